Background: an optimization exercise with open tools, aiming at small area. Do not read the settings as production practice. At most, simulation tests tie the RTL to the original design; equivalence was not proved. Runs are listed by start time; runs that overlapped did not see each other's results, and the first one shown may already differ from the original design. Not every run is shown, and edits may drop behaviour that the tests do not exercise. No functional check of the RTL was part of run 1. Power is estimated from default activity; no workload was simulated.

$ cat micro.mem
001000000000000000000000110000000000100000000000
001000000000000000000001000000000000100000000000
110001000000011100000000001000000000000000001000
000000000000000000000000000000000000000000000000
001000000000000000000000000000000000000000000000
001000000000000000000000000000000000000000000000
001000000000000000000000000000000000000000000000
001000000000000000000000000000000000000000000000
001000000000000000000000000000000000000000000000
001000000000000000000000000000000000000000000000
000100001000100110100000000010000001000000000000
000100001000100110100000000010000011000000000000
000100001001100010100000000010000101000000000000
000100001001100010100000000010000111000000000000
000000000000000000000000000000000000100000000000
000100001000100110100000000010010001000000000000
000100001000100110100000000010110001000000000000
001000000000000000000001100000000000100000000000
001000000000000000000001100000000000100000000000
001000000000000000000001100000000000100000000000
001000000000000000000001100000000000100000000000
000000000000000000000000000000000000000000000000
001000000000000000000001100000000000100000000000
001000000000000000000001100000000000100000000000
000000000000000000000000000000000000000000000000
000000000000000000000000000000000000000000000000
000000000000000000000000000000000000000000000000
000000000000000000000000000000000000000000000000
000100001000000010100000000010000001000000000100
000000000000000000000000000000000000000000000000
001000000000000000000010000000000000100000000000
000000100000000000000000000000000000000000000000
100000000110000000000000000010000000000000000000
000100001010000001110000000010000001000000000000
000000000000000000000000000000000000000000000000
000000000000000000000000000000000001000100000000
000000100000000000000000000000000000000000000000
000000000000000000000000000000000000000001000000
000100001111000010100000000010000001000000000000
000100001000000011110000000010000001000000000000
000000001000100100000000000010000001000000010000
001000001000000000001000000010000000000000000000
000000001000000000000000000000000001000000100000
000100000000000010100000011010000001000000000000
000000001010000000000000000010000001000000000000
001000000000000000000010100000000000000000000000
001000000000000000000010100000000000000000000000
000100001000100110100000000010001001000000000000
000100001000100110100000000010001011000000000000
100000000110000000000000000010000000000000000000
001000001111000000001000000010000000100010000000
001000001000000000001000000010000000100000000000
000000000000000000000000000000000000000000000000
000000000000000000000000000000000000000000000000
000000000000000000000000000000000000000000000000
000000000000000000000000000000000000000000000000
000000000000000000000000000000000000000000000000
000000000000000000000000000000000000000000000000
000000000000000000000000000000000000000000000000
000000000000000000000000000000000000000000000000
000000000000000000000000000000000000000000000000
000000000000000000000000000000000000000000000000
000000000000000000000000000000000000000000000000
000000000000000000000000000000000000000000000000
000000000000000000000000000000000000000000000000
000000000000000000000000000000000000000000000000
000000000000000000000000000000000000000000000000
000000000000000000000000000000000000000000000000
100000000101000000000000010000000000000000000000
100000000101000000000000010000000000000000000000
100000000101000000000000010000000000000000000000
100000000101000000000000010000000000000000000000
100000000101000000000000010000000000000000000000
100000000101000000000000010000000000000000000000
000000000000000000000000000000000000000000000000
000000000000000000000000000000000000000000000000
000000000000000000000000000000000000000000000000
000000000000000000000000000000000000000000000000
000000000000000000000000000000000000000000000000
000000000000000000000000000000000000000000000000
000000000000000000000000000000000000000000000000
000000000000000000000000000000000000000000000000
000000000000000000000000000000000000000000000000
000000000000000000000000000000000000000000000000
000000000000000000000000000000000000000000000000
000000000000000000000000000000000000000000000000
000000000000000000000000000000000000000000000000
000000000000000000000000000000000000000000000000
100000001000100100000000000010000000000000000000
100000001000100100000000000010000000000000000000
100000001000100100000000000010000000000000000000
100000001000100100000000000010000000000000000000
000000000000000000000000000000000000000000000000
000000000000000000000000000000000000000000000000
000000000000000000000000000000000000000000000000
100000000110000000000000000010000000000000000000
001100000000000010100100010000000000000000001000
000000000000000000000000000000000000000000000000
000000000000000000000000000000000000000000000000
000000000000000000000000000000000000000000000000
100000000110000000000000000010000000000000000000
000000000000000000000000000000000000000000000000
000000000000000000000000000000000000000000000000
000000000000000000000000000000000000000000000000
000000000000000000000000000000000000000000000000
000000000000000000000000000000000000000000000000
000000000000000000000000000000000000000000000000
000000000000000000000000000000000000000000000000
000000000000000000000000000000000000000000000000
000000000000000000000000000000000000000000000000
000000000000000000000000000000000000000000000000
000000000000000000000000000000000000000000000000
000000000000000000000000000000000000000000000000
001100000000000010100100010000000000000010001000
000000000000000000000000000000000000000000000000
000000000000000000000000000000000000000000000000
000000000000000000000000000000000000000000000000
000000000000000000000000000000000000000000000000
000000000000000000000000000000000000000000000000
000000000000000000000000000000000000000000000000
000000000000000000000000000000000000000000000000
000000000000000000000000000000000000000000000000
000000000000000000000000000000000000000000000000
000000000000000000000000000000000000000000000000
000000000000000000000000000000000000000000000000
000000000000000000000000000000000000000000000000
000000000000000000000000000000000000000000000000
000000000000000000000000000000000000000000000000
000100000000000010100000010000000000000000000000
000100000111000001110000010000000000000000000000
000000000000000000000000000000000000000000000000
000000000000000000000000000000000000000000000000
001100000000000010110100010000000000000000001000
001100010000000010110100010000000000000000001000
001010001011000000001000000010000000000000000000
001010011011000000001000000010000000000000000000
001010000000000000001000000010000000000000000000
001010010000000000001000000010000000000000000000
000000000000000000000000000000000000000000000000
000000000000000000000000000000000000000000000000
000000000000000000000000000000000000000000000000
000000000000000000000000000000000000000000000000
000000001000100100000000000011010010000000000000
000000000000000000000000000000000000000000000000
000000000000000000000000000000000000000000000000
000100000000100110100000001100000000000000000000
000100000000100110100000001100000010000000000000
000100001001000010100000000100000100000000000000
000100001001000010100000000100000110000000000000
000000000000000000000000000000000000000000000000
000100000000100110100000010010010000000000000000
000100000000100110100000010010110000000000000000
001100000000000010100100010000000000000000001000
001100010000000010100100010000000000000000001000
001010001010000000001000000010000000000000000000
001010011010000000001000000010000000000000000000
000000000000000000000000000000000000000000000000
000000000000000000000000000000000000000000000000
000100000000101110110000010010001100000000000000
001010001010000000001000000010000000000000000000
000000000000000000000000000000000000010000000000
000000000000000000000000000000000000000000000000
000000000000000000000000000000000000000000000000
000000000000000000000000000000000000000000000000
001010001010000000001000000010000000000010000000
000000000000000000000000000000000000000001000000
000000000000000000000000000000000000000000000000
000000000000000000000000000000000000000000000000
000000000000000000000000000000000000000000000000
000100000000000010100000000110000000000000000000
000000000000000000000000000000000000000000000000
000000000000000000000000000000000000000000000000
000000000000000000000000000000000000000000000000
000100001100000010110000000100001000000000000000
000100001100000010110000000100001010000000000000
000000000000000000000000000000000000000000000000
000000000000000000000000000000000000000000000000
000000000000000000000000000000000000010000000000
000100000000000010100000010010000000000000000000
000100000000000011110000010010000000000010000000
000000000000000000000000000000000000000000000000
000000000000000000000000000000000000000000000000
000000000000000000000000000000000000000000000000
000000000000000000000000000000000000000000000000
000000000000000000000000000000000000000000000000
000000000000000000000000000000000000000000000000
000000000000000000000000000000000000000000000000
000000000000000000000000000000000000000000000000
000000000000000000000000000000000000000000000000
000000000000000000000000000000000000000000000000
000000000000000000000000000000000000000000000000
000000000000000000000000000000000000000000000000
$ cat run.sh
#!/bin/bash
# synth_recipe.tcl (not shown) runs the flow's synth.tcl, then flattens the netlist and writes it again
# the make line also repeats each setting of config.mk as NAME=value (left out here)
make -C /OpenROAD-flow-scripts/flow DESIGN_CONFIG=/design/flow/config.mk WORK_HOME=/design/flow/orfs CLKGATE_MAP_FILE= SYNTH_SCRIPT=/design/flow/synth_recipe.tcl finish
$ cat config.mk
export PLATFORM = sky130hd
export DESIGN_NAME = cpu
export DESIGN_NICKNAME = cpu
export VERILOG_FILES = /design/flow/design.v
export SDC_FILE = /design/flow/constraint.sdc
export NUM_CORES = 4
export LEC_CHECK = 0
export CAP_MARGIN = 20
export CORE_MARGIN = 2
export CORE_UTILIZATION = 30
export PLACE_DENSITY = 0.5
export SLEW_MARGIN = 20
export SYNTH_MEMORY_MAX_BITS = 16384
$ cat constraint.sdc
create_clock -name core_clock -period 28.0 [get_ports {clk}]
set_input_delay 5.6000 -clock core_clock [delete_from_list [all_inputs] [get_ports {clk}]]
set_output_delay 5.6000 -clock core_clock [all_outputs]
set_load 0.01 [all_outputs]
$ cat design.v
module alu(
  x,y,
  f,
	sext,
  out,
	carry_out
);
  input       [15:0]  x,y;
  input       [2:0]   f;
	input				sext;
  output      [15:0]  out;
	output			carry_out;
  reg [15:0] out;
	reg [16:0] cout;
	assign carry_out = cout[16];
  always @* begin
		cout = 0;
    case(f)
      3'b000:
				begin
					if (sext) begin
						out =  { {8{x[7]}}, {x[7:0]}};
					end else begin
						out = x + y;
						cout = x + y;
					end
				end
      3'b001:
				begin
					out = x - y;
					cout = x - y;
				end
			3'b010: out = x & y;
			3'b011: out = x | y;
			3'b100: out = x << y;
			3'b101: out = x >> y;
			3'b110: out = (x << 9) | (y & 16'h1ff);
      default:
				begin
					out = x + y;
					cout = x + y;
				end
    endcase
  end
endmodule
module register(
in, reset, load, clk, out
);
input [15:0] in;
input load, reset, clk;
output [15:0] out;
reg [15:0] out;
always @(negedge clk)
begin
if (reset && load)
	out <= 0;
else if (reset)
	out <= 0;
else if (load)
	out <= in;
end
endmodule
module register_posedge(
in, reset, load, clk, out
);
input [15:0] in;
input load, reset, clk;
output [15:0] out;
reg [15:0] out;
always @(posedge clk)
begin
if (reset && load)
	out <= 0;
else if (reset)
	out <= 0;
else if (load)
	out <= in;
end
endmodule
module controlreg(
	reset,
	clk,
	in,
	curr_out,
	read_out,
	we,
	bank,
	ureg,
	CRY,
	setCRY
);
input reset, clk, we, bank, CRY, setCRY, ureg;
input [7:0] in;
output [7:0] curr_out, read_out;
reg [7:0] uCR, sCR;
assign curr_out = (bank == 0) ? uCR : sCR;
assign read_out = (ureg) ? uCR :
									(bank == 0) ? uCR : sCR;
always @(posedge clk) begin
	if (reset) begin
		uCR <= 8'h8;
		sCR <= 8'h1;
	end else if (we) begin
		if (bank == 0 || ureg)
			uCR <= in;
		else
			sCR <= in;
	end else if (setCRY) begin
		if (bank == 0)
			uCR[1] <= CRY;
		else
			sCR[1] <= CRY;
	end
end
endmodule
module irq_encoder(
	reset,
	uart_irq,
	timer_irq,
	disk_irq,
	syscall_irq,
	page_fault,
	prot_fault,
	trapnr,
	irq,
	deassert,
	fault,
	clk
);
input reset, uart_irq, timer_irq, disk_irq, syscall_irq, page_fault, prot_fault, deassert, clk;
output irq, fault;
output [7:0] trapnr;
reg [7:0] trapnr;
wire irq, fault;
assign fault = (trapnr[0] | trapnr[1]);
assign irq = (trapnr[2] | trapnr[3] | trapnr[4] | trapnr[5]);
always @(posedge clk)
begin
	if (reset == 1) begin
		trapnr <= 0;
	end else if (prot_fault == 1) begin
		trapnr <= trapnr | 8'b00000001;
  end else if (page_fault == 1) begin
   	trapnr <= trapnr | 8'b00000010;
  end else if (uart_irq == 1) begin
   	trapnr <= trapnr | 8'b00000100;
  end else if (disk_irq == 1) begin
   	trapnr <= trapnr | 8'b00001000;
  end else if (syscall_irq == 1) begin
   	trapnr <= trapnr | 8'b00010000;
  end else if (timer_irq == 1) begin
   	trapnr <= trapnr | 8'b00100000;
	end
	if (deassert == 1) begin
		if (trapnr[0] == 1) begin
			trapnr[0] <= 0;
		end else if (trapnr[1] == 1) begin
			trapnr[1] <= 0;
		end else if (trapnr[2] == 1) begin
			trapnr[2] <= 0;
		end else if (trapnr[3] == 1) begin
			trapnr[3] <= 0;
		end else if (trapnr[4] == 1) begin
			trapnr[4] <= 0;
		end else if (trapnr[5] == 1) begin
			trapnr[5] <= 0;
		end else if (trapnr[6] == 1) begin
			trapnr[6] <= 0;
		end else if (trapnr[7] == 1) begin
			trapnr[7] <= 0;
		end
	end
end
endmodule
module rom (
address,   
data       
);
input [7:0] address;
output [47:0] data;
reg [47:0] mem [0:191];
assign data = mem[address];
initial begin
  $readmemb("micro.mem", mem);  
end
endmodule
module decoder (
  instr,
  MAR_LOAD,
  IR_LOAD,
  MDR_LOAD,
  REG_LOAD,
  RAM_LOAD,
  INCR_PC,
	DECR_SP,
	INCR_SP,
  BE,
	RE,
  REGR0S,
  REGR1S,
  REGWS,
  OP0S,
  OP1S,
  IRimm,
  MDRS,
  ALUfunc,
  COND_CHK,
  cond,
  state,
  reset,
	HLT,
	fault_r,
	irq_r,
	SYSCALL,
	RETI,
	cont_r,
	WPTB,
	WPTE,
	IVEC_LOAD,
	UREG,
	SEXT,
  clk
);
input clk, reset, fault_r, irq_r, cont_r;
input [15:0] instr;
output MDR_LOAD, REG_LOAD, MAR_LOAD, IR_LOAD, RAM_LOAD, INCR_PC, BE, COND_CHK, HLT, RE, SYSCALL, RETI, DECR_SP, INCR_SP;
output WPTB, WPTE, IVEC_LOAD, UREG, SEXT;
output [1:0] MDRS, OP0S, OP1S;
output [15:0] IRimm;
output [2:0] ALUfunc, cond;
output [3:0] REGWS, REGR0S, REGR1S;
output [3:0] state;
reg [15:0] IRimm;
reg HLT;
wire brk;
reg [3:0] state;
wire [3:0] next_state;
parameter FETCH = 4'b0001, FETCHM = 4'b0010, DECODE = 4'b0011, DECODEM = 4'b0100, READ = 4'b0101, READM = 4'b0110, EXEC = 4'b0111, EXECM = 4'b1000, BREAK = 4'b1001;
parameter ARG0 = 8, ARG1 = 9, TGT = 10, TGT2 = 11, ARG2 = 12, FLAGS = 15;
parameter IMM7 = 0, IMM10 = 1, IMM13 = 2, IMMIR = 3, IMM7U = 4, IMM4 = 5;
assign next_state = fsm_function(state, skipstate);
function [3:0] fsm_function;
	input [3:0] state;
  input [2:0] skipstate;
	case(state)
		FETCH: fsm_function = FETCHM;
		FETCHM: fsm_function = DECODE;
		DECODE: fsm_function = DECODEM;
		DECODEM:
      begin
        if(skipstate == 0) begin
          fsm_function = READ;
        end else if(skipstate == 1) begin
          fsm_function = EXEC;
        end else begin
          fsm_function = FETCH;
        end
      end
		READ: fsm_function = READM;
		READM: fsm_function = EXEC;
		EXEC: fsm_function = EXECM;
		EXECM:
			begin
					if (brk == 1) begin
						fsm_function = BREAK;
					end else if (irq_r == 1) begin
						fsm_function = 0;
					end else begin
						fsm_function = FETCH;
					end
			end
		BREAK: fsm_function = BREAK;
		default: fsm_function = FETCH;
	endcase
endfunction
reg [7:0] ROMaddr;
wire [47:0] ROMread;
rom micro (
  .address (ROMaddr),
  .data    (ROMread)
);
always @(negedge clk)
begin
  if(reset == 1) begin
    state <= 0;
		HLT <= 0;
  end
	else if (instr == 16'hfe00) begin
		state <= 0;
		HLT <= 1;
	end
	else if (state == BREAK && cont_r == 1) begin
		state <= 0;
	end
	else if (fault_r == 1) begin
		state <= 0;
	end else begin
	  state <= next_state;
		HLT <= 0;
  end
end
wire codetype;
wire [5:0] opcodelong;
wire [1:0] opcodeshort;
reg [5:0] opcode;
assign codetype = instr[15];
assign opcodelong = instr[14:9];
assign opcodeshort = instr[14:13];
wire [12:0] imm13;
wire [9:0] imm10;
wire [6:0] imm7;
wire [3:0] imm4;
reg [15:0] immir;
assign imm7 = instr[8:2];
assign imm10 = instr[12:3];
assign imm13 = instr[12:0];
assign imm4 = instr[8:5];
wire [2:0] tgt, arg0, arg1, arg2;
wire [1:0] tgt2;
assign arg0 = instr[8:6];
assign arg1 = instr[5:3];
assign tgt = instr[2:0];
assign tgt2 = instr[1:0];
assign arg2 = instr[5:2];
wire [3:0] xregr0s, xregr1s, xregws, imms;
reg [3:0] REGR0S, REGR1S, REGWS;
wire [1:0] MDRS, condtype, skipstate;
wire [2:0] ALUfunc;
reg [2:0] cond;
assign xregr0s = ROMread[39:36];
assign xregr1s = ROMread[35:32];
assign xregws = ROMread[31:28];
assign MDRS = ROMread[27:26];
assign imms = ROMread[25:23];
assign OP0S = ROMread[22:21];
assign OP1S = ROMread[20:19];
assign condtype = ROMread[18:17];
assign COND_CHK = ROMread[16];
assign ALUfunc = ROMread[15:13];
assign skipstate = ROMread[12:11];
assign RETI = ROMread[8];
assign UREG = ROMread[7];
assign brk = ROMread[6];
wire loadpos, loadneg;
assign loadpos = state[0];
not(loadneg, state[0]);
and( MAR_LOAD, loadpos, ROMread[47]);
and( IR_LOAD, loadneg, ROMread[46]);
and( MDR_LOAD, loadpos, ROMread[45]);
and( REG_LOAD, loadneg, ROMread[44]);
and( RAM_LOAD, loadneg, ROMread[43]);
and( INCR_PC, loadneg, ROMread[42]);
and( DECR_SP, loadneg, ROMread[41]);
and( INCR_SP, loadneg, ROMread[10]);
reg RE_fetch;
assign BE = ROMread[40];
assign WPTB = ROMread[5];
assign WPTE = ROMread[4];
or(RE, RE_fetch, ROMread[3]);
assign SEXT = ROMread[2];
assign IVEC_LOAD = (opcode == 6'd44 && state == DECODEM) ? 1'b1 : 1'b0;
assign SYSCALL = (opcode == 6'd34 && state == DECODEM) ? 1'b1 : 1'b0;
always @* begin
	RE_fetch = 0;
  ROMaddr = 3;  
  if(codetype != 1) begin
    opcode = {4'b0, opcodeshort};
  end else begin
    opcode = opcodelong;
  end
  case(state)
    FETCH:
			begin
				ROMaddr = 2;
				RE_fetch = 1'b1;
			end
    FETCHM:
			begin
				ROMaddr = 2;
				RE_fetch = 1'b1;
			end
    DECODE: ROMaddr = opcode;
    DECODEM: ROMaddr = opcode;
    READ: ROMaddr = opcode + 64;
    READM: ROMaddr = opcode + 64;
    EXEC: ROMaddr = opcode + 128;
    EXECM: ROMaddr = opcode + 128;
    default: ROMaddr = 3;
  endcase
  case(xregr0s)
    ARG0: REGR0S = arg0;
    ARG1: REGR0S = arg1;
    TGT: REGR0S = tgt;
    TGT2: REGR0S = tgt2 + 1;  
    ARG2: REGR0S = arg2;
    default: REGR0S = xregr0s[3:0];
  endcase
  case(xregr1s)
    ARG0: REGR1S = arg0;
    ARG1: REGR1S = arg1;
    TGT: REGR1S = tgt;
    TGT2: REGR1S = tgt2 + 1;  
	 	ARG2: REGR1S = arg2;
    default: REGR1S = xregr1s[3:0];
  endcase
  case(xregws)
    ARG0: REGWS = arg0;
    ARG1: REGWS = arg1;
    TGT: REGWS = tgt;
    TGT2: REGWS = tgt2 + 1;  
    default: REGWS = xregws[3:0];
  endcase
  case(arg0)
    0: immir = 1;
    1: immir = 2;
    2: immir = 4;
    3: immir = 8;
    4: immir = -8;
    5: immir = -4;
    6: immir = -2;
    7: immir = -1;
  endcase
  case(imms)
    IMM7: IRimm = { {9{imm7[6]}}, {imm7}} ;
    IMM10: IRimm = { {6{imm10[9]}}, {imm10}} ;
    IMM13: IRimm = { {3{imm13[12]}}, {imm13}} ;
    IMMIR: IRimm = immir;  
		IMM7U: IRimm = { {9'b000000000}, {imm7} };
		IMM4: IRimm = { {12'b000000000000}, {imm4} };
    default: IRimm = 0;
  endcase
  case(condtype)
    0: cond = 0;
    1: cond = 1;
    2: cond = tgt;
    default: cond = 0;
  endcase
end
endmodule
module cpu (
  reset,
	RAMin,
  RAMout,
  RAMaddr,
	we,
	re,
  be,
	hlt,
	UART_intr,
	cont,
	brk,
  clk
);
input clk, reset, UART_intr, cont;
input [15:0] RAMout;
output we, be, hlt, re, brk;
output [15:0] RAMin;
output [18:0] RAMaddr;
wire [1:0] op0s, op1s, mdrs;
wire [15:0] IRimm;
wire [2:0] cond, ALUfunc;
wire [3:0] regr0s, regr1s, regws;
wire [15:0] IRout;
wire [3:0] state;
wire mdr_load, mar_load, mar_load_decoder, reg_load, ram_load, ir_load, incr_pc, cond_chk, fault, irq, reti, incr_sp, decr_sp;
wire wptb, wpte, ivec_load, syscall_irq, ureg, sext, brk;
wire [7:0] CRin, CRout, CRread;
wire [15:0] regw;
wire [15:0] ALUout, ivec_out;
reg skip;
reg bank;
reg [15:0] ptb, ptidx, pte, pageaddr_t;
reg [15:0] pagetable [0:63];
integer pt_i;
parameter FETCH = 4'b0001, FETCHM = 4'b0010, DECODE = 4'b0011, DECODEM = 4'b0100, READ = 4'b0101, READM = 4'b0110, EXEC = 4'b0111, EXECM = 4'b1000;
assign brk = (state == 4'b1001) ? 1'b1 : 0;
wire handle_irq;
assign handle_irq = irq & CRout[3];
decoder decoder (
  .instr      (IRout),
  .MDR_LOAD   (mdr_load),
  .MAR_LOAD   (mar_load_decoder),
  .REG_LOAD   (reg_load),
  .RAM_LOAD   (ram_load),
  .IR_LOAD    (ir_load),
  .INCR_PC    (incr_pc),
	.DECR_SP		(decr_sp),
	.INCR_SP		(incr_sp),
  .BE			    (be),
	.RE					(re),
  .OP0S       (op0s),
  .OP1S       (op1s),
  .IRimm      (IRimm),
  .MDRS       (mdrs),
  .REGR0S     (regr0s),
  .REGR1S     (regr1s),
  .REGWS      (regws),
  .ALUfunc    (ALUfunc),
  .COND_CHK   (cond_chk),
  .cond       (cond),
  .state      (state),
  .reset      (reset),
	.HLT				(hlt),
	.fault_r		(fault),
	.irq_r			(handle_irq),
	.RETI				(reti),
	.cont_r			(cont),
	.WPTB				(wptb),
	.WPTE				(wpte),
	.IVEC_LOAD	(ivec_load),
	.SYSCALL		(syscall_irq),
	.UREG				(ureg),
	.SEXT				(sext),
  .clk        (clk)
);
wire [7:0] trapnr;
reg deassert_trap;
wire page_fault, prot_fault;
irq_encoder irq_encoder (
	.reset			(reset),
	.uart_irq		(UART_intr),
	.timer_irq	(1'b0),
	.disk_irq		(1'b0),
	.syscall_irq (syscall_irq),
	.page_fault	(page_fault),
	.prot_fault	(prot_fault),
	.trapnr			(trapnr),
	.irq				(irq),
	.fault			(fault),
	.deassert		(deassert_trap),
	.clk				(clk)
);
wire [15:0] MDRout, MARin, MARout, IRin;
reg [15:0] MDRin;
register_posedge MDR (
  .in     (MDRin),
  .reset  (reset),
  .load   (mdr_load),
  .clk    (clk),
  .out    (MDRout)
);
reg mar_force;
or(mar_load, mar_load_decoder, mar_force);
register_posedge MAR (
  .in     (MARin),
  .reset  (reset),
  .load   (mar_load),
  .clk    (clk),
  .out    (MARout)
);
wire load_cr2;
wire [15:0] CR2out;
and(load_cr2, ~bank, mar_load);
register_posedge CR2 (
  .in     (MARin),
  .reset  (reset),
  .load   (load_cr2),
  .clk    (clk),
  .out    (CR2out)
);
register IR (
  .in     (RAMout),
  .reset  (reset),
  .load   (ir_load),
  .clk    (clk),
  .out    (IRout)
);
wire CRY, setCRY, uMode, sMode, CRwe;
controlreg Creg (
	.reset		(reset),
	.clk			(clk),
	.in				(CRin),
	.curr_out	(CRout),
	.read_out (CRread),
	.we				(CRwe),
	.bank			(bank),
	.ureg     (ureg),
	.CRY			(CRY),
	.setCRY		(setCRY)
);
register Ivec (
  .in     (ALUout),
  .reset  (reset),
  .load   (ivec_load),
  .clk    (clk),
  .out    (ivec_out)
);
assign setCRY = (state == EXEC) ? 1'b1 : 0;
assign CRin = regw[7:0];
assign CRwe = (regws == 4'b1111 && reg_load) ? 1'b1 : 0;
assign sMode = CRout[0];
not(uMode, CRout[0]);
reg [15:0] op0, op1;
alu alu (
  .x          (op0),
  .y          (op1),
  .f          (ALUfunc),
	.sext				(sext),
  .out        (ALUout),
	.carry_out	(CRY)
);
assign regw = ALUout;
assign MARin = ALUout;
assign RAMin = MDRout;
assign we = ram_load;
reg [15:0] regr0, regr1;
always @* begin
  case(mdrs)
  2'b00: MDRin = IRimm;
  2'b01: MDRin = RAMout;
  2'b10: MDRin = ALUout;
  default: MDRin = IRimm;
  endcase
  case(op0s)
  2'b00: op0 = regr0;
  2'b01: op0 = regr1;
  2'b10: op0 = MDRout;
  2'b11: op0 = ptb;
  default: op0 = regr0;
  endcase
  case(op1s)
  2'b00: op1 = regr0;
  2'b01: op1 = regr1;
  2'b10: op1 = MDRout;
  2'b11: op1 = pagetable[MDRout[5:0]];
  default: op1 = regr1;
  endcase
  skip = 0;
  if (cond_chk == 1) begin
    if(ALUout == 0) begin
      if(cond == 3 | cond == 0 | cond == 5 | cond == 7) begin
        skip = 1;
      end
    end else begin
			if ($signed(op0) < $signed(op1)) begin
      	if(cond == 3 | cond == 1 | cond == 2) begin
        	skip = 1;
      	end
			end
    	if ($signed(op0) > $signed(op1))  begin
	      if(cond == 5 | cond == 1 | cond == 4) begin
	        skip = 1;
	      end
    	end
			if(CRout[1] == 1) begin
				if(cond == 6 | cond == 7) begin
					skip = 1;
				end
			end
		end
  end
end
always @(posedge clk) begin
	if (reset == 1) begin
		bank <= 1;
		deassert_trap <= 0;
		mar_force <= 0;
	end else if (state == 0 && fault == 1) begin
		bank <= 1'b1;
		mar_force <= 1'b1;  
		deassert_trap <= 1'b1;
	end else if (state == 0 && handle_irq) begin
		bank <= 1'b1;
		deassert_trap <= 1;
	end else if (reti == 1) begin
		bank <= 0;
	end else begin
		deassert_trap <= 0;
		mar_force <= 0;
	end
end
reg [18:0] pageaddr;
wire page_not_present, prot_f;
not(page_not_present, pte[0]);
and(prot_f, uMode, pte[1]);
and(page_fault, CRout[2], page_not_present);
and(prot_fault, CRout[2], prot_f);
assign RAMaddr = (MARout >= 16'hff80) ? MARout :
								 (CRout[2] == 1) ? pageaddr :
								 MARout;
always @* begin
	ptidx <= ptb + {{11{1'b0}},{MARout[15:11]}};
	pte <= pagetable[ptidx[5:0]];
	pageaddr <= {{pte[15:8]}, {MARout[10:0]}};
end
always @(negedge clk) begin
	if (reset) begin
		for (pt_i = 0; pt_i < 64; pt_i = pt_i + 1)
			pagetable[pt_i] <= 16'h0000;
	end else if (wpte) begin
		pagetable[op0[5:0]] <= op1;
	end
	if (reset) begin
		ptb <= 0;
	end else if (wptb) begin
		ptb <= op0;
	end
end
wire loadneg, incr_pc_temp, incr_pc_out;
not(loadneg, state[0]);
or(incr_pc_temp, skip, incr_pc);
and(incr_pc_out, loadneg, incr_pc_temp);
reg [15:0] R1;
reg [15:0] R2;
reg [15:0] R3;
reg [15:0] R4;
reg [15:0] R5;
reg [15:0] R6;
reg [15:0] PC;
reg [15:0] sR1;
reg [15:0] sR2;
reg [15:0] sR3;
reg [15:0] sR4;
reg [15:0] sR5;
reg [15:0] sR6;
reg [15:0] sPC;
always @*
begin
	if (bank==0 || ureg == 1) begin
		case(regr0s)
		4'b0000: regr0 = 0;
		4'b0001: regr0 = R1;
		4'b0010: regr0 = R2;
		4'b0011: regr0 = R3;
		4'b0100: regr0 = R4;
		4'b0101: regr0 = R5;
		4'b0110: regr0 = R6;
		4'b0111: regr0 = PC;
		4'b1110: regr0 = 16'hdead;
		4'b1111: regr0 = CRread;
	  default: regr0 = 0;
		endcase
		case(regr1s)
		4'b0000: regr1 = 0;
		4'b0001: regr1 = R1;
		4'b0010: regr1 = R2;
		4'b0011: regr1 = R3;
		4'b0100: regr1 = R4;
		4'b0101: regr1 = R5;
		4'b0110: regr1 = R6;
		4'b0111: regr1 = PC;
	  default: regr1 = 0;
		endcase
	end else begin
		case(regr0s)
		4'b0000: regr0 = 0;
		4'b0001: regr0 = sR1;
		4'b0010: regr0 = sR2;
		4'b0011: regr0 = sR3;
		4'b0100: regr0 = sR4;
		4'b0101: regr0 = sR5;
		4'b0110: regr0 = sR6;
		4'b0111: regr0 = sPC;
		4'b1110: regr0 = CR2out;
		4'b1111: regr0 = CRread;
	  default: regr0 = 0;
		endcase
		case(regr1s)
		4'b0000: regr1 = 0;
		4'b0001: regr1 = sR1;
		4'b0010: regr1 = sR2;
		4'b0011: regr1 = sR3;
		4'b0100: regr1 = sR4;
		4'b0101: regr1 = sR5;
		4'b0110: regr1 = sR6;
		4'b0111: regr1 = sPC;
	  default: regr1 = 0;
		endcase
	end
end
always @(negedge clk)
begin
	if (reset) begin
		R1 <= 0;
		R2 <= 0;
		R3 <= 0;
		R4 <= 0;
		R5 <= 0;
		sR1 <= 0;
		sR2 <= 0;
		sR3 <= 0;
		sR4 <= 0;
		sR5 <= 0;
	end else if ((irq == 1 || fault == 1) && deassert_trap) begin
		sR1 <= { {8'b00000000}, {trapnr} };
		if (syscall_irq) begin
		end
	end else if (reg_load) begin
		if (bank==0 || ureg==1) begin
	    case(regws)
			4'b0001: R1 <= regw;
			4'b0010: R2 <= regw;
			4'b0011: R3 <= regw;
			4'b0100: R4 <= regw;
			4'b0101: R5 <= regw;
	    endcase
  	end else begin
			case(regws)
			4'b0001: sR1 <= regw;
			4'b0010: sR2 <= regw;
			4'b0011: sR3 <= regw;
			4'b0100: sR4 <= regw;
			4'b0101: sR5 <= regw;
			endcase
		end
	end
	if (reset) begin
		R6 <= 0;
		sR6 <= 0;
	end else if (incr_sp) begin
		if (bank == 0)
			R6 <= R6 + 16'h2;
		else
			sR6 <= sR6 + 16'h2;
	end else if (decr_sp) begin
		if (bank == 0)
			R6 <= R6 - 16'h2;
		else
			sR6 <= sR6 - 16'h2;
	end else if (reg_load && regws == 4'b0110) begin
		if (bank == 0 || ureg == 1)
			R6 <= regw;
		else
			sR6 <= regw;
	end
	if (reset) begin
		PC <= 0;
		sPC <= ivec_out;
	end else if (syscall_irq) begin
		sPC <= ivec_out;
	end else if (mar_force) begin
		PC <= PC - 16'h2;
	end else if (incr_pc_out) begin
		if (bank == 0)
			PC <= PC + 16'h2;
		else
			sPC <= sPC + 16'h2;
	end else if (reti) begin
		sPC <= ivec_out;
	end else if (reg_load && regws == 4'b0111) begin
		if (bank == 0 || ureg == 1)
			PC <= regw;
		else
			sPC <= regw;
	end
end
endmodule
==> results.txt, run 1 <==
combinational cell fraction of total power 0.166; max-slew violations 0; setup bufs post-CTS 0; Power, Total 6510 uW; Critical Path End Type register; Setup violations, final 0; library cells used by synthesis 110; TritonCTS clock tree yes; data required time of the critical path ~29 ns; Post-Syn Area between 70000 and 80000 um2; Top cell by count, worst path nor2_1; Clock Root Buffer clkbuf_16; Sw Share 0.341; clock slew at reported path FFs ~0.06 ns; main combinational cell family by area after synthesis multiplexers; Worst VDD drop around 0.056 mV; Power Density 69.2 nW/um2; DR vias 68783; Primary FF master, synth edfxtp_1; routed length per instance about 30 um; Iter 0 DRT Violations about 8600; Simple-Gate Fraction of Synth Area 0.148; Startpoint Class register; register area share after synthesis 0.485; Synth warnings 8; initial antenna violation count 17; HP Class reg -> reg; Pleak ~0.035 uW; Sequential Power Share 0.357; vias in the first global route between 60000 and 70000; most flop-heavy register pagetable; Initial Util 0.302; crit path max fanout 25; syn_area_per_cell between 10 and 15 um2; Compound-Gate Fraction of Synth Area 0.124; Largest stage delay, worst path between 0.8 and 0.9 ns; Syn Inst Count approximately 7200; Area growth syn-to-layout 19.8%; Seq cells post-synth 1381; number of synthesized flops with an enable pin 1040; Net Count, Synth roughly 7300; clock latency (worst-skew pair) approximately 0.89 ns; register area ~38000 um2; final-stage net count 8399; CTS sink cnt about 1400; area leader, netlist edfxtp_1; count leader, synth nor2_1; top post-synthesis cells by area edfxtp_1 (40%), mux4_2 (15%), dfxtp_1 (8.7%); Multi-input gate area 37800 um2; core area ~260000 um2; internal power 4290 uW; Setup Skew between 0.1 and 0.15 ns; FP Rows 187; top cell type's share of synthesized area 0.398; unrepaired setup endpoints after global routing no; total CTS buffers about 170; Max stage delay cell, worst path ha_1; CTS Buffer Depth 4; first-pass GRT wire length 501 mm; Routability Congestion approximately 1; filler cell count 26069; Post-synth top cells nor2_1 (1568), edfxtp_1 (1040), mux4_2 (540); GRT Residual Overflow 0; io pins 60; TritonRoute pass-1 iters 6; number of flip-flops in the largest register between 1000 and 1500; vias per cell ~5.8; All-Layer GR Usage 0.263; antenna viol nets, final 0; largest net degree at the start of global routing 110; worst slew pin tran approximately 1.2 ns; share of cells above drive strength 1 0.149; Slew headroom 0.166; chip width approximately 520 um; DRC viols 0; H-tree Lvls 4; clock power share 0.477; cts hold-fix bufs 0; XOR/XNOR Fraction of Synth Area 0.00558; final core utilization 0.362; die area between 200000 and 300000 um2; Final TNS setup 0 ns; Post-Synth Adder-Cell Area 0.0129; outcome no timing/DRC/antenna violations; PortBufs 59; Max-Cap Viols 0; arrival time worst endpoint roughly 27 ns; placed wire-length estimate 242 mm; drt total wl 358 mm; Net Sw Power between 2000 and 2500 uW; die boundary height roughly 520 um; post-cts gate resize count 0; crit path kind reg -> reg; final hold violation count 0; asr flop ratio synth 0; post-synthesis mux area share 0.184
-- worst paths after layout --
| path | from | to | slack [ns] | cells after the start |
|---|---|---|---|---|
| worst max-delay path | decoder.state[3] | MDR.out[15] | 1.84 | 38 |
| worst min-delay path | ptb[6] | ptb[6] | 0.46 | 2 |
| worst min register to register | ptb[6] | ptb[6] | 0.46 | 2 |
| worst max register to register | decoder.state[3] | MDR.out[15] | 1.84 | 38 |
-- per-stage QoR --
stage,setup slack [ns],hold WS [ns],std cells,area [um2]
after floorplan,3.86,0.432,7191,78500
after global placement,2.10,0.444,10315,83300
after detailed placement,2.04,0.451,10316,83300
after CTS,1.99,0.456,11916,94000
after global routing,1.27,0.477,11919,94100
final,1.84,0.458,11922,94100
-- layout make-up --
cell class / count / share of cell area
clock buffers: 181 / 0.0472
flip-flops and latches: 1381 / 0.405
repair buffers: 321 / 0.0289
clock inverters: 1420 / 0.0670
multi-input cells: 5015 / 0.401
diodes: 4 / 0.000106
inverters: 104 / 0.00415
well taps: 3496 / 0.0465
-- cell usage in the layout (no fill, tap or decap), types with 18 or more instances in the layout --
| master | n |
|---|---|
| a211o_1 | 27 |
| a211oi_1 | 227 |
| a21o_1 | 36 |
| a21oi_1 | 354 |
| a221oi_1 | 31 |
| a22oi_1 | 53 |
| a31oi_1 | 43 |
| and2_1 | 34 |
| and3_1 | 37 |
| buf_4 | 247 |
| bufinv_16 | 31 |
| clkbuf_16 | 176 |
| clkdlybuf4s50_1 | 58 |
| clkinvlp_2 | 31 |
| dfxtp_1 | 336 |
| edfxtp_1 | 1040 |
| ha_1 | 75 |
| inv_1 | 1430 |
| mux2_2 | 31 |
| mux2i_1 | 194 |
| mux4_2 | 540 |
| nand2_1 | 488 |
| nand2b_1 | 69 |
| nand3_1 | 161 |
| nand4_1 | 42 |
| nor2_1 | 1554 |
| nor2b_1 | 26 |
| nor3_1 | 94 |
| nor4_1 | 27 |
| o211ai_1 | 47 |
| o21ai_0 | 201 |
| o221ai_1 | 21 |
| o22a_1 | 18 |
| o22ai_1 | 51 |
| o31ai_1 | 24 |
| or2_2 | 18 |
| or3_1 | 26 |
| xnor2_1 | 26 |
| xor2_1 | 20 |
-- worst max-delay path, delay by kind of cell (launching register included) --
kind	cells	cell delay, ns
AO/OA/AOI/OAI	17	5.34
AND/OR/NAND/NOR	15	3.84
adder cells (fa/ha/maj)	2	1.16
buffers and inverters	4	0.89
flip-flops	1	0.75
-- per-layer routing --
metal | track usage | vias to the layer above | share of wire
met3 | 0.0588 | 693 | 0.087
met4 | 0.128 | 6 | 0.047
li1 | - | 29255 | -
met5 | 0 | - | 0.00011
met2 | 0.422 | 3846 | 0.47
met1 | 0.332 | 34983 | 0.39
-- power by group through the flow --
| stage | combinational, uW | sequential (uW) | clock, uW |
|---|---|---|---|
| final | 1080 | 2330 | 3100 |
| after global routing | 1110 | 2330 | 3400 |
| after CTS | 1060 | 2330 | 3170 |
| after detailed placement | 1060 | 2350 | 277 |
| after global placement | 1060 | 2350 | 277 |
| after floorplan | 615 | 2320 | 277 |
-- kinds of logic after synthesis --
logic type               after synthesis
AND/OR/NAND/NOR                     2704
AO/OA/AOI/OAI                       1415
flip-flops                          1381
buffers and inverters                795
multiplexers                         767
adder cells (fa/ha/maj)               79
XOR/XNOR                              50
==> run 2: changes to the inputs <==
==> design.v (replaced) <==
module alu (
  input [15:0] x, y,
  input [2:0] f,
  input sext,
  output [15:0] out,
  output carry_out,
  output zero,
  output ne,
  output lt
);
wire sub   = (f == 3'd1);
wire f_add = ((f == 3'd0) & ~sext) | sub | (f == 3'd7);
wire f_sx  = (f == 3'd0) & sext;
wire f_and = (f == 3'd2);
wire f_or  = (f == 3'd3);
wire f_shr = (f == 3'd5);
wire f_mrg = (f == 3'd6);
wire big   = |y[15:4];
wire f_l   = (f == 3'd4) & ~big;
wire f_r   = f_shr & ~big;
wire [15:0] yb, p, sum;
wire [16:0] c;
assign c[0] = sub;
genvar i;
generate
  for (i = 0; i < 16; i = i + 1) begin : add
    c_xor2 ux (.a(y[i]), .b(sub), .y(yb[i]));
    c_xor2 up (.a(x[i]), .b(yb[i]), .y(p[i]));
    c_xor2 us (.a(p[i]), .b(c[i]), .y(sum[i]));
    c_maj3 uc (.a(x[i]), .b(yb[i]), .c(c[i]), .y(c[i+1]));
  end
endgenerate
assign carry_out = f_add & (c[16] ^ sub);
assign ne = |p;
assign lt = sum[15] ^ (~p[15] & (x[15] ^ sum[15]));
wire [15:0] s0, s1, s2, s3, s4;
wire na0 = ~y[0], na2 = ~y[2];
generate
  for (i = 0; i < 16; i = i + 1) begin : sh
    c_mux2 ur (.a0(x[i]), .a1(x[15-i]), .s(f_shr), .y(s0[i]));
    if (i >= 1) begin : l0
      c_mux2i m (.a0(s0[i]), .a1(s0[i-1]), .s(y[0]), .y(s1[i]));
    end else begin : z0
      c_nand2 m (.a(s0[i]), .b(na0), .y(s1[i]));
    end
    if (i >= 2) begin : l1
      c_mux2i m (.a0(s1[i]), .a1(s1[i-2]), .s(y[1]), .y(s2[i]));
    end else begin : z1
      c_nor2 m (.a(s1[i]), .b(y[1]), .y(s2[i]));
    end
    if (i >= 4) begin : l2
      c_mux2i m (.a0(s2[i]), .a1(s2[i-4]), .s(y[2]), .y(s3[i]));
    end else begin : z2
      c_nand2 m (.a(s2[i]), .b(na2), .y(s3[i]));
    end
    if (i >= 8) begin : l3
      c_mux2i m (.a0(s3[i]), .a1(s3[i-8]), .s(y[3]), .y(s4[i]));
    end else begin : z3
      c_nor2 m (.a(s3[i]), .b(y[3]), .y(s4[i]));
    end
  end
endgenerate
wire [15:0] sx  = {{8{x[7]}}, x[7:0]};
wire [15:0] mrg = {x[6:0], y[8:0]};
generate
  for (i = 0; i < 16; i = i + 1) begin : res
    wire t1, t2, t3, t4;
    c_a222oi u1 (.a1(f_add), .a2(sum[i]), .b1(f_l), .b2(s4[i]), .c1(f_r), .c2(s4[15-i]), .y(t1));
    c_a22oi  u2 (.a1(f_mrg), .a2(mrg[i]), .b1(f_sx), .b2(sx[i]), .y(t2));
    c_o21ai  u3 (.a1(x[i]), .a2(y[i]), .b1(f_or), .y(t3));
    c_nand3  u4 (.a(f_and), .b(x[i]), .c(y[i]), .y(t4));
    c_nand4  u5 (.a(t1), .b(t2), .c(t3), .d(t4), .y(out[i]));
  end
endgenerate
assign zero = ~|out;
endmodule
module c_a222oi (input a1, a2, b1, b2, c1, c2, output y);
  assign y = ~((a1 & a2) | (b1 & b2) | (c1 & c2));
endmodule
module c_a22oi (input a1, a2, b1, b2, output y);
  assign y = ~((a1 & a2) | (b1 & b2));
endmodule
module c_o21ai (input a1, a2, b1, output y);
  assign y = ~((a1 | a2) & b1);
endmodule
module c_nand4 (input a, b, c, d, output y);
  assign y = ~(a & b & c & d);
endmodule
module c_nand3 (input a, b, c, output y);
  assign y = ~(a & b & c);
endmodule
module c_nand2 (input a, b, output y);
  assign y = ~(a & b);
endmodule
module c_nor2 (input a, b, output y);
  assign y = ~(a | b);
endmodule
module c_or2 (input a, b, output y);
  assign y = a | b;
endmodule
module c_xor2 (input a, b, output y);
  assign y = a ^ b;
endmodule
module c_maj3 (input a, b, c, output y);
  assign y = (a & b) | (a & c) | (b & c);
endmodule
module c_mux2 (input a0, a1, s, output y);
  assign y = s ? a1 : a0;
endmodule
module c_mux2i (input a0, a1, s, output y);
  assign y = ~(s ? a1 : a0);
endmodule
module rd64 (input [63:0] d, input [63:0] s, output y);
  wire [21:0] t;
  genvar i;
  generate
    for (i = 0; i < 21; i = i + 1) begin : g
      c_a222oi u (.a1(d[3*i]), .a2(s[3*i]), .b1(d[3*i+1]), .b2(s[3*i+1]),
                  .c1(d[3*i+2]), .c2(s[3*i+2]), .y(t[i]));
    end
  endgenerate
  c_nand2 u21 (.a(d[63]), .b(s[63]), .y(t[21]));
  wire [5:0] o;
  c_nand4 n0 (.a(t[0]),  .b(t[1]),  .c(t[2]),  .d(t[3]),  .y(o[0]));
  c_nand4 n1 (.a(t[4]),  .b(t[5]),  .c(t[6]),  .d(t[7]),  .y(o[1]));
  c_nand4 n2 (.a(t[8]),  .b(t[9]),  .c(t[10]), .d(t[11]), .y(o[2]));
  c_nand4 n3 (.a(t[12]), .b(t[13]), .c(t[14]), .d(t[15]), .y(o[3]));
  c_nand4 n4 (.a(t[16]), .b(t[17]), .c(t[18]), .d(t[19]), .y(o[4]));
  c_nand2 n5 (.a(t[20]), .b(t[21]), .y(o[5]));
  wire [2:0] p;
  c_nor2 m0 (.a(o[0]), .b(o[1]), .y(p[0]));
  c_nor2 m1 (.a(o[2]), .b(o[3]), .y(p[1]));
  c_nor2 m2 (.a(o[4]), .b(o[5]), .y(p[2]));
  c_nand3 f (.a(p[0]), .b(p[1]), .c(p[2]), .y(y));
endmodule
module rd18 (input [17:0] d, input [17:0] s, output y);
  wire [5:0] t;
  genvar i;
  generate
    for (i = 0; i < 6; i = i + 1) begin : g
      c_a222oi u (.a1(d[3*i]), .a2(s[3*i]), .b1(d[3*i+1]), .b2(s[3*i+1]),
                  .c1(d[3*i+2]), .c2(s[3*i+2]), .y(t[i]));
    end
  endgenerate
  wire x0, x1;
  c_nand3 n0 (.a(t[0]), .b(t[1]), .c(t[2]), .y(x0));
  c_nand3 n1 (.a(t[3]), .b(t[4]), .c(t[5]), .y(x1));
  c_or2 o (.a(x0), .b(x1), .y(y));
endmodule
module rd16 (input [15:0] d, input [15:0] s, output y);
  wire [5:0] t;
  genvar i;
  generate
    for (i = 0; i < 5; i = i + 1) begin : g
      c_a222oi u (.a1(d[3*i]), .a2(s[3*i]), .b1(d[3*i+1]), .b2(s[3*i+1]),
                  .c1(d[3*i+2]), .c2(s[3*i+2]), .y(t[i]));
    end
  endgenerate
  c_nand2 u5 (.a(d[15]), .b(s[15]), .y(t[5]));
  wire x0, x1;
  c_nand3 n0 (.a(t[0]), .b(t[1]), .c(t[2]), .y(x0));
  c_nand3 n1 (.a(t[3]), .b(t[4]), .c(t[5]), .y(x1));
  c_or2 o (.a(x0), .b(x1), .y(y));
endmodule
module rom (
address,   
data       
);
input [7:0] address;
output [47:0] data;
reg [47:0] mem [0:191];
assign data = mem[address];
initial begin
  $readmemb("micro.mem", mem);  
end
endmodule
module cpu (
  reset,
  RAMin,
  RAMout,
  RAMaddr,
  we,
  re,
  be,
  hlt,
  UART_intr,
  cont,
  brk,
  clk
);
input clk, reset, UART_intr, cont;
input [15:0] RAMout;
output we, be, hlt, re, brk;
output [15:0] RAMin;
output [18:0] RAMaddr;
parameter FETCH = 4'd1, FETCHM = 4'd2, DECODE = 4'd3, DECODEM = 4'd4,
          READ = 4'd5, READM = 4'd6, EXEC = 4'd7, EXECM = 4'd8, BREAK = 4'd9;
reg [3:0] state;
reg HLT;
reg [15:0] IR;
reg [15:0] MDR, MAR, Ivec, ptb;
reg [7:0] uCR, sCR;
reg [15:0] op0, op1;
reg t0, t1, t2, t4;
wire [7:0] trapnr = {3'b000, t4, 1'b0, t2, t1, t0};
reg bank, deassert_trap, mar_force;
wire [5:0] opcode = IR[15] ? IR[14:9] : {4'b0000, IR[14:13]};
reg [7:0] ROMaddr;
always @* begin
  case (state)
    FETCH, FETCHM:   ROMaddr = 8'd2;
    DECODE, DECODEM: ROMaddr = {2'b00, opcode};
    READ, READM:     ROMaddr = {2'b01, opcode};
    EXEC, EXECM:     ROMaddr = {2'b10, opcode};
    default:         ROMaddr = 8'd3;
  endcase
end
wire [47:0] R;
rom micro (.address(ROMaddr), .data(R));
wire loadpos = state[0];
wire loadneg = ~state[0];
wire [3:0] xregr0s = R[39:36];
wire [3:0] xregr1s = R[35:32];
wire [3:0] xregws  = R[31:28];
wire [1:0] mdrs    = R[27:26];
wire [2:0] imms    = R[25:23];
wire [1:0] op0s    = R[22:21];
wire [1:0] op1s    = R[20:19];
wire [1:0] condtype = R[18:17];
wire cond_chk      = R[16];
wire [2:0] ALUfunc = R[15:13];
wire [1:0] skipstate = R[12:11];
wire reti          = R[8];
wire ureg          = R[7];
wire ubrk          = R[6];
wire wptb          = R[5];
wire wpte          = R[4];
wire sext          = R[2];
wire mar_load_dec = loadpos & R[47];
wire ir_load      = loadneg & R[46];
wire mdr_load     = loadpos & R[45];
wire reg_load     = loadneg & R[44];
wire ram_load     = loadneg & R[43];
wire incr_pc      = loadneg & R[42];
wire decr_sp      = loadneg & R[41];
wire incr_sp      = loadneg & R[10];
wire fetch_st = (state == FETCH) | (state == FETCHM);
assign be  = R[40];
assign re  = fetch_st | R[3];
assign we  = ram_load;
assign hlt = HLT;
assign brk = (state == BREAK);
wire decodem    = (state == DECODEM);
wire ivec_load  = decodem & (opcode == 6'd44);
wire syscall    = decodem & (opcode == 6'd34);
wire [2:0] arg0 = IR[8:6];
wire [2:0] arg1 = IR[5:3];
wire [2:0] tgt  = IR[2:0];
wire [1:0] tgt2 = IR[1:0];
wire [2:0] arg2 = IR[4:2];    
function [3:0] regsel;
  input [3:0] x;
  input allow_arg2;
  begin
    case (x)
      4'd8:  regsel = {1'b0, arg0};
      4'd9:  regsel = {1'b0, arg1};
      4'd10: regsel = {1'b0, tgt};
      4'd11: regsel = {2'b00, tgt2} + 4'd1;
      4'd12: regsel = allow_arg2 ? {1'b0, arg2} : x;
      default: regsel = x;
    endcase
  end
endfunction
wire [3:0] regr0s = regsel(xregr0s, 1'b1);
wire [3:0] regr1s = regsel(xregr1s, 1'b1);
wire [3:0] regws  = regsel(xregws, 1'b0);
reg [15:0] immir;
always @* begin
  case (arg0)
    3'd0: immir = 16'd1;
    3'd1: immir = 16'd2;
    3'd2: immir = 16'd4;
    3'd3: immir = 16'd8;
    3'd4: immir = 16'hfff8;
    3'd5: immir = 16'hfffc;
    3'd6: immir = 16'hfffe;
    default: immir = 16'hffff;
  endcase
end
reg [15:0] IRimm;
always @* begin
  case (imms)
    3'd0: IRimm = {{9{IR[8]}}, IR[8:2]};
    3'd1: IRimm = {{6{IR[12]}}, IR[12:3]};
    3'd2: IRimm = {{3{IR[12]}}, IR[12:0]};
    3'd3: IRimm = immir;
    3'd4: IRimm = {9'd0, IR[8:2]};
    3'd5: IRimm = {12'd0, IR[8:5]};
    default: IRimm = 16'd0;
  endcase
end
reg [2:0] cond;
always @* begin
  case (condtype)
    2'd1: cond = 3'd1;
    2'd2: cond = tgt;
    default: cond = 3'd0;
  endcase
end
wire fault = trapnr[0] | trapnr[1];
wire irq   = trapnr[2] | trapnr[4];
wire [7:0] CRout  = bank ? sCR : uCR;
wire [7:0] CRread = (ureg | ~bank) ? uCR : sCR;
wire handle_irq = irq & CRout[3];
wire paging = CRout[2];
wire uMode = ~CRout[0];
reg [15:0] R1, R2, R3, R4, R5, R6, PC;
reg [15:0] sR1, sR2, sR3, sR4, sR5, sR6, sPC;
wire uview = ~bank | ureg;
wire op1pt = (op1s == 2'd3);
wire [5:0] tidx  = ptb[5:0] + {1'b0, MAR[15:11]};
reg ph_p, ph_n;
always @(posedge clk) ph_p <= ~reset & ~ph_p;
always @(negedge clk) ph_n <= ph_p;
wire ph2 = ph_p ^ ph_n;
wire [5:0] pt_ra = (ph2 & op1pt) ? MDR[5:0] : tidx;
reg [1023:0] ptf;
wire [63:0] pt_sel = 64'd1 << pt_ra;
wire [15:0] pt_rd;
genvar g, b;
generate
  for (b = 0; b < 16; b = b + 1) begin : ptbit
    wire [63:0] col;
    for (g = 0; g < 64; g = g + 1) begin : ptcol
      assign col[g] = ptf[g*16 + b];
    end
    rd64 rd (.d(col), .s(pt_sel), .y(pt_rd[b]));
  end
endgenerate
reg pw_en;
reg [5:0] pw_idx;
reg [15:0] pw_d;
always @(negedge clk) begin
  pw_en <= wpte;
  pw_idx <= op0[5:0];
  pw_d <= op1;
end
wire [15:0] pt_wd = reset ? 16'd0 : pw_d;
generate
  for (g = 0; g < 64; g = g + 1) begin : ptrow
    always @(posedge clk)
      if (reset | (pw_en & (pw_idx == g)))
        ptf[g*16 +: 16] <= pt_wd;
  end
endgenerate
wire thit = pw_en & (pw_idx == tidx);
wire [9:0] tpte = reset ? 10'd0 : thit ? {pw_d[15:8], pw_d[1:0]} : {pt_rd[15:8], pt_rd[1:0]};
wire page_fault = paging & ~tpte[0];
wire prot_fault = paging & uMode & tpte[1];
wire untrans = &MAR[15:7];
assign RAMaddr = {(paging & ~untrans) ? tpte[9:2] : {3'b000, MAR[15:11]}, MAR[10:0]};
function [17:0] opsel;
  input [1:0] ops;
  input [3:0] r0s, r1s;
  input uv;
  reg [3:0] rs;
  integer j;
  begin
    rs = ops[0] ? r1s : r0s;
    for (j = 1; j < 8; j = j + 1) begin
      opsel[j-1] = ~ops[1] & (rs == j) & uv;
      opsel[j+6] = ~ops[1] & (rs == j) & ~uv;
    end
    opsel[14] = (ops == 2'd2);
    opsel[15] = (ops == 2'd3);
    opsel[16] = (ops == 2'd0) & (r0s == 4'd15) & uv;
    opsel[17] = (ops == 2'd0) & (r0s == 4'd15) & ~uv;
  end
endfunction
wire [17:0] sa = opsel(op0s, regr0s, regr1s, uview);
wire [17:0] sb = opsel(op1s, regr0s, regr1s, uview);
wire [15:0] op0w, op1w;
always @* begin
  op0 = op0w;
  op1 = op1w;
end
generate
  for (b = 0; b < 16; b = b + 1) begin : opbit
    wire [15:0] rv = {MDR[b], sPC[b], sR6[b], sR5[b], sR4[b], sR3[b], sR2[b], sR1[b],
                      PC[b], R6[b], R5[b], R4[b], R3[b], R2[b], R1[b]} ;
    if (b < 8) begin : lo
      rd18 ra (.d({sCR[b], uCR[b], ptb[b], rv[14:0]}), .s(sa), .y(op0w[b]));
      rd18 rb (.d({sCR[b], uCR[b], pt_rd[b], rv[14:0]}), .s(sb), .y(op1w[b]));
    end else begin : hi
      rd16 ra (.d({ptb[b], rv[14:0]}), .s(sa[15:0]), .y(op0w[b]));
      rd16 rb (.d({pt_rd[b], rv[14:0]}), .s(sb[15:0]), .y(op1w[b]));
    end
  end
endgenerate
wire [15:0] ALUout;
wire CRY, zero, ne, lt;
alu alu (.x(op0), .y(op1), .f(ALUfunc), .sext(sext), .out(ALUout), .carry_out(CRY), .zero(zero), .ne(ne), .lt(lt));
reg skip;
always @* begin
  skip = 1'b0;
  if (cond_chk) begin
    if (zero)
      skip = (cond == 3'd0) | (cond == 3'd3) | (cond == 3'd5) | (cond == 3'd7);
    else
      case (cond)
        3'd1: skip = (ALUfunc == 3'd1) | ne;
        3'd2, 3'd3: skip = lt;
        3'd4, 3'd5: skip = ~lt;
        3'd6, 3'd7: skip = CRout[1];
        default: skip = 1'b0;
      endcase
  end
end
wire [15:0] regw = ALUout;
assign RAMin = MDR;
reg [3:0] next_state;
always @* begin
  case (state)
    FETCH:   next_state = FETCHM;
    FETCHM:  next_state = DECODE;
    DECODE:  next_state = DECODEM;
    DECODEM: next_state = (skipstate == 2'd0) ? READ : (skipstate == 2'd1) ? EXEC : FETCH;
    READ:    next_state = READM;
    READM:   next_state = EXEC;
    EXEC:    next_state = EXECM;
    EXECM:   next_state = ubrk ? BREAK : handle_irq ? 4'd0 : FETCH;
    BREAK:   next_state = BREAK;
    default: next_state = FETCH;
  endcase
end
always @(negedge clk) begin
  if (reset) begin
    state <= 4'd0;
    HLT <= 1'b0;
  end else if (IR == 16'hfe00) begin
    state <= 4'd0;
    HLT <= 1'b1;
  end else if ((state == BREAK && cont) || fault) begin
    state <= 4'd0;
  end else begin
    state <= next_state;
    HLT <= 1'b0;
  end
end
wire mar_load = mar_load_dec | mar_force;
always @(posedge clk) begin
  if (reset) begin
    bank <= 1'b1;
    deassert_trap <= 1'b0;
    mar_force <= 1'b0;
  end else if (state == 4'd0 && fault) begin
    bank <= 1'b1;
    mar_force <= 1'b1;
    deassert_trap <= 1'b1;
  end else if (state == 4'd0 && handle_irq) begin
    bank <= 1'b1;
    deassert_trap <= 1'b1;
  end else if (reti) begin
    bank <= 1'b0;
  end else begin
    deassert_trap <= 1'b0;
    mar_force <= 1'b0;
  end
end
reg [15:0] MDRin;
always @* begin
  case (mdrs)
    2'd1: MDRin = RAMout;
    2'd2: MDRin = ALUout;
    default: MDRin = IRimm;
  endcase
end
wire [15:0] aluw = reset ? 16'd0 : ALUout;
always @(posedge clk) begin
  if (reset | mdr_load) MDR <= reset ? 16'd0 : MDRin;
  if (reset | mar_load) MAR <= aluw;
end
wire CRwe = reg_load & (regws == 4'd15);
always @(posedge clk) begin
  if (reset) begin
    uCR <= 8'h8;
    sCR <= 8'h1;
  end else if (CRwe) begin
    if (uview) uCR <= regw[7:0];
    else sCR <= regw[7:0];
  end else if (state == EXEC) begin
    if (~bank) uCR[1] <= CRY;
    else sCR[1] <= CRY;
  end
end
wire s0 = prot_fault;
wire s1 = ~prot_fault & page_fault;
wire s2 = ~prot_fault & ~page_fault & UART_intr;
wire s4 = ~prot_fault & ~page_fault & ~UART_intr & syscall;
wire c0 = deassert_trap & t0;
wire c1 = deassert_trap & ~t0 & t1;
wire c2 = deassert_trap & ~t0 & ~t1 & t2;
wire c4 = deassert_trap & ~t0 & ~t1 & ~t2 & t4;
always @(posedge clk) begin
  if (reset) begin
    t0 <= 1'b0; t1 <= 1'b0; t2 <= 1'b0; t4 <= 1'b0;
  end else begin
    t0 <= (t0 | s0) & ~c0;
    t1 <= (t1 | s1) & ~c1;
    t2 <= (t2 | s2) & ~c2;
    t4 <= (t4 | s4) & ~c4;
  end
end
always @(negedge clk) begin
  if (reset | ir_load) IR <= reset ? 16'd0 : RAMout;
  if (reset | ivec_load) Ivec <= aluw;
  if (reset | wptb) ptb <= reset ? 16'd0 : op0;
end
wire trapw = (irq | fault) & deassert_trap;
wire wr_u = reg_load & uview & ~trapw;
wire wr_s = reg_load & ~uview & ~trapw;
always @(negedge clk) begin
  if (reset | (wr_u && regws == 4'd1)) R1 <= aluw;
  if (reset | (wr_u && regws == 4'd2)) R2 <= aluw;
  if (reset | (wr_u && regws == 4'd3)) R3 <= aluw;
  if (reset | (wr_u && regws == 4'd4)) R4 <= aluw;
  if (reset | (wr_u && regws == 4'd5)) R5 <= aluw;
  if (reset | trapw | (wr_s && regws == 4'd1)) sR1 <= reset ? 16'd0 : trapw ? {8'd0, trapnr} : ALUout;
  if (reset | (wr_s && regws == 4'd2)) sR2 <= aluw;
  if (reset | (wr_s && regws == 4'd3)) sR3 <= aluw;
  if (reset | (wr_s && regws == 4'd4)) sR4 <= aluw;
  if (reset | (wr_s && regws == 4'd5)) sR5 <= aluw;
end
wire spop = incr_sp | decr_sp;
wire [15:0] sp_src = bank ? sR6 : R6;
wire [15:0] sp_nx = {sp_src[15:1] + (incr_sp ? 15'd1 : 15'h7fff), sp_src[0]};
wire rl6 = ~spop & reg_load & (regws == 4'd6);
wire [15:0] sp_d = reset ? 16'd0 : spop ? sp_nx : ALUout;
always @(negedge clk) begin
  if (reset | (spop & ~bank) | (rl6 & uview)) R6 <= sp_d;
  if (reset | (spop & bank) | (rl6 & ~uview)) sR6 <= sp_d;
end
wire incpc = loadneg & (skip | incr_pc);
wire pcop = mar_force | incpc;
wire [15:0] pc_src = (bank & ~mar_force) ? sPC : PC;
wire [15:0] pc_nx = {pc_src[15:1] + (mar_force ? 15'h7fff : 15'd1), pc_src[0]};
wire rl7 = reg_load & (regws == 4'd7);
wire pc_en = ~syscall & (mar_force | (incpc & ~bank) | (~incpc & ~reti & rl7 & uview));
wire spc_en = syscall | (~mar_force & ((incpc & bank) | (~incpc & (reti | (rl7 & ~uview)))));
always @(negedge clk) begin
  if (reset | pc_en) PC <= reset ? 16'd0 : pcop ? pc_nx : ALUout;
  if (reset | spc_en) sPC <= (reset | syscall | (~incpc & reti)) ? Ivec : incpc ? pc_nx : ALUout;
end
endmodule
--- a/config.mk
+++ b/config.mk
@@ -9,5 +9,7 @@
 export CORE_MARGIN = 2
-export CORE_UTILIZATION = 30
-export PLACE_DENSITY = 0.5
+export CORE_UTILIZATION = 50
+export CTS_BUF_LIST = sky130_fd_sc_hd__clkbuf_4 sky130_fd_sc_hd__clkbuf_8
+export PLACE_DENSITY = 0.6
 export SLEW_MARGIN = 20
+export SYNTH_HIERARCHICAL = 1
 export SYNTH_MEMORY_MAX_BITS = 16384
==> run 2 against run 1 <==
Die area is 54% lower. Clock power is 36% lower. Synthesized cell count is 44% lower.
==> results.txt, run 2 <==
outcome no timing/DRC/antenna violations; data required time of the critical path 22.40 ns (-6.33 ns); clock slew at reported path FFs 0.06 ns (about the same); clock latency (worst-skew pair) 1.01 ns (+0.12 ns); Routability Congestion 1.00 (+1.8%); internal power 4000 uW (-6.6%); crit path max fanout 16 (-36%); FP Rows 126 (-33%); Crit path buffers/inverters 6 (+2); pre-CTS WS -0.119 ns (-2.16 ns); Iter 0 DRT Violations 7821 (-8.9%); max-slew violations 0 (unchanged); CTS Buffer Depth 3 (-1); HP Class reg -> reg; Setup violations, final 0 (unchanged); CTS sink cnt 1381 (unchanged); Area after DPL 63100 um2 (-24%); most flop-heavy register ptf; io pins 60 (unchanged); Worst Slack Setup Final 0.260 ns (-1.58 ns); core area 118000 um2 (-55%); DR vias 43273 (-37%); Area growth syn-to-layout 16.0%; cts hold-fix bufs 0 (unchanged); routed length per instance 31.8 um (+6.0%); Post-Syn Area 59500 um2 (-24%); vias per cell 6.77 (+17%); Top cell by count, worst path buf_4; largest net degree at the start of global routing 92 (-16%); Sequential Power Share 0.444 (+0.087); PortBufs 59 (unchanged); commonest non-fill, non-tap cell in the layout edfxtp_1; Setup Skew 0.163 ns (+0.0491 ns); TritonCTS clock tree yes; chip width 349 um (-32%); Synth warnings 8 (unchanged); antenna viol nets, final 0 (unchanged); final-stage net count 4728 (-44%); Syn Inst Count 4030 (-44%); final hold violation count 0 (unchanged); share of cells above drive strength 1 0.156 (+0.00694); die boundary height 349 um (-32%); H-tree Lvls 4 (unchanged); Startpoint Class register; first-pass GRT wire length 287 mm (-43%); Worst VDD drop 0.0619 mV (+10%); Critical Path End Type primary output; filler cell count 9361 (-64%); post-route design area 69000 um2 (-27%); All-Layer GR Usage 0.328 (+0.0650); TritonRoute pass-1 iters 17 (+11); GRT Residual Overflow 0 (unchanged); total CTS buffers 221 (+29%); drt total wl 203 mm (-43%); initial antenna violation count 4 (-13); Slew headroom 0.208 (+0.0424); syn_area_per_cell 14.8 um2 (+35%); crit path kind reg -> out; worst slew pin tran 1.18 ns (-0.0364 ns); Clock Root Buffer clkbuf_8; Max stage delay cell, worst path a222oi_1; arrival time worst endpoint 22.14 ns (-4.75 ns); most frequent cells in the layout edfxtp_1 (1328), a222oi_1 (529), inv_1 (356), nor2_1 (259), clkbuf_8 (229); number of flip-flops in the largest register 1024 (unchanged); combinational cell fraction of total power 0.234 (+0.068); Power Density 88.7 nW/um2 (+28%); clock power share 0.322 (-0.155); Max-Cap Viols 0 (unchanged); Initial Util 0.504 (+0.202); vias in the first global route 41419 (-40%); die area 122000 um2 (-54%); Net Sw Power 2120 uW (-4.6%); Largest stage delay, worst path 0.57 ns (-0.31 ns); Net Count, Synth 4088 (-44%); DRC viols 0 (unchanged); Pleak 0.0259 uW (-27%); CP top delay family simple AND/OR/NAND/NOR gates; placed wire-length estimate 136 mm (-44%); Sw Share 0.346 (+0.00479)
[run 2: cell count changes in the layout (fill, tap and decap cells not counted), sizes merged, moves of 201 or more]
cell / previous run / this run
a211oi: 229 / 28
inv: 1446 / 373
a222oi: 2 / 529
mux4: 540 / 1
dfxtp: 341 / 53
edfxtp: 1040 / 1328
a21oi: 359 / 106
nand2: 493 / 224
nor2: 1571 / 276
[run 2: layout make-up]
class / count / area (um2) / area share
multi-input cells: 2444 / 18000 / 0.261
well taps: 1536 / 1920 / 0.0278
diodes: 3 / 7.51 / 0.000109
flip-flops and latches: 1381 / 40900 / 0.593
clock inverters: 429 / 2230 / 0.0323
clock buffers: 277 / 3510 / 0.0508
inverters: 44 / 165 / 0.00239
repair buffers: 277 / 2260 / 0.0327
[run 2: path summary, 6_finish.rpt]
kind           start  cells after the start          end  slack (ns)
max           IR[15]                     25  RAMaddr[16]        0.26
min             ph_p                      1         ph_p        0.46
max reg2reg  MAR[11]                     48       sPC[5]        0.47
min reg2reg     ph_p                      1         ph_p        0.46
[run 2: power by group through the flow]
| stage | Combinational (uW) | Sequential [uW] | Clock, uW |
|---|---|---|---|
| 2_1_floorplan | 746 | 2660 | 63.9 |
| 3_3_place_gp | 1360 | 2740 | 63.9 |
| 3_5_place_dp | 1360 | 2750 | 63.9 |
| 4_1_cts | 1370 | 2710 | 2000 |
| 5_1_grt | 1480 | 2730 | 2120 |
| 6_report | 1430 | 2720 | 1970 |
[run 2: worst reg2reg max path: cells and delay by family (launching register included)]
family | cells | cell delay, ns
AOI/OAI and AO/OA | 8 | 2.38
xor gates and xnor gates | 3 | 0.66
adders and majority gates | 17 | 5.77
buffers and inverters | 5 | 0.94
DFF | 1 | 0.40
and+or+nand+nor | 15 | 2.98
[run 2: timing repair]
item	CTS	global route
setup buffers	0	2
gates resized for setup	6	27
setup endpoints to repair	38	73
pin swaps	0	7
[run 2: layer usage]
layer / part of all wire / global-route usage / wire length [um] / vias to the layer above
met2: 0.46 / 0.512 / 94000 / 2768
met4: 0.052 / 0.161 / 10600 / 2
li1: - / - / - / 18442
met3: 0.10 / 0.0733 / 21200 / 463
met5: 0.000059 / 0 / 12 / -
met1: 0.38 / 0.434 / 77700 / 21598
[run 2: per-stage QoR]
stage	total power (uW)	utilization	TNS (ns)	hold slack [ns]	instances
after floorplan	3470	-	0	0.406	4030
after global placement	4160	0.534	0	0.417	5678
after detailed placement	4170	0.534	-1.97	0.429	5678
after CTS	6080	0.583	0	0.449	6383
after global routing	6320	0.584	-0.412	0.481	6390
final	6120	0.585	0	0.455	6391
==> run 3: changes to the inputs <==
--- a/design.v
+++ b/design.v
@@ -21,3 +21,4 @@
 wire [15:0] yb, p, sum;
-wire [16:0] c;
+wire [16:0] c;       
+wire [15:0] k0, k1;  
 assign c[0] = sub;
@@ -28,4 +29,26 @@
     c_xor2 up (.a(x[i]), .b(yb[i]), .y(p[i]));
-    c_xor2 us (.a(p[i]), .b(c[i]), .y(sum[i]));
-    c_maj3 uc (.a(x[i]), .b(yb[i]), .c(c[i]), .y(c[i+1]));
+    if (i < 4) begin : b0
+      wire cin = (i == 0) ? c[0] : k0[i-1];
+      c_xor2 us (.a(p[i]), .b(cin), .y(sum[i]));
+      c_maj3 uc (.a(x[i]), .b(yb[i]), .c(cin), .y(k0[i]));
+      assign k1[i] = k0[i];
+    end else if (i % 4 == 0) begin : bf
+      c_xor2 us (.a(p[i]), .b(c[i]), .y(sum[i]));
+      c_and2 ua (.a(x[i]), .b(yb[i]), .y(k0[i]));
+      c_or2  uo (.a(x[i]), .b(yb[i]), .y(k1[i]));
+    end else begin : bn
+      wire s0, s1;
+      c_xor2 us0 (.a(p[i]), .b(k0[i-1]), .y(s0));
+      c_xor2 us1 (.a(p[i]), .b(k1[i-1]), .y(s1));
+      c_mux2 um (.a0(s0), .a1(s1), .s(c[i - i % 4]), .y(sum[i]));
+      c_maj3 uc0 (.a(x[i]), .b(yb[i]), .c(k0[i-1]), .y(k0[i]));
+      c_maj3 uc1 (.a(x[i]), .b(yb[i]), .c(k1[i-1]), .y(k1[i]));
+    end
+    if (i % 4 == 3) begin : bc
+      if (i == 3) begin : c0
+        assign c[4] = k0[3];
+      end else begin : cs
+        c_mux2 uk (.a0(k0[i]), .a1(k1[i]), .s(c[i-3]), .y(c[i+1]));
+      end
+    end
   end
@@ -97,2 +120,5 @@
 endmodule
+module c_and2 (input a, b, output y);
+  assign y = a & b;
+endmodule
 module c_or2 (input a, b, output y);
@@ -322,7 +348,8 @@
 wire [5:0] tidx  = ptb[5:0] + {1'b0, MAR[15:11]};
-reg ph_p, ph_n;
+reg ph_p, ph_n, op1pt_p;
 always @(posedge clk) ph_p <= ~reset & ~ph_p;
 always @(negedge clk) ph_n <= ph_p;
+always @(posedge clk) op1pt_p <= op1pt;
 wire ph2 = ph_p ^ ph_n;
-wire [5:0] pt_ra = (ph2 & op1pt) ? MDR[5:0] : tidx;
+wire [5:0] pt_ra = (ph2 & op1pt_p) ? MDR[5:0] : tidx;
 reg [1023:0] ptf;
--- a/config.mk
+++ b/config.mk
@@ -10,3 +10,5 @@
 export CORE_UTILIZATION = 50
-export CTS_BUF_LIST = sky130_fd_sc_hd__clkbuf_4 sky130_fd_sc_hd__clkbuf_8
+export CTS_BUF_LIST = sky130_fd_sc_hd__clkbuf_8 sky130_fd_sc_hd__clkbuf_16
+export CTS_CLUSTER_DIAMETER = 70
+export CTS_CLUSTER_SIZE = 20
 export PLACE_DENSITY = 0.6
==> run 3 against run 2 <==
Still clean on timing, DRC and antenna. Critical path depth increased by 9. Via count grew 0.11%. Die area is 1.1% higher. Cell area shrank 1.4%. Register-to-register slack gained 1.2 ns. Final cell count down 1.5%. Combinational power is 5% higher. Clock power down 18%. Synthesized area up 1.1%. Utilization fell by 1.6 points. Sequential share of layout area increased by 0.89 points. Worst hold slack lost 0.0096 ns. Largest cell class unchanged.
==> results.txt, run 3 <==
crit path kind reg -> reg; FP Rows 127 (+0.79%); Critical Path End Type register; worst hold path endpoint ph_p; crit path max fanout 21 (+5); PortBufs 59 (unchanged); drt total wl 206 mm (+1.0%); Clock Root Buffer clkbuf_16; Slew headroom 0.177 (-0.0310); Crit path buffers/inverters 2 (-4); worst hold path stage count 1 (unchanged); TritonRoute pass-1 iters 15 (-2); reg2reg end sPC[9]; Max-Cap Viols 0 (unchanged); final hold violation count 0 (unchanged); arrival time worst endpoint 12.81 ns (-9.33 ns); DRC viols 0 (unchanged); Sw Share 0.357 (+0.0114); Syn Inst Count 4133 (+2.6%); Largest stage delay, worst path 0.73 ns (+0.16 ns); HP Class reg -> reg; TritonCTS clock tree yes; All-Layer GR Usage 0.327 (about the same); Multi-input gate area 18600 um2 (+3.2%); unrepaired setup endpoints after global routing no; final core utilization 0.569 (-0.0159); Final TNS setup 0 ns (unchanged); share of cells above drive strength 1 0.120 (-0.0363); antenna viol nets, final 0 (unchanged); CP top delay family simple AND/OR/NAND/NOR gates; max-slew violations 0 (unchanged); CTS Buffer Depth 3 (unchanged); worst r2r path cells 34 (-29%); outcome no timing/DRC/antenna violations; Power Density 85.9 nW/um2 (-3.2%); Startpoint Class register; Net Count, Synth 4191 (+2.5%); most frequent cells in the layout edfxtp_1 (1328), a222oi_1 (529), inv_1 (360), nand2_1 (278), nor2_1 (236); worst slew pin tran 1.23 ns (+0.0414 ns); Top cell by count, worst path maj3_2; die boundary height 351 um (+0.54%); Iter 0 DRT Violations 8087 (+3.4%); combinational cell fraction of total power 0.257 (+0.023); Max stage delay cell, worst path nor2_1; vias per cell 6.88 (+1.7%); DR vias 43320 (+0.11%); first-pass GRT wire length 289 mm (+0.45%); vias in the first global route 40474 (-2.3%); most flop-heavy register ptf; filler cell count 9705 (+3.7%); Setup violations, final 0 (unchanged); GRT Residual Overflow 0 (unchanged); Net Sw Power 2090 uW (-1.4%); Initial Util 0.503 (-0.00116); Worst VDD drop 0.0477 mV (-23%); Synth warnings 8 (unchanged); Area growth syn-to-layout 13.1%; clock slew at reported path FFs 0.08 ns (+0.02 ns); syn_area_per_cell 14.6 um2 (-1.4%); data required time of the critical path 14.46 ns (-7.94 ns); Setup Skew 0.0861 ns (-0.0774 ns); Post-Syn Area 60200 um2 (+1.1%); core area 120000 um2 (+1.3%); clock power share 0.276 (-0.046); Routability Congestion 1.03 (+2.9%); clock latency (worst-skew pair) 0.75 ns (-0.26 ns); Sequential Power Share 0.467 (+0.023); final-stage net count 4673 (-1.2%); total CTS buffers 91 (-59%); r2r setup slk 1.66 ns (+1.19 ns); cts hold-fix bufs 0 (unchanged); largest net degree at the start of global routing 74 (-20%); RR Startpoint MAR[12]; chip width 351 um (+0.54%); routed length per instance 32.7 um (+2.6%); post-cts gate resize count 0 (-6); number of flip-flops in the largest register 1024 (unchanged); Pleak 0.0251 uW (-3.1%); setup bufs post-CTS 0 (unchanged); Hold Startpoint ph_p; initial antenna violation count 6 (+2); internal power 3750 uW (-6.3%); io pins 60 (unchanged); H-tree Lvls 3 (-1); commonest non-fill, non-tap cell in the layout edfxtp_1; die area 123000 um2 (+1.1%); register area 41000 um2 (about the same); placed wire-length estimate 137 mm (+0.82%); CTS sink cnt 1382 (+0.072%)
[run 3: power by group through the flow]
stage | clock [uW] | combinational, uW | sequential [uW]
finish | 1610 | 1500 | 2730
global route | 1730 | 1540 | 2740
CTS | 1630 | 1450 | 2720
detailed placement | 63.9 | 1440 | 2760
global placement | 63.9 | 1440 | 2750
floorplan | 63.9 | 799 | 2670
[run 3: worst max path at each step]
| stage | startpoint | endpoint | slack, ns | cells past startpoint |
|---|---|---|---|---|
| floorplan | MAR[12] | sPC[0] | 3.47 | 34 |
| global placement | MAR[12] | sPC[9] | 2.11 | 34 |
| detailed placement | MAR[12] | sPC[9] | 1.89 | 34 |
| CTS | ptb[1] | RAMaddr[14] | 1.71 | 14 |
| global route | MAR[12] | sPC[9] | 1.48 | 34 |
| finish | MAR[12] | sPC[9] | 1.66 | 34 |
[run 3: layout make-up]
cell class	count	share of cell area
antenna	9	0.000331
clock buffer	99	0.0364
clock inverter	351	0.0255
inverter	55	0.00307
multi-input combinational	2532	0.273
sequential	1382	0.602
tap	1612	0.0296
timing repair buffer	252	0.0301
[run 3: per-stage QoR]
stage / setup slack [ns] / power [uW] / area, um2 / std cells / hold slack (ns)
2_1_floorplan: 3.47 / 3530 / 60200 / 4133 / 0.406
3_3_place_gp: 2.11 / 4250 / 63700 / 5830 / 0.414
3_5_place_dp: 1.89 / 4270 / 63800 / 5832 / 0.432
4_1_cts: 1.71 / 5800 / 68000 / 6281 / 0.450
5_1_grt: 1.48 / 6020 / 68000 / 6283 / 0.490
6_report: 1.66 / 5840 / 68000 / 6292 / 0.446
[run 3: layer usage]
layer  GRT usage  vias up  wire length [um]
li1            -    18389                 -
met1       0.437    21704             77500
met2       0.512     2741             94600
met3      0.0621      482             21300
met4       0.169        4             12100
met5           0        -                28
[run 3: worst register-to-register path: cells and delay by family, from the launching register on]
family          cells  cell delay, ns
simple gates       14            4.92
compound gates      6            2.20
mux                 6            1.97
fa+ha+maj           5            1.78
buf+inv             2            0.55
flops               1            0.47
xor+xnor            1            0.22
==> run 4: changes to the inputs <==
--- a/design.v
+++ b/design.v
@@ -373,5 +373,5 @@
   pw_idx <= op0[5:0];
-  pw_d <= op1;
+  pw_d <= reset ? 16'd0 : op1;    
 end
-wire [15:0] pt_wd = reset ? 16'd0 : pw_d;
+wire [15:0] pt_wd = pw_d;
 generate
--- a/config.mk
+++ b/config.mk
@@ -10,5 +10,5 @@
 export CORE_UTILIZATION = 50
-export CTS_BUF_LIST = sky130_fd_sc_hd__clkbuf_8 sky130_fd_sc_hd__clkbuf_16
-export CTS_CLUSTER_DIAMETER = 70
-export CTS_CLUSTER_SIZE = 20
+export CTS_BUF_LIST = sky130_fd_sc_hd__clkbuf_8
+export CTS_CLUSTER_DIAMETER = 60
+export CTS_CLUSTER_SIZE = 14
 export PLACE_DENSITY = 0.6
==> run 4 against run 3 <==
Highest routed layer unchanged. Critical path depth down 2. Sequential share of layout area rose by 0.75 points. Total power shrank 2.6%. Combinational power is 3% higher. Final cell count grew 0.67%. Still clean on timing, DRC and antenna. Setup slack lost 0.30 ns. Clock-buffer cell count up 27. Die area shrank 0.40%. Register-to-register slack got worse by 0.30 ns. Synthesized cell count down 0.85%.
==> results.txt, run 4 <==
chip width 350 um (-0.20%); die area 123000 um2 (-0.40%); Worst VDD drop 0.0571 mV (+20%); reg2reg end sPC[14]; post-cts gate resize count 0 (unchanged); final-stage net count 4689 (+0.34%); total CTS buffers 120 (+32%); most frequent cells in the layout edfxtp_1 (1328), a222oi_1 (529), inv_1 (376), nand2_1 (299), nor2_1 (287); Startpoint Class register; Post-Syn Area 59900 um2 (-0.41%); Initial Util 0.502 (-0.000705); TritonRoute pass-1 iters 23 (+8); CTS Buffer Depth 3 (unchanged); M3 GR Usage 0.0665 (+0.00446); placed wire-length estimate 144 mm (+5.6%); routed length per instance 34.0 um (+4.0%); first-pass GRT wire length 298 mm (+3.3%); RR Startpoint MAR[12]; Power Density 84.6 nW/um2 (-1.5%); worst r2r path cells 32 (-5.9%); DR vias 43455 (+0.31%); unrepaired setup endpoints after global routing no; H-tree Lvls 3 (unchanged); post-route design area 67200 um2 (-1.2%); CTS sink cnt 1382 (unchanged); data required time of the critical path 14.40 ns (-0.06 ns); worst hold path endpoint ph_p; PortBufs 59 (unchanged); vias per cell 6.86 (-0.35%); antenna viol nets, final 0 (unchanged); clock slew at reported path FFs 0.11 ns (+0.03 ns); Max-Cap Viols 0 (unchanged); Final TNS setup 0 ns (unchanged); busiest layer in global routing met2; cts hold-fix bufs 0 (unchanged); Top cell by count, worst path a222oi_1; met2 usage 0.536 (+0.0232); clock power share 0.244 (-0.032); crit path max fanout 25 (+19%); syn_area_per_cell 14.6 um2 (+0.45%); worst hold path stage count 1 (unchanged); DRC viols 0 (unchanged); Hold Startpoint ph_p; arrival time worst endpoint 13.04 ns (+0.23 ns); Setup violations, final 0 (unchanged); die boundary height 350 um (-0.20%); worst slew pin tran 1.15 ns (-0.0762 ns); Routability Congestion 1.01 (-1.8%); share of cells above drive strength 1 0.120 (about the same); Synth warnings 8 (unchanged); Clock Root Buffer clkbuf_8; final hold violation count 0 (unchanged); Setup Skew 0.126 ns (+0.0403 ns); Slew headroom 0.226 (+0.0490); Sw Share 0.372 (+0.0147); Critical Path End Type register; FP Rows 127 (unchanged); vias in the first global route 40298 (-0.43%); r2r setup slk 1.35 ns (-0.30 ns); core area 119000 um2 (-0.27%); Area growth syn-to-layout 12.2%; All-Layer GR Usage 0.343 (+0.0158); max-slew violations 0 (unchanged); most flop-heavy register ptf; number of flip-flops in the largest register 1024 (unchanged); crit path kind reg -> reg; HP Class reg -> reg; Sequential Power Share 0.484 (+0.017); Iter 0 DRT Violations 8489 (+5.0%); largest net degree at the start of global routing 66 (-11%); TritonCTS clock tree yes; commonest non-fill, non-tap cell in the layout edfxtp_1; Max stage delay cell, worst path o221ai_2; outcome no timing/DRC/antenna violations; Net Sw Power 2120 uW (+1.4%); io pins 60 (unchanged); drt total wl 215 mm (+4.7%); setup bufs post-CTS 0 (unchanged); Area after DPL 63600 um2 (-0.28%); GRT Residual Overflow 0 (unchanged); initial antenna violation count 24 (+18); Syn Inst Count 4098 (-0.85%); Net Count, Synth 4156 (-0.84%); clock latency (worst-skew pair) 0.86 ns (+0.11 ns); combinational cell fraction of total power 0.272 (+0.015); Pleak 0.0248 uW (-0.84%); internal power 3570 uW (-4.9%); Largest stage delay, worst path 1.05 ns (+0.32 ns); met1 usage 0.449 (+0.0117)
## run 4: area by class of cell
cell class / instances / area (um2)
flip-flops and latches: 1382 / 41000
diodes: 14 / 35.0
fillers: 9767 / 52100
clock buffers: 126 / 1730
multi-input cells: 2513 / 18300
repair buffers: 266 / 2170
clock inverters: 374 / 1830
inverters: 47 / 179
well taps: 1612 / 2020
## run 4: power by group through the flow
stage / combinational, uW / sequential [uW] / clock [uW]
after floorplan: 785 / 2690 / 63.9
after global placement: 1490 / 2780 / 63.9
after detailed placement: 1490 / 2780 / 63.9
after CTS: 1490 / 2740 / 1410
after global routing: 1580 / 2760 / 1520
final: 1550 / 2750 / 1390
## run 4: stage by stage
step                      utilization  hold WS, ns  worst slack, ns  total power [uW]  std cells
after detailed placement        0.533        0.425             1.80              4330       5818
final                           0.563        0.455             1.35              5690       6334
after floorplan                     -        0.406             3.60              3540       4098
after global placement          0.533        0.414             1.81              4330       5817
after CTS                       0.563        0.450             1.63              5650       6317
after global routing            0.563        0.466             1.27              5860       6324
## run 4: critical path, delay by kind of cell (launching register included)
| kind | cells | cell delay, ns |
|---|---|---|
| adders and majority gates | 3 | 1.15 |
| buffers and inverters | 2 | 0.56 |
| muxes | 3 | 1.03 |
| AOI/OAI and AO/OA | 11 | 3.80 |
| DFF | 1 | 0.49 |
| and+or+nand+nor | 11 | 4.61 |
| xor gates and xnor gates | 2 | 0.49 |
## run 4: worst max path at each step
stage          depth (start not counted)       to  slack, ns  startpoint
2_1_floorplan                         36    PC[0]       3.60     MAR[11]
3_3_place_gp                          32   sPC[2]       1.81     MAR[12]
3_5_place_dp                          32   sPC[2]       1.80     MAR[12]
4_1_cts                               32  sPC[12]       1.63     MAR[12]
5_1_grt                               33  sPC[12]       1.27     MAR[11]
6_report                              32  sPC[14]       1.35     MAR[12]
## run 4: routing by layer
| layer | routed length (um) | part of all wire | up-vias |
|---|---|---|---|
| li1 | - | - | 18275 |
| met1 | 79700 | 0.37 | 21643 |
| met2 | 98900 | 0.46 | 2948 |
| met3 | 21800 | 0.10 | 577 |
| met4 | 14600 | 0.068 | 12 |
| met5 | 117 | 0.00054 | - |
==> run 5: changes to the inputs <==
--- a/design.v
+++ b/design.v
@@ -21,5 +21,5 @@
 wire [15:0] yb, p, sum;
-wire [16:0] c;       
 wire [15:0] k0, k1;  
-assign c[0] = sub;
+wire c4, cn8, cn12, cn16;
+wire [3:0] bsel = {cn12, cn8, c4, 1'b0};    
 genvar i;
@@ -30,3 +30,3 @@
     if (i < 4) begin : b0
-      wire cin = (i == 0) ? c[0] : k0[i-1];
+      wire cin = (i == 0) ? sub : k0[i-1];
       c_xor2 us (.a(p[i]), .b(cin), .y(sum[i]));
@@ -35,3 +35,7 @@
     end else if (i % 4 == 0) begin : bf
-      c_xor2 us (.a(p[i]), .b(c[i]), .y(sum[i]));
+      if (i == 4) begin : t
+        c_xor2 us (.a(p[i]), .b(bsel[i/4]), .y(sum[i]));
+      end else begin : n
+        c_xnor2 us (.a(p[i]), .b(bsel[i/4]), .y(sum[i]));
+      end
       c_and2 ua (.a(x[i]), .b(yb[i]), .y(k0[i]));
@@ -39,6 +43,10 @@
     end else begin : bn
-      wire s0, s1;
-      c_xor2 us0 (.a(p[i]), .b(k0[i-1]), .y(s0));
-      c_xor2 us1 (.a(p[i]), .b(k1[i-1]), .y(s1));
-      c_mux2 um (.a0(s0), .a1(s1), .s(c[i - i % 4]), .y(sum[i]));
+      wire s0n, s1n;
+      c_xnor2 us0 (.a(p[i]), .b(k0[i-1]), .y(s0n));
+      c_xnor2 us1 (.a(p[i]), .b(k1[i-1]), .y(s1n));
+      if (i < 8) begin : t
+        c_mux2i um (.a0(s0n), .a1(s1n), .s(bsel[i/4]), .y(sum[i]));
+      end else begin : n
+        c_mux2i um (.a0(s1n), .a1(s0n), .s(bsel[i/4]), .y(sum[i]));
+      end
       c_maj3 uc0 (.a(x[i]), .b(yb[i]), .c(k0[i-1]), .y(k0[i]));
@@ -46,12 +54,9 @@
     end
-    if (i % 4 == 3) begin : bc
-      if (i == 3) begin : c0
-        assign c[4] = k0[3];
-      end else begin : cs
-        c_mux2 uk (.a0(k0[i]), .a1(k1[i]), .s(c[i-3]), .y(c[i+1]));
-      end
-    end
   end
 endgenerate
-assign carry_out = f_add & (c[16] ^ sub);
+assign c4 = k0[3];
+c_mux2i uk8  (.a0(k0[7]),  .a1(k1[7]),  .s(c4),   .y(cn8));
+c_mux2i uk12 (.a0(k1[11]), .a1(k0[11]), .s(cn8),  .y(cn12));
+c_mux2i uk16 (.a0(k1[15]), .a1(k0[15]), .s(cn12), .y(cn16));
+assign carry_out = f_add & ~(cn16 ^ sub);
 assign ne = |p;
@@ -87,2 +92,3 @@
 wire [15:0] mrg = {x[6:0], y[8:0]};
+wire sxh = f_sx & x[7];
 generate
@@ -91,3 +97,7 @@
     c_a222oi u1 (.a1(f_add), .a2(sum[i]), .b1(f_l), .b2(s4[i]), .c1(f_r), .c2(s4[15-i]), .y(t1));
-    c_a22oi  u2 (.a1(f_mrg), .a2(mrg[i]), .b1(f_sx), .b2(sx[i]), .y(t2));
+    if (i < 8) begin : lo
+      c_a22oi  u2 (.a1(f_mrg), .a2(mrg[i]), .b1(f_sx), .b2(sx[i]), .y(t2));
+    end else begin : hi
+      c_a21oi  u2 (.a1(f_mrg), .a2(mrg[i]), .b1(sxh), .y(t2));
+    end
     c_o21ai  u3 (.a1(x[i]), .a2(y[i]), .b1(f_or), .y(t3));
@@ -105,2 +115,8 @@
 endmodule
+module c_a21oi (input a1, a2, b1, output y);
+  assign y = ~((a1 & a2) | b1);
+endmodule
+module c_xnor2 (input a, b, output y);
+  assign y = ~(a ^ b);
+endmodule
 module c_o21ai (input a1, a2, b1, output y);
--- a/config.mk
+++ b/config.mk
@@ -9,3 +9,3 @@
 export CORE_MARGIN = 2
-export CORE_UTILIZATION = 50
+export CORE_UTILIZATION = 60
 export CTS_BUF_LIST = sky130_fd_sc_hd__clkbuf_8
@@ -13,3 +13,3 @@
 export CTS_CLUSTER_SIZE = 14
-export PLACE_DENSITY = 0.6
+export PLACE_DENSITY = 0.7
 export SLEW_MARGIN = 20
==> run 5 against run 4 <==
Clock-buffer cell count shrank 7. Sequential power is essentially flat. Setup slack gained 0.45 ns. Combinational power shrank 4%. Global-route usage grew 3.7 points. Critical path type is now reg -> out.
==> results.txt, run 5 <==
outcome no timing/DRC/antenna violations; Clock Root Buffer clkbuf_8; max-slew violations 0 (unchanged); crit path max fanout 16 (-36%); Initial Util 0.607 (+0.105); commonest non-fill, non-tap cell in the layout edfxtp_1; arrival time worst endpoint 20.60 ns (+7.56 ns); met2 usage 0.546 (+0.0107); die area 102000 um2 (-17%); cts hold-fix bufs 0 (unchanged); worst hold path endpoint ph_p; M3 GR Usage 0.120 (+0.0530); setup bufs post-CTS 0 (unchanged); Max-Cap Viols 0 (unchanged); H-tree Lvls 3 (unchanged); worst hold path stage count 1 (unchanged); routed length per instance 33.2 um (-2.3%); worst-path cell chain ha_1, a211oi_2, o21bai_1, a21oi_1, xnor2_1, mux2i_1, nand2_1, nor2_1, a222oi_1, nand4_1, nor2_1, nand3_1, mux2i_1, o21ai_0, clkdlybuf4s50_1; r2r setup slk 1.81 ns (+0.46 ns); met1 usage 0.541 (+0.0915); busiest layer in global routing met2; RR Startpoint MAR[12]; TritonRoute pass-1 iters 17 (-26%); Post-Syn Area 59800 um2 (-0.13%); CTS sink cnt 1382 (unchanged); unrepaired setup endpoints after global routing no; total CTS buffers 115 (-4.2%); Hold Startpoint ph_p; Startpoint Class register; post-cts gate resize count 0 (unchanged); Max stage delay cell, worst path nor2_1; crit path kind reg -> out; Net Count, Synth 4156 (unchanged); core area 98600 um2 (-17%); placed cells 5474 (-5.9%); non-filler cells, final 5963 (-5.9%); chip width 320 um (-8.7%); antenna viol nets, final 0 (unchanged); Largest stage delay, worst path 0.94 ns (-0.11 ns); reg2reg end sPC[12]; Worst VDD drop 0.0629 mV (+10%); worst slew pin tran 1.25 ns (+0.0986 ns); most frequent cells in the layout edfxtp_1 (1328), a222oi_1 (529), inv_1 (364), nand2_1 (299), nor2_1 (284); final core utilization 0.674 (+0.111); placed wire-length estimate 133 mm (-7.8%); io pins 60 (unchanged); initial antenna violation count 11 (-54%); TritonCTS clock tree yes; drt total wl 198 mm (-8.0%); share of cells above drive strength 1 0.113 (-0.00709); die boundary height 320 um (-8.7%); first-pass GRT wire length 280 mm (-6.1%); GRT Residual Overflow 0 (unchanged); most flop-heavy register ptf; DR vias 43647 (+0.44%); Setup violations, final 0 (unchanged); vias per cell 7.32 (+6.7%); Iter 0 DRT Violations 9946 (+17%); syn_area_per_cell 14.6 um2 (-0.13%); worst r2r path cells 37 (+16%); data required time of the critical path 22.40 ns (+8.00 ns); CTS Buffer Depth 3 (unchanged); vias in the first global route 40551 (+0.63%); final-stage net count 4664 (-0.53%); PortBufs 59 (unchanged); Final TNS setup 0 ns (unchanged); Syn Inst Count 4098 (unchanged); clock latency (worst-skew pair) 0.86 ns (about the same); Area growth syn-to-layout 11.0%; Pleak 0.0245 uW (-1.3%); final hold violation count 0 (unchanged); HP Class reg -> reg; DRC viols 0 (unchanged); Routability Congestion 1.05 (+3.9%); Synth warnings 8 (unchanged); All-Layer GR Usage 0.380 (+0.0368); Critical Path End Type primary output; Setup Skew 0.101 ns (-0.0255 ns); Slew headroom 0.162 (-0.0640); Crit path buffers/inverters 1 (-1); number of flip-flops in the largest register 1024 (unchanged); FP Rows 115 (-9.4%); Power Density 84.4 nW/um2 (-0.26%); largest net degree at the start of global routing 73 (+11%); CP top delay family simple AND/OR/NAND/NOR gates; clock slew at reported path FFs 0.08 ns (-0.03 ns)
run 5: per-layer routing:
layer  routed length (um)  vias to the layer above
li1                     -                    18199
met1                73600                    21455
met2                84700                     3511
met3                30300                      480
met4                 9200                        2
met5                   16                        -
run 5: stage by stage:
| stage | cell area [um2] | worst slack (ns) | power (uW) | hold WS [ns] |
|---|---|---|---|---|
| after floorplan | 59800 | 3.50 | 3530 | 0.406 |
| after global placement | 62900 | 2.13 | 4220 | 0.424 |
| after detailed placement | 62900 | 1.99 | 4230 | 0.440 |
| after CTS | 66400 | 1.77 | 5520 | 0.459 |
| after global routing | 66400 | 1.26 | 5760 | 0.486 |
| final | 66400 | 1.80 | 5600 | 0.464 |
run 5: how the worst max path moves through the flow:
stage | startpoint | end | cells past startpoint
3_5_place_dp | MAR[12] | sPC[7] | 36
2_1_floorplan | MAR[11] | PC[0] | 36
3_3_place_gp | MAR[12] | sPC[7] | 36
5_1_grt | MAR[12] | sPC[5] | 37
6_report | ptb[1] | RAMaddr[13] | 15
4_1_cts | MAR[12] | sPC[5] | 36
run 5: final cells by class:
type                       count  area (um2)
antenna                        9        22.5
clock buffer                 119        1640
clock inverter               360        1850
fill                        6969       32100
inverter                      46         175
multi-input combinational   2514       18100
sequential                  1382       41000
tap                         1287        1610
timing repair buffer         246        2000
run 5: where the power goes:
group          switching, uW  leakage, uW  internal (uW)
clock network            788      0.00287            593
logic                   1070      0.00750            416
registers                175       0.0141           2560
total                   2030       0.0245           3570
run 5: worst reg2reg max path: cells and delay by family (launching register included):
family | cells | cell delay [ns]
XOR/XNOR | 2 | 0.40
AO/OA/AOI/OAI | 11 | 3.29
AND/OR/NAND/NOR | 11 | 3.48
flip-flops | 1 | 0.52
buffers and inverters | 4 | 0.99
multiplexers | 4 | 1.24
adder cells (fa/ha/maj) | 5 | 1.79
